This is an optimization exercise on Yosys and OpenROAD, whose aim is small area, a short achievable clock period and few clock cycles per item, not a production implementation. RTL that was checked went through simulation tests only; none was proved equivalent to the original. The runs stand in the order in which they began. Some may have run side by side, so a run need not build on the results above it, and the first need not be the original design. Not every run is shown, and edits may drop behaviour that the tests do not exercise. The RTL of runs 2 and 3 was laid out without a check of its function.

File: design/flow/design.v
module MULDIV_ctrl (
    input clk,
    input start,
    input reset,
    input muldiv_sel,
    input [5:0] AB_status,
    input div_rdy,
    input [1:0] op_mul,
    input op_div1,
    input [31:0] A,
    input [31:0] B,
    input [31:0] A_2C,
	input [31:0] B_2C,
    output reg div_start,
    output reg reg_AB_en,
    output reg reg_muldiv_en,
    output reg mux_muldiv_sel,
    output reg mux_muldiv_out_sel,
    output reg mux_fastres_sel,
    output reg [31:0] fastres,
    output reg muldiv_done
	);
    wire Am1, Bm1, A0, B0, A1, B1;
    parameter IDLE = 3'd0, DIV = 3'd1, DIV_out = 3'd2,
    MUL1 = 3'd3, MUL2 = 3'd4, MUL_out = 3'd5;
    reg [2:0] current_state , next_state;
    reg mux_fastres_sel_temp;
    assign {Bm1, B0, B1, Am1, A0, A1} = AB_status;
always @ (posedge clk or negedge reset) begin
    if(!reset)
        current_state <= IDLE;
    else
        current_state <= next_state;
end
always @*
    mux_fastres_sel = mux_fastres_sel_temp;
always @*
begin
    casez(AB_status)
        6'b???001: begin
        	if(AB_status[5:3] == 3'b000 ||
        	   AB_status[5:3] == 3'b001 ||
        	   AB_status[5:3] == 3'b010 ||
        	   AB_status[5:3] == 3'b100) begin
            	fastres = 32'd0;
           		mux_fastres_sel_temp = 1'b1;
       		end
           	else begin
		       	fastres = 32'd0;
		        mux_fastres_sel_temp = 1'b1;
          	end
           	if(AB_status[3] && muldiv_sel && !op_div1)
           	    fastres = 32'hffffffff;
        end
        6'b000010: begin
            if(muldiv_sel == 1'b0) begin
                if(op_mul == 2'b00)
                    fastres = B;
                else if(op_mul == 2'b01)
                    fastres = {32{B[31]}};
                else
                    fastres = 32'd0;
            end
            else begin
                if (op_div1 == 1'b0)
                    fastres = 32'd0;
                else
                    fastres = 32'd1;
            end
            mux_fastres_sel_temp = 1'b1;
        end
        6'b000100: begin
            if(muldiv_sel == 1'b0) begin
				if(op_mul == 2'b00)
                    fastres = B_2C;
                else if(op_mul == 2'b01)
                    fastres = {32{~B[31]}};
                else
                    fastres = 32'hffffffff;
			end
			else begin
				if (op_div1 == 1'b0)
					fastres = 32'd0;
				else
					fastres = 32'hffffffff;
			end
			mux_fastres_sel_temp = 1'b1;
        end
        6'b010010: begin
            if(muldiv_sel == 1'b0) begin
                if(op_mul == 2'b00)
                    fastres = 32'd1;
                else
                    fastres = 32'd0;
            end
            else begin
                if (op_div1 == 1'b0)
                    fastres = 32'd1;
                else
                    fastres = 32'd0;
            end
            mux_fastres_sel_temp = 1'b1;
        end
        6'b100010: begin
			if(muldiv_sel == 1'b0) begin
				fastres = 32'hffffffff;
			end
			else begin
				if (op_div1 == 1'b0)
					fastres = 32'hffffffff;
				else
					fastres = 32'd0;
			end
            mux_fastres_sel_temp = 1'b1;
        end
       	6'b010100: begin
			if(muldiv_sel == 1'b0) begin
				fastres = 32'hffffffff;
			end
			else begin
				if (op_div1 == 1'b0)
					fastres = 32'hffffffff;
				else
					fastres = 32'd0;
			end
            mux_fastres_sel_temp = 1'b1;
        end
        6'b100100: begin
			if(muldiv_sel == 1'b0) begin
				if(op_mul == 2'b00)
                    fastres = 32'd1;
                else
                    fastres = 32'd0;
			end
			else begin
				if (op_div1 == 1'b0)
					fastres = 32'd1;
				else
					fastres = 32'd0;
			end
			mux_fastres_sel_temp = 1'b1;
        end
        6'b010000: begin
            if(muldiv_sel == 1'b0) begin
                if(op_mul == 2'b00)
                    fastres = A;
                else if(op_mul != 2'b11)
                    fastres = {32{A[31]}};
                else
                    fastres = 32'd0;
            end
            else begin
                if (op_div1 == 1'b0)
                    fastres = A;
                else
                    fastres = 32'd0;
            end
            mux_fastres_sel_temp = 1'b1;
        end
        6'b100000: begin
			if(muldiv_sel == 1'b0) begin
				if(op_mul == 2'b00)
                    fastres = A_2C;
                else
                    fastres = {32{~A[31]}};
			end
			else begin
				if (op_div1 == 1'b0)
					fastres = A_2C;
				else
					fastres = 32'd0;
			end
			mux_fastres_sel_temp = 1'b1;
        end
        6'b001??0: begin
        	if(AB_status[2:1] != 2'b11) begin
		        if(muldiv_sel == 1'b0)
		            fastres = 32'd0;
		        else begin
		            if (op_div1 == 1'b0)
		                fastres = 32'hffffffff;
		            else
		                fastres = A;
		        end
		        mux_fastres_sel_temp = 1'b1;
		  	end
		  	else begin
		  		fastres = 32'd0;
		  		mux_fastres_sel_temp = 1'b0;
		  	end
        end
        6'b000000: begin
            mux_fastres_sel_temp = 1'b0;
            fastres = 32'd0;
        end
		default: begin
            mux_fastres_sel_temp = 1'b1;
            fastres = 32'd0;
        end
    endcase
end
always @*
begin
case(current_state)
    IDLE: begin
        if(start == 1'b1) begin
            div_start = 1'b0;
            reg_muldiv_en = 1'b0;
            mux_muldiv_sel = 1'b0;
            mux_muldiv_out_sel = 1'b0;
            if(mux_fastres_sel_temp) begin
                reg_AB_en = 1'b0;
                muldiv_done = 1'b1;
                next_state = IDLE;
            end
            else begin
                reg_AB_en = 1'b1;
                muldiv_done = 1'b0;
                if(muldiv_sel)
                    next_state = DIV;
                else
                    next_state = MUL1;
            end
        end
        else begin
            div_start = 1'b0;
            reg_AB_en = 1'b0;
            reg_muldiv_en = 1'b0;
            mux_muldiv_sel = 1'b0;
            mux_muldiv_out_sel = 1'b0;
            muldiv_done = 1'b0;
            next_state = IDLE;
       end
    end
    DIV: begin
        reg_AB_en = 1'b0;
        mux_muldiv_sel = 1'b1;
        mux_muldiv_out_sel = 1'b0;
        muldiv_done = 1'b0;
        if (div_rdy == 1'b1) begin
            div_start = 1'b0;
            reg_muldiv_en = 1'b1;
            next_state = DIV_out;
        end
        else begin
            div_start = 1'b1;
            reg_muldiv_en = 1'b0;
            next_state = DIV;
        end
    end
    DIV_out: begin
        div_start = 1'b0;
        reg_AB_en = 1'b0;
        reg_muldiv_en = 1'b0;
        mux_muldiv_sel = 1'b0;
        mux_muldiv_out_sel = 1'b1;
        muldiv_done = 1'b1;
        next_state = IDLE;
    end
    MUL1: begin
        div_start = 1'b0;
        reg_AB_en = 1'b0;
        reg_muldiv_en = 1'b0;
        mux_muldiv_sel = 1'b0;
        mux_muldiv_out_sel = 1'b0;
        muldiv_done = 1'b0;
        next_state = MUL2;
    end
    MUL2: begin
        div_start = 1'b0;
        reg_AB_en = 1'b0;
        reg_muldiv_en = 1'b1;
        mux_muldiv_sel = 1'b0;
        mux_muldiv_out_sel = 1'b0;
        muldiv_done = 1'b0;
        next_state = MUL_out;
    end
    MUL_out: begin
        div_start = 1'b0;
        reg_AB_en = 1'b0;
        reg_muldiv_en = 1'b1;
        mux_muldiv_sel = 1'b0;
        mux_muldiv_out_sel = 1'b0;
        muldiv_done = 1'b1;
        next_state = IDLE;
    end
    default: begin
        div_start = 1'b0;
        reg_AB_en = 1'b0;
        reg_muldiv_en = 1'b0;
        mux_muldiv_sel = 1'b0;
        mux_muldiv_out_sel = 1'b0;
        muldiv_done = 1'b0;
        next_state = IDLE;
    end
    endcase
end
endmodule
module MULDIV_in(
    input [31:0] in_A,
    input [31:0] in_B,
    input op_div0,
    input [1:0] op_mul,
    input muldiv_sel,
    output [5:0] AB_status,
    output [31:0] out_A,
    output [31:0] out_B,
    output [31:0] out_A_2C,
	output [31:0] out_B_2C
	);
    wire [31:0] A_2C, B_2C, A_s, B_s;
    wire [31:0] Dividend, Divisor, M_inA, M_inB;
    reg A0, B0, A1, B1, Am1, Bm1;
    assign A_2C = ~in_A + 1;
    assign B_2C = ~in_B + 1;
    assign A_s = in_A[31] ? A_2C : in_A;
    assign B_s = in_B[31] ? B_2C : in_B;
    assign Dividend = op_div0 ? in_A : A_s;
    assign Divisor = op_div0 ? in_B : B_s;
    assign M_inA = op_mul[1] ? (op_mul[0] ? in_A : A_s) : A_s;
    assign M_inB = op_mul[1] ? in_B : B_s;
    assign out_A = muldiv_sel ? Dividend : M_inA;
    assign out_B = muldiv_sel ? Divisor : M_inB;
	assign out_A_2C = A_2C;
	assign out_B_2C = B_2C;
	always @* begin
		case(in_A)
			32'd0: begin
				A0 = 1'b1;
				A1 = 1'b0;
				Am1 = 1'b0;
	       end
			32'd1: begin
				A0 = 1'b0;
				A1 = 1'b1;
				Am1 = 1'b0;
			end
			32'hffffffff: begin
			    A0 = 1'b0;
				A1 = 1'b0;
				if(muldiv_sel) begin
					if(op_div0)
						Am1 = 1'b0;
					else
						Am1 = 1'b1;
				end
				else begin
					if(op_mul != 2'b11)
						Am1 = 1'b1;
					else
						Am1 = 1'b0;
				end
			end
			default: begin
				A0 = 1'b0;
				A1 = 1'b0;
				Am1 = 1'b0;
			end
		endcase
	end
	always @* begin
		case(in_B)
			32'd0: begin
				B0 = 1'b1;
				B1 = 1'b0;
				Bm1 = 1'b0;
	       end
			32'd1: begin
				B0 = 1'b0;
				B1 = 1'b1;
				Bm1 = 1'b0;
			end
			32'hffffffff: begin
			    B0 = 1'b0;
				B1 = 1'b0;
				if(muldiv_sel) begin
					if(op_div0)
						Bm1 = 1'b0;
					else
						Bm1 = 1'b1;
				end
				else begin
					if(op_mul == 2'b00 || op_mul == 2'b01)
						Bm1 = 1'b1;
					else
						Bm1 = 1'b0;
				end
			end
			default: begin
				B0 = 1'b0;
				B1 = 1'b0;
				Bm1 = 1'b0;
			end
		endcase
	end
    assign AB_status = {Bm1, B1, B0, Am1, A1, A0};
endmodule
module multiplier_32(
    input clk,
    input reset,
    input [31:0] M_inA,
    input [31:0] M_inB,
    output [63:0] P
    );
    wire [7:0] A[0:3], B[0:3];
    wire [15:0] PPHH[3:0], PPHL[3:0], PPLH[3:0], PPLL[3:0];
    wire [15:0] PPHHs2[3:0], PPHLs2[3:0], PPLHs2[3:0], PPLLs2[3:0];
    wire [31:0] MHHs2, MHLs2, MLHs2, MLLs2;
    reg [15:0] PPHH_mreg[3:0], PPHL_mreg[3:0], PPLH_mreg[3:0], PPLL_mreg[3:0];
    assign A[3][7:0] = M_inA[31:24];
    assign A[2][7:0] = M_inA[23:16];
    assign A[1][7:0] = M_inA[15:8];
    assign A[0][7:0] = M_inA[7:0];
    assign B[3][7:0] = M_inB[31:24];
    assign B[2][7:0] = M_inB[23:16];
    assign B[1][7:0] = M_inB[15:8];
    assign B[0][7:0] = M_inB[7:0];
    multiplier_8 PPHH3(A[3], B[3], PPHH[3]);
    multiplier_8 PPHH2(A[3], B[2], PPHH[2]);
    multiplier_8 PPHH1(A[2], B[3], PPHH[1]);
    multiplier_8 PPHH0(A[2], B[2], PPHH[0]);
    multiplier_8 PPHL3(A[3], B[1], PPHL[3]);
    multiplier_8 PPHL2(A[3], B[0], PPHL[2]);
    multiplier_8 PPHL1(A[2], B[1], PPHL[1]);
    multiplier_8 PPHL0(A[2], B[0], PPHL[0]);
    multiplier_8 PPLH3(A[1], B[3], PPLH[3]);
    multiplier_8 PPLH2(A[1], B[2], PPLH[2]);
    multiplier_8 PPLH1(A[0], B[3], PPLH[1]);
    multiplier_8 PPLH0(A[0], B[2], PPLH[0]);
    multiplier_8 PPLL3(A[1], B[1], PPLL[3]);
    multiplier_8 PPLL2(A[1], B[0], PPLL[2]);
    multiplier_8 PPLL1(A[0], B[1], PPLL[1]);
    multiplier_8 PPLL0(A[0], B[0], PPLL[0]);
    always @ (posedge clk or negedge reset)
    begin
        if(!reset) begin
            PPHH_mreg[0] <= 16'd0;
            PPHH_mreg[1] <= 16'd0;
            PPHH_mreg[2] <= 16'd0;
            PPHH_mreg[3] <= 16'd0;
            PPHL_mreg[0] <= 16'd0;
            PPHL_mreg[1] <= 16'd0;
            PPHL_mreg[2] <= 16'd0;
            PPHL_mreg[3] <= 16'd0;
            PPLH_mreg[0] <= 16'd0;
            PPLH_mreg[1] <= 16'd0;
            PPLH_mreg[2] <= 16'd0;
            PPLH_mreg[3] <= 16'd0;
            PPLL_mreg[0] <= 16'd0;
            PPLL_mreg[1] <= 16'd0;
            PPLL_mreg[2] <= 16'd0;
            PPLL_mreg[3] <= 16'd0;
        end
        else begin
            PPHH_mreg[0] <= PPHH[0];
            PPHH_mreg[1] <= PPHH[1];
            PPHH_mreg[2] <= PPHH[2];
            PPHH_mreg[3] <= PPHH[3];
            PPHL_mreg[0] <= PPHL[0];
            PPHL_mreg[1] <= PPHL[1];
            PPHL_mreg[2] <= PPHL[2];
            PPHL_mreg[3] <= PPHL[3];
            PPLH_mreg[0] <= PPLH[0];
            PPLH_mreg[1] <= PPLH[1];
            PPLH_mreg[2] <= PPLH[2];
            PPLH_mreg[3] <= PPLH[3];
            PPLL_mreg[0] <= PPLL[0];
            PPLL_mreg[1] <= PPLL[1];
            PPLL_mreg[2] <= PPLL[2];
            PPLL_mreg[3] <= PPLL[3];
        end
    end
    assign PPHHs2[0] = PPHH_mreg[0];
    assign PPHHs2[1] = PPHH_mreg[1];
    assign PPHHs2[2] = PPHH_mreg[2];
    assign PPHHs2[3] = PPHH_mreg[3];
    assign PPHLs2[0] = PPHL_mreg[0];
    assign PPHLs2[1] = PPHL_mreg[1];
    assign PPHLs2[2] = PPHL_mreg[2];
    assign PPHLs2[3] = PPHL_mreg[3];
    assign PPLHs2[0] = PPLH_mreg[0];
    assign PPLHs2[1] = PPLH_mreg[1];
    assign PPLHs2[2] = PPLH_mreg[2];
    assign PPLHs2[3] = PPLH_mreg[3];
    assign PPLLs2[0] = PPLL_mreg[0];
    assign PPLLs2[1] = PPLL_mreg[1];
    assign PPLLs2[2] = PPLL_mreg[2];
    assign PPLLs2[3] = PPLL_mreg[3];
    assign MHHs2 = (PPHHs2[3] << 16) + ((PPHHs2[2] + PPHHs2[1]) << 8) + PPHHs2[0];
    assign MHLs2 = (PPHLs2[3] << 16) + ((PPHLs2[2] + PPHLs2[1]) << 8) + PPHLs2[0];
    assign MLHs2 = (PPLHs2[3] << 16) + ((PPLHs2[2] + PPLHs2[1]) << 8) + PPLHs2[0];
    assign MLLs2 = (PPLLs2[3] << 16) + ((PPLLs2[2] + PPLLs2[1]) << 8) + PPLLs2[0];
    assign P = (MHHs2 << 32) + ((MHLs2 + MLHs2) << 16) + MLLs2;
endmodule
module multiplier_8(
    input [7:0] a,
    input [7:0] b,
    output [15:0] f
    );
    assign f = a * b;
endmodule
module divider_32(
	input clk,
	input start,
	input reset,
	input [31:0] dividend,
	input [31:0] divisor,
	output rdy,
	output [63:0] div_out);
	wire [31:0] Q32;
	wire A;
	wire [31:0] Rin, Rout, R;
	wire Q;
	wire [4:0] mux_A_sel;
	wire mux_Rin_sel;
	wire reg_Rin_en;
	wire reg_Q_en;
	reg [31:0] reg_R, reg_Q;
	div_control div_control(start, clk, reset, mux_A_sel, mux_Rin_sel, reg_Rin_en, reg_Q_en, rdy);
	div_block div_block(A, divisor, Rin, Rout, Q);
	assign A = dividend[31-mux_A_sel];
	assign Rin = mux_Rin_sel ? reg_R : 32'd0;
	assign Q32 = reg_Q;
	assign R = reg_R;
	assign div_out = {Q32, R};
	always @ (posedge clk or negedge reset) begin
	   if(!reset) begin
	       reg_R <= 32'd0;
           reg_Q <= 32'd0;
	   end
	   else begin
            if (start == 0) begin
                reg_R <= 32'd0;
                reg_Q <= 32'd0;
            end
            else begin
                if (reg_Rin_en == 1)
                    reg_R <= Rout;
                else
                	reg_R <= reg_R;
                if (reg_Q_en == 1) begin
                    reg_Q[31:1] <= reg_Q[30:0];
                    reg_Q[0] <= Q;
                end else
                    reg_Q <= reg_Q;
            end
        end
	end
endmodule
module div_array(
	input [31:0] a,
	input [31:0] b,
	output [31:0] r,
	output q);
	wire [32:0] r_temp;
	wire q_temp;
	assign r_temp = a - b;
	assign q_temp = ~r_temp[32];
	assign r = q_temp ? r_temp[31:0] : a;
	assign q = q_temp;
endmodule
module div_block(
	input A,
	input [31:0] B,
	input [31:0] Rin,
	output [31:0] Rout,
	output Q);
    div_array row_0({Rin[30:0], A}, B, Rout, Q);
endmodule
module div_control(
	input start,
	input clk,
	input reset,
	output reg [4:0] mux_A_sel,
	output reg mux_Rin_sel,
	output reg reg_Rin_en,
	output reg reg_Q_en,
	output reg rdy);
	parameter R1 = 1'b0, Rounds = 1'b1;
	reg current_state;
	reg next_state;
	reg [4:0] round_count;
	reg start_count, rdy_b4_delay;
	always @ (posedge clk or negedge reset) begin
		if(!reset) begin
			current_state <= 1'b0;
			rdy <= 1'b0;	
		end
		else begin
			current_state <= next_state;
			rdy <= rdy_b4_delay;			
		end
	end
	always @ (posedge clk or negedge reset) begin
		if(!reset)
			round_count <= 5'b0;
		else
		begin
			if(start_count)
				round_count <= round_count + 1;
			else
				round_count <= 5'b0;			
		end
	end
	always @* begin
    	case(current_state)
	    	R1: begin
	       		mux_A_sel = 5'b0;
	           	mux_Rin_sel = 1'b0;
	           	rdy_b4_delay = 1'b0;
	    		if(start) begin
	           	   	start_count = 1'b1;
	               	reg_Rin_en = 1'b1;
	               	reg_Q_en = 1'b1;
	               	next_state = Rounds;
	           	end
	           	else begin
	           		start_count = 1'b0;
	               	reg_Rin_en = 1'b0;
	               	reg_Q_en = 1'b0;
	               	next_state = R1;
	           	end
	       	end
	       	Rounds: begin
	       		if(round_count != 5'd31) begin
			   		mux_A_sel = round_count;
			   		start_count = 1'b1;
			   		mux_Rin_sel = 1'b1;
			       	reg_Rin_en = 1'b1;
			       	reg_Q_en = 1'b1;
			       	rdy_b4_delay = 1'b0;
			       	next_state = Rounds;
	           	end
	           	else begin
	           		mux_A_sel = round_count;
	           		start_count = 1'b0;
			   		mux_Rin_sel = 1'b1;
			       	reg_Rin_en = 1'b1;
			       	reg_Q_en = 1'b1;
			       	rdy_b4_delay = 1'b1;
			       	next_state = R1;
	           	end
	       	end
	       	default: begin
	           	start_count = 1'b0;
	           	next_state = R1;
	           	mux_A_sel = 5'b0;
	           	rdy_b4_delay = 0;
	           	mux_Rin_sel = 0;
	           	reg_Rin_en = 0;
	           	reg_Q_en = 0;
	       	end
        endcase
	end
endmodule
module DIVout(
    input [31:0] Q,
    input [31:0] R,
    input Dividend32,
    input [31:0] Divisor_2C,
    input Divisor32,
    input [1:0] op_div,
    output [31:0] out_div);
    wire [31:0] Q_2C, R_2C, out_Rs, out_Qs, out_Q, out_R;
    wire [1:0] signs;
    assign Q_2C = ~Q + 1;
    assign R_2C = ~R + 1;
    assign signs = {Divisor32, Dividend32};
    assign out_Qs = signs[1] ? (signs[0] ? Q : Q_2C) : (signs[0] ? Q_2C : Q);
    assign out_Q = op_div[0] ? Q : out_Qs;
    assign out_Rs = signs[0] ? R_2C : R;
    assign out_R = op_div[0] ? R : out_Rs;
    assign out_div = op_div[1] ? out_R : out_Q;
endmodule
module MULout(
    input [63:0] P,
    input M_inA32,
    input M_inB32,
    input [1:0] op_mul,
    output [31:0] out_mul
    );
    wire [63:0] P_2C, P_s, P_su;
    wire [1:0] signs;
    assign P_2C = ~P + 1;
    assign signs = {M_inA32, M_inB32};
    assign P_s = signs[1] ? (signs[0] ? P : P_2C) : (signs[0] ? P_2C : P);
    assign P_su = signs[1] ? P_2C : P;
    assign out_mul = op_mul[1] ? (op_mul[0] ? P[63:32] : P_su[63:32]) : (op_mul[0] ? P_s[63:32] : P_s[31:0]);
endmodule
module MULDIV_top (
    input clk,
    input start,
    input reset,
    input [31:0] in_A,
    input [31:0] in_B,
    input [1:0] op_div,
    input [1:0] op_mul,
    input muldiv_sel,
    output [31:0] R,
    output muldiv_done
	);
    wire [63:0] AB, P, QR, muldiv1, muldiv2;
    wire [31:0] out_A, out_B, out_A_2C, out_B_2C;
    wire [31:0] out_mul, out_div, muldiv_out;
    wire [5:0] AB_status;
    wire div_start, div_rdy;
    wire reg_AB_en, reg_muldiv_en, mux_muldiv_sel, mux_muldiv_out_sel, mux_fastres_sel;
    wire [31:0] fastres;
    reg [63:0] reg_AB, reg_muldiv;
    MULDIV_ctrl MULDIV_ctrl(clk, start, reset, muldiv_sel, AB_status, div_rdy, op_mul, op_div[1], in_A, in_B, out_A_2C, out_B_2C,
    div_start, reg_AB_en, reg_muldiv_en, mux_muldiv_sel, mux_muldiv_out_sel, mux_fastres_sel, fastres, muldiv_done);
    MULDIV_in MULDIV_in(in_A, in_B, op_div[0], op_mul, muldiv_sel,
    AB_status, out_A, out_B, out_A_2C, out_B_2C);
    assign AB = reg_AB;
    multiplier_32 MUL(clk, reset, AB[63:32], AB[31:0], P);
    divider_32 DIV(clk, div_start, reset, AB[63:32], AB[31:0], div_rdy, QR);
    assign muldiv1 = mux_muldiv_sel ? QR : P;
    assign muldiv2 = reg_muldiv;
    MULout MULout(muldiv2, in_A[31], in_B[31], op_mul, out_mul);
    DIVout DIVout(muldiv2[63:32], muldiv2[31:0], in_A[31], out_B, in_B[31], op_div, out_div);
    assign muldiv_out = mux_muldiv_out_sel ? out_div : out_mul;
    assign R = mux_fastres_sel ? fastres : muldiv_out;
    always @ (posedge clk or negedge reset) begin
        if(!reset) begin
            reg_AB <= 63'd0;
            reg_muldiv <= 63'd0;
        end
        else begin
            if(reg_AB_en) begin
                reg_AB[31:0] <= out_B;
                reg_AB[63:32] <= out_A;
            end
            if(reg_muldiv_en)
                reg_muldiv <= muldiv1;
        end
    end
endmodule
File: design/flow/run.sh
#!/bin/bash
# synth_recipe.tcl (not shown) runs the flow's synth.tcl, then flattens the netlist and writes it again
# the make line also repeats each setting of config.mk as NAME=value (left out here)
make -C /OpenROAD-flow-scripts/flow DESIGN_CONFIG=/design/flow/config.mk WORK_HOME=/design/flow/orfs CLKGATE_MAP_FILE= SYNTH_SCRIPT=/design/flow/synth_recipe.tcl finish
File: design/flow/config.mk
export PLATFORM = sky130hd
export DESIGN_NAME = MULDIV_top
export DESIGN_NICKNAME = MULDIV_top
export VERILOG_FILES = /design/flow/design.v
export SDC_FILE = /design/flow/constraint.sdc
export NUM_CORES = 4
export LEC_CHECK = 0
export CAP_MARGIN = 20
export CORE_MARGIN = 2
export CORE_UTILIZATION = 45
export PLACE_DENSITY = 0.6
export SLEW_MARGIN = 20
File: design/flow/constraint.sdc
create_clock -name core_clock -period 10.0 [get_ports {clk}]
set_input_delay 2.0000 -clock core_clock [delete_from_list [all_inputs] [get_ports {clk}]]
set_output_delay 2.0000 -clock core_clock [all_outputs]
set_load 0.01 [all_outputs]
==> summary.txt, run 1 <==
worst-path fanout max = 18
asr flop ratio synth = 1.000
area added between synthesis and finish = 7.765%
slew at the pin with the worst max-slew slack = 1.202 ns
I/O Buffers = 104
top cell type's share of synthesized area = 0.1773
Hold-fix buffers, CTS = 0
final WL = 222,000 um
type of origin of the critical path = primary input
hold crit path type = reg -> reg
starting density of the core = 0.4542
drc violations = 0
Worst-path clk slew = 0.07 ns
Final Max Slew Viols = 0
Clk Latency, worst-skew pair = 0.70 ns
Seq/Total Area, Yosys = 0.1729
clk_skew = 0.05279 ns
r2r endpoint = reg_muldiv[62]$_DFFE_PN0P_
Crit path largest cell delay = 0.80 ns
Final period util = 0.9414
fmax = 0.1062 GHz
core box area = 145,900 sq um
initial antenna violation count = 31
Register Area = 11,470 sq um
die area = 150,400 sq um
cell taking the most area after synthesis = fa_1
io pins = 105
post-synth cell types = 82
overall routing resource usage = 0.2953
cell breakdown of the critical path = clkdlybuf4s50_1, or4_1, nor4_1, nand4_1, a221oi_1, nand4_1, inv_1, nand2_1, and2_1, nor4b_1, o21ai_0, clkdlybuf4s50_1
hold path start = DIV.reg_Q[0]$_DFFE_PN0P_
Num CTS Buffers = 60
Hold Path Cell Cnt = 1
drt via density = 5.726
Multi-input gate area = 49,680 sq um
TritonCTS clock tree = built
Post-Synth Adder-Cell Area = 0.3315
Synth Area in Compound Gates = 0.1315
Final setup viols = 0
vias post-DR = 56.39k
Reg2Reg Depth = 35
Antenna Nets Post-Route = 0
Post-Synth XOR/XNOR Area = 0.07612
CP max stage cell = nand4_1
Post-Synth Simple-Gate Area = 0.2003
critical path class = in -> out
worst reg2reg startpoint = MUL.PPLH_mreg[2][0]$_DFF_PN0_
row cnt = 140
die width = 387.8 um
root buffer cell = clkbuf_16
WP data required = 8.00 ns
relative slew slack = 0.1988
vias in the first global route = 57.17k
Post-CTS Setup Inserts = 0
Starting DRT DRC Count = 4,613
HPWL Detailed = 167,900 um
Die Height = 387.8 um
clock period minus worst slack = 9.414 ns
DRT Pass-1 Iters = 8
WHS Endpoint = DIV.reg_Q[1]$_DFFE_PN0P_
mapped cell area = 66,280 sq um
status = timing/DRC/antenna clean
RSZ-0062 raised after global routing = no
first-pass GRT wire length = 343,300 um
Final nets = 9,344
Num Clock Sinks = 458
crit end category = output pin
post-synth net total = 9,484
mux contribution to synthesized area = 0.008760
EDFF count, synth = 0
total grt overflow = 0
gpl congestion = 1.071
Fillers = 14.12k
clock buffer depth = 3
Synth area leaders = fa_1 (18%), dfrtp_1 (17%), ha_1 (15%)
Final TNS setup = 0 ns
largest family of logic cells by synthesized area = adder cells
max_cap viols = 0
Avg Cell Area, Syn = 8.276 sq um
wire length per cell = 22.54 um
Syn. warnings = 14
CTS H-Tree Depth = 2
fraction of layout cells with a size suffix above 1 = 0.04016
Post-Syn Instances = 8,008
CP arrival = 7.41 ns
largest net degree at the start of global routing = 149
Final Hold Fails = 0
post-cts resize count = 0
flop-to-flop setup slack = 1.55 ns
register bit count reported by yosys = 458
Primary FF master, synth = dfrtp_1
flip-flops by register name (all words and copies together), names as in the netlist:
signal	cells
DIV.div_control.current_state	1
MUL.PPLH_mreg	64
MUL.PPLL_mreg	64
reg_AB	64
MULDIV_ctrl.current_state	3
DIV.div_control.round_count	5
MUL.PPHL_mreg	64
DIV.reg_R	32
MUL.PPHH_mreg	64
reg_muldiv	64
DIV.reg_Q	32
DIV.div_control.rdy	1
cell type report:
type | instances | area share
Sequential cell | 458 | 0.1606
Clock inverter | 41 | 0.008899
Antenna cell | 13 | 0.0004555
Timing Repair Buffer | 234 | 0.02841
Tap cell | 1917 | 0.03358
Inverter | 951 | 0.04998
Clock buffer | 71 | 0.02244
Multi-Input combinational cell | 6163 | 0.6956
placed cells by master (no fill, tap or decap), types with 104 or more instances in the layout:
| cell type | synthesis | routed |
|---|---|---|
| xnor2_1 | 401 | 400 |
| and2_1 | 670 | 670 |
| fa_1 | 587 | 587 |
| dfrtp_1 | 458 | 450 |
| buf_4 | 0 | 129 |
| nand2_1 | 862 | 861 |
| xor2_1 | 175 | 174 |
| a21oi_1 | 428 | 428 |
| nor2_1 | 546 | 543 |
| inv_1 | 950 | 950 |
| ha_1 | 817 | 817 |
| nand3_1 | 104 | 104 |
| o21ai_0 | 433 | 433 |
layer usage:
| metal | wire, um | up-vias | GRT usage | part of all wire |
|---|---|---|---|---|
| li1 | - | 25970 | - | - |
| met1 | 95890 | 27960 | 0.3930 | 0.43 |
| met2 | 97800 | 1968 | 0.4693 | 0.44 |
| met3 | 17470 | 465 | 0.05577 | 0.079 |
| met4 | 10620 | 28 | 0.1253 | 0.048 |
| met5 | 175 | - | 0 | 0.00079 |
worst max-delay path by stage:
stage / cells after the start / start / end / slack (ns)
floorplan: 38 / MUL.PPLH_mreg[2][0]$_DFF_PN0_ / reg_muldiv[62]$_DFFE_PN0P_ / 2.76
global placement: 12 / in_B[16] / R[18] / 0.45
detailed placement: 12 / in_B[16] / R[18] / 0.76
CTS: 12 / in_B[16] / R[18] / 0.74
global route: 12 / in_B[16] / R[9] / 0.42
finish: 12 / in_B[16] / R[9] / 0.59
critical path: cells and delay by family:
family                 cells  cell delay, ns
AOI/OAI and AO/OA          2            0.49
buffers and inverters      3            1.52
and+or+nand+nor            7            3.40
synth_stat cells, types with 102 or more instances:
cell      count
xor2_1      175
ha_1        817
a21o_1      102
o21ai_0     433
clkbuf_1    419
and2_1      670
nand2_1     862
a21oi_1     428
fa_1        587
xnor2_1     401
nand3_1     104
nor2_1      546
dfrtp_1     458
inv_1       950
metrics by stage:
step | cells | util | setup WS, ns | instance area (sq um) | hold WS, ns
after floorplan | 8008 | - | 2.758 | 66280 | 0.4443
after global placement | 9723 | 0.4738 | 0.4493 | 69130 | 0.4582
after detailed placement | 9723 | 0.4738 | 0.7565 | 69130 | 0.4585
after CTS | 9835 | 0.4891 | 0.7445 | 71370 | 0.4371
after global routing | 9839 | 0.4893 | 0.4163 | 71400 | 0.4723
final | 9848 | 0.4895 | 0.5857 | 71420 | 0.4532
cells by family after synthesis:
logic type / count (synthesis)
XOR/XNOR: 576
AND/OR/NAND/NOR: 2696
flip-flops: 458
buffers and inverters: 1387
multiplexers: 50
adder cells (fa/ha/maj): 1404
AO/OA/AOI/OAI: 1437
Testbench counts, summed over its fixed seeds: cycles 28,472, items 2,400.
Power of run 1 is not shown: default switching activity piles up to over one toggle a cycle in this logic, so the estimate is an artifact.
==> inputs of run 2 (changes only) <==
==> design/flow/design.v (replaced) <==
module MULDIV_top (
    input clk,
    input start,
    input reset,
    input [31:0] in_A,
    input [31:0] in_B,
    input [1:0] op_div,
    input [1:0] op_mul,
    input muldiv_sel,
    output [31:0] R,
    output muldiv_done
    );
    localparam S_IDLE = 3'd0, S_NORM = 3'd1, S_ITER = 3'd2, S_FIX = 3'd3, S_DONE = 3'd4;
    reg [2:0] state;
    reg       done_r;
    reg        is_div, na, nb, bz, out_hi;
    reg  [1:0] op;
    reg  [5:0] wa, wb;
    reg  [5:0] cnt;
    reg [33:0] areg, breg;
    reg [63:0] acc;
    function [5:0] bitlen;
        input [31:0] v;
        integer i;
        begin
            bitlen = 6'd0;
            for (i = 0; i < 32; i = i + 1)
                if (v[i]) bitlen = i + 1;
        end
    endfunction
    wire sa_in = muldiv_sel ? ~op_div[0] : (op_mul != 2'd3);
    wire sb_in = muldiv_sel ? ~op_div[0] : ~op_mul[1];
    wire na_in = sa_in & in_A[31];
    wire nb_in = sb_in & in_B[31];
    wire [4:0] ha = wa[5:1];
    wire [4:0] hb = wb[5:1];
    wire swap = ~is_div & (ha < hb);
    wire [4:0] hsel = swap ? ha : hb;
    wire [6:0] wa_est = {1'b0, wa} + {6'b0, na};
    wire [6:0] dsh = wa_est - {1'b0, wb};           
    wire div_none = dsh[6] | bz;                     
    wire [5:0] mul_sh = {(5'd16 - hsel), 1'b0};
    wire [5:0] sh = is_div ? dsh[5:0] : mul_sh;
    wire [33:0] sh_src = swap ? areg : breg;
    wire [33:0] sh_out = sh_src << sh;
    wire fix_q   = ~op[1];
    wire fix_neg = op[1] ? na : (na ^ nb) & ~bz;
    wire need_fix = fix_neg | (bz & ~op[1]);
    wire in_norm = (state == S_NORM);
    wire in_iter = (state == S_ITER);
    wire in_fix  = (state == S_FIX);
    wire [2:0] bd = in_norm ? (na ? 3'b110 : 3'b001) :
                    (in_iter & ~is_div) ? breg[33:31] : 3'b000;
    wire d_mag2 = (bd == 3'b011) | (bd == 3'b100);
    wire d_mag1 = bd[1] ^ bd[0];
    wire d_neg  = bd[2] & ~(bd[1] & bd[0]);
    wire [34:0] pp_mag = d_mag2 ? {areg, 1'b0} : d_mag1 ? {areg[33], areg} : 35'd0;
    wire div_step = in_iter & is_div;
    wire [34:0] Yop = div_step ? ({breg[33], breg} ^ {35{~nb}}) : (pp_mag ^ {35{d_neg}});
    wire        cin = div_step ? ~nb : in_fix ? fix_neg : d_neg;
    wire [34:0] Xop = div_step ? {3'b0, acc[31:0]} :
                      in_fix ? {3'b111, ~(fix_q ? acc[63:32] : acc[31:0])} :
                      {acc[32:0], 2'b00};
    wire [35:0] S = {1'b0, Xop} + {1'b0, Yop} + {35'd0, cin};
    wire hi_y = pp_mag[34] ^ d_neg;
    wire [28:0] hi_new = acc[61:33] + {29{hi_y}} + {28'd0, S[35]};
    wire q = ~S[34];
    wire last = (cnt == 6'd1);
    always @(posedge clk or negedge reset) begin
        if (!reset) begin
            state  <= S_IDLE;
            done_r <= 1'b0;
        end else begin
            done_r <= 1'b0;
            case (state)
                S_IDLE: if (start) state <= S_NORM;
                S_NORM: begin
                    if (is_div & div_none) begin
                        if (need_fix) state <= S_FIX;
                        else begin state <= S_DONE; done_r <= 1'b1; end
                    end else state <= S_ITER;
                end
                S_ITER: if (last) begin
                    if (is_div & need_fix) state <= S_FIX;
                    else begin state <= S_DONE; done_r <= 1'b1; end
                end
                S_FIX: begin state <= S_DONE; done_r <= 1'b1; end
                default: state <= S_IDLE;
            endcase
        end
    end
    always @(posedge clk) begin
        case (state)
            S_IDLE: begin
                areg   <= {na_in, na_in, in_A};
                breg   <= {nb_in, nb_in, in_B};
                acc    <= 64'd0;
                wa     <= bitlen(in_A ^ {32{na_in}});
                wb     <= bitlen(in_B ^ {32{nb_in}});
                na     <= na_in;
                nb     <= nb_in;
                bz     <= (in_B == 32'd0);
                is_div <= muldiv_sel;
                op     <= muldiv_sel ? op_div : op_mul;
            end
            S_NORM: begin
                breg <= sh_out;
                if (swap) areg <= breg;
                if (is_div) begin
                    acc <= {hi_new, S[34:0]};
                    cnt <= dsh[5:0] + 6'd1;
                    out_hi  <= ~op[1] & ~need_fix;
                end else begin
                    cnt <= {1'b0, hsel} + 6'd1;
                    out_hi  <= (op != 2'd0);
                end
            end
            S_ITER: begin
                cnt <= cnt - 6'd1;
                if (is_div) begin
                    breg <= {breg[33], breg[33:1]};
                    acc  <= {acc[62:32], q, q ? S[31:0] : acc[31:0]};
                end else begin
                    breg <= {breg[31:0], 2'b00};
                    acc  <= {hi_new, S[34:0]};
                end
            end
            S_FIX: begin
                acc[31:0] <= S[31:0];
            end
            default: ;
        endcase
    end
    assign R = out_hi ? acc[63:32] : acc[31:0];
    assign muldiv_done = done_r;
endmodule
==> run 2 against run 1 <==
Area after synthesis is 75% lower. Clock skew is 0.042 ns lower. Cell count is 74% lower. Die area is 74% lower. Sequential share of layout area is 9.5 points higher.
==> summary.txt, run 2 <==
status = timing/DRC/antenna clean
crit end category = flop
Bufs and invs on worst path = 0 (-3)
DRT Pass-1 Iters = 6 (-2)
Final period util = 0.9075 (-0.03396)
cell taking the most area after synthesis = edfxtp_1
Crit path top cell by count = a21oi_1
asr flop ratio synth = 0.02484 (-0.9752)
Crit path largest cell delay = 0.58 ns (-0.22 ns)
io pins = 105 (unchanged)
vias in the first global route = 15.01k (-74%)
commonest cells in the synthesized netlist = nand2_1 (272), a21oi_1 (233), nor2_1 (202)
Post-CTS Setup Inserts = 0 (unchanged)
Fillers = 3,522 (-75%)
r2r endpoint = acc[61]$_DFFE_PP_
final WL = 53,790 um (-76%)
critical path class = reg -> reg
Syn. warnings = 1 (-13)
drt via density = 6.050 (+5.6%)
row cnt = 70 (-50%)
CP arrival = 9.27 ns (+1.86 ns)
commonest cells after routing, fill and taps aside = nand2_1 (271), a21oi_1 (232), nor2_1 (200)
count leader, synth = nand2_1
Final nets = 2,276 (-76%)
drc violations = 0 (unchanged)
CP Launch Point = state[0]$_DFFE_PN0P_
Largest regs = acc (64), areg (34), breg (34)
total grt overflow = 0 (unchanged)
post-synth net total = 2,248 (-76%)
Final setup viols = 0 (unchanged)
Final TNS setup = 0 ns (unchanged)
slew at the pin with the worst max-slew slack = 1.027 ns (-0.1746 ns)
EDFF count, synth = 157 (+157)
die area = 38,960 sq um (-74%)
first-pass GRT wire length = 83,870 um (-76%)
root buffer cell = clkbuf_16
worst-path fanout max = 27 (+9)
largest family of logic cells by synthesized area = compound AO/OA/AOI/OAI gates
Hold Path Cell Cnt = 1 (unchanged)
fraction of layout cells with a size suffix above 1 = 0.07606 (+0.03589)
worst reg2reg startpoint = state[0]$_DFFE_PN0P_
CP max stage cell = dfrtp_1
Num CTS Buffers = 17 (-72%)
top cell type's share of synthesized area = 0.2801 (+0.1028)
Final Hold Fails = 0 (unchanged)
Worst-path clk slew = 0.06 ns (about the same)
type of origin of the critical path = flop
CTS H-Tree Depth = 4 (+2)
commonest non-fill, non-tap cell in the layout = nand2_1
Multi-input gate area = 11,350 sq um (-77%)
RSZ-0062 raised after global routing = no
Reg2Reg Depth = 36 (+2.9%)
hold crit path type = reg -> reg
clock period minus worst slack = 9.075 ns (-0.3396 ns)
mapped cell area = 16,830 sq um (-75%)
I/O Buffers = 104 (unchanged)
Seq/Total Area, Yosys = 0.2861 (+0.1131)
Synth area leaders = edfxtp_1 (28%), a21oi_1 (6.9%), nand2_1 (6.1%)
Clk Latency, worst-skew pair = 0.46 ns (-0.24 ns)
Post-Synth XOR/XNOR Area = 0.07545 (-0.0006651)
WP data required = 10.20 ns (+2.20 ns)
max_cap viols = 0 (unchanged)
clock buffer depth = 2 (-1)
Antenna Nets Post-Route = 0 (unchanged)
vias post-DR = 15.72k (-72%)
mux contribution to synthesized area = 0.09753 (+0.08877)
largest net degree at the start of global routing = 64 (-57%)
relative slew slack = 0.3090 (+0.1102)
overall routing resource usage = 0.2764 (-0.01888)
Crit path depth = 36 (+24)
HPWL Detailed = 40,880 um (-76%)
core box area = 36,700 sq um (-75%)
register bit count reported by yosys = 161 (-65%)
TritonCTS clock tree = built
Num Clock Sinks = 161 (-65%)
post-synth cell types = 75 (-8.5%)
post-cts resize count = 0 (unchanged)
Post-Synth Simple-Gate Area = 0.1909 (-0.009420)
wire length per cell = 20.70 um (-8.1%)
area added between synthesis and finish = 11.98%
Synth Area in Compound Gates = 0.2373 (+0.1058)
clk_skew = 0.01106 ns (-0.04173 ns)
Die Height = 197.4 um (-49%)
Worst Setup EP = acc[61]$_DFFE_PP_
die width = 197.4 um (-49%)
Crit path max-delay family = compound AO/OA/AOI/OAI gates
gpl congestion = 0.9444 (-12%)
max FFs per register = 64
starting density of the core = 0.4586 (+0.004433)
Primary FF master, synth = edfxtp_1
Post-Syn Instances = 2,089 (-74%)
Most flops, register = acc
Avg Cell Area, Syn = 8.057 sq um (-2.6%)
Starting DRT DRC Count = 1,356 (-71%)
Post-Synth Adder-Cell Area = 0.06780 (-0.2637)
Antenna diodes = 0 (-13)
flop-to-flop setup slack = 0.93 ns (-0.62 ns)
Hold-fix buffers, CTS = 0 (unchanged)
fmax = 0.1102 GHz (+3.7%)
Register Area = 4815 sq um (-58%)
Final Max Slew Viols = 0 (unchanged)
initial antenna violation count = 0 (-100%)
-- run 2: cell count changes in the layout (fill, tap and decap cells not counted), moves of 67 or more --
cell and change:
edfxtp_1 +157, and2_1 -664, fa_1 -580, dfrtp_1 -446, nand2_1 -590, ha_1 -737, buf_4 -94, xnor2_1 -326
o21ai_0 -280, inv_1 -887, xor2_1 -103, a21oi_1 -196, nor2_1 -343, nor3_1 -67
-- run 2: cells by family after synthesis --
kind of cell	Yosys count
mux	136
xor+xnor	145
buf+inv	195
flops	161
fa+ha+maj	87
compound gates	652
simple gates	713
-- run 2: stage by stage --
stage	worst slack [ns]	utilization	cells	instance area [sq um]	hold WS, ns
2_1_floorplan	1.776	-	2089	16830	0.5051
3_3_place_gp	1.170	0.4985	2566	18290	0.5262
3_5_place_dp	0.9752	0.4985	2566	18290	0.5171
4_1_cts	0.9386	0.5136	2598	18850	0.5393
5_1_grt	0.1314	0.5136	2598	18850	0.5549
6_report	0.9253	0.5136	2598	18850	0.5359
-- run 2: layout make-up --
class,instances,share of cell area
Tap cell,468,0.03107
Clock buffer,19,0.02297
Clock inverter,13,0.006373
Inverter,65,0.01295
Timing Repair Buffer,139,0.06918
Multi-Input combinational cell,1733,0.6020
Sequential cell,161,0.2555
-- run 2: worst min-delay path by stage --
stage	from	endpoint	slack, ns
2_1_floorplan	op[0]$_DFFE_PP_	out_hi$_DFFE_PP_	0.51
3_3_place_gp	op[0]$_DFFE_PP_	out_hi$_DFFE_PP_	0.53
3_5_place_dp	op[0]$_DFFE_PP_	out_hi$_DFFE_PP_	0.52
4_1_cts	op[0]$_DFFE_PP_	out_hi$_DFFE_PP_	0.54
5_1_grt	op[0]$_DFFE_PP_	out_hi$_DFFE_PP_	0.55
6_report	op[0]$_DFFE_PP_	out_hi$_DFFE_PP_	0.54
-- run 2: routing by layer --
layer,GRT usage,up-vias,wire length [um]
li1,-,7699,-
met1,0.3668,7382,23730
met2,0.4686,567,25590
met3,0.04285,69,3290
met4,0.07463,0,1171
met5,0,-,0
-- run 2: worst register-to-register path: cells and delay by family, from the launching register on --
kind / cells / cell delay, ns
AOI/OAI and AO/OA: 21 / 4.27
xor gates and xnor gates: 2 / 0.30
adders and majority gates: 4 / 1.51
DFF: 1 / 0.58
muxes: 1 / 0.51
and+or+nand+nor: 8 / 1.67
Power of run 2 is left out for the same reason.
==> inputs of run 3 (changes only) <==
--- a/design/flow/design.v
+++ b/design/flow/design.v
@@ -19,6 +19,11 @@
     reg  [5:0] cnt;
     reg [33:0] areg, breg;
     reg [63:0] acc;
+    reg x_div, x_fix;            
+    reg y_div;                   
+    reg b_s1, b_s2, b_neg;       
+    reg fix_hi;                  
+    reg c_fix;                   
     function [5:0] bitlen;
         input [31:0] v;
         integer i;
@@ -43,29 +48,33 @@
     wire [5:0] sh = is_div ? dsh[5:0] : mul_sh;
     wire [33:0] sh_src = swap ? areg : breg;
     wire [33:0] sh_out = sh_src << sh;
-    wire fix_q   = ~op[1];
     wire fix_neg = op[1] ? na : (na ^ nb) & ~bz;
     wire need_fix = fix_neg | (bz & ~op[1]);
-    wire in_norm = (state == S_NORM);
-    wire in_iter = (state == S_ITER);
-    wire in_fix  = (state == S_FIX);
-    wire [2:0] bd = in_norm ? (na ? 3'b110 : 3'b001) :
-                    (in_iter & ~is_div) ? breg[33:31] : 3'b000;
-    wire d_mag2 = (bd == 3'b011) | (bd == 3'b100);
-    wire d_mag1 = bd[1] ^ bd[0];
-    wire d_neg  = bd[2] & ~(bd[1] & bd[0]);
-    wire [34:0] pp_mag = d_mag2 ? {areg, 1'b0} : d_mag1 ? {areg[33], areg} : 35'd0;
-    wire div_step = in_iter & is_div;
-    wire [34:0] Yop = div_step ? ({breg[33], breg} ^ {35{~nb}}) : (pp_mag ^ {35{d_neg}});
-    wire        cin = div_step ? ~nb : in_fix ? fix_neg : d_neg;
-    wire [34:0] Xop = div_step ? {3'b0, acc[31:0]} :
-                      in_fix ? {3'b111, ~(fix_q ? acc[63:32] : acc[31:0])} :
+    wire [34:0] pp = ({35{b_s2}} & {areg, 1'b0}) | ({35{b_s1}} & {areg[33], areg});
+    wire [34:0] Yop = y_div ? ({breg[33], breg} ^ {35{~nb}}) : (pp ^ {35{b_neg}});
+    wire [34:0] Xop = x_div ? {3'b0, acc[31:0]} :
+                      x_fix ? {3'b111, ~(fix_hi ? acc[63:32] : acc[31:0])} :
                       {acc[32:0], 2'b00};
-    wire [35:0] S = {1'b0, Xop} + {1'b0, Yop} + {35'd0, cin};
-    wire hi_y = pp_mag[34] ^ d_neg;
-    wire [28:0] hi_new = acc[61:33] + {29{hi_y}} + {28'd0, S[35]};
+    wire        cin = y_div ? ~nb : (b_neg | c_fix);
+    wire [36:0] S2 = {1'b0, Xop, 1'b1} + {1'b0, Yop, cin};
+    wire [35:0] S = S2[36:1];
+    wire hi_y = ((b_s1 | b_s2) & areg[33]) ^ b_neg;
+    wire [28:0] hi = acc[61:33];
+    wire [28:0] hi_p = hi + 29'd1;
+    wire [28:0] hi_m = hi - 29'd1;
+    wire [28:0] hi_new = hi_y ? (S[35] ? hi : hi_m) : (S[35] ? hi_p : hi);
     wire q = ~S[34];
     wire last = (cnt == 6'd1);
+    function [2:0] bdec;    
+        input [2:0] x;
+        begin
+            bdec[2] = (x == 3'b011) | (x == 3'b100);
+            bdec[1] = x[1] ^ x[0];
+            bdec[0] = x[2] & ~(x[1] & x[0]);
+        end
+    endfunction
+    wire go_fix  = is_div & need_fix;
+    wire norm_end = is_div & div_none;
     always @(posedge clk or negedge reset) begin
         if (!reset) begin
             state  <= S_IDLE;
@@ -75,13 +84,13 @@
             case (state)
                 S_IDLE: if (start) state <= S_NORM;
                 S_NORM: begin
-                    if (is_div & div_none) begin
-                        if (need_fix) state <= S_FIX;
+                    if (norm_end) begin
+                        if (go_fix) state <= S_FIX;
                         else begin state <= S_DONE; done_r <= 1'b1; end
                     end else state <= S_ITER;
                 end
                 S_ITER: if (last) begin
-                    if (is_div & need_fix) state <= S_FIX;
+                    if (go_fix) state <= S_FIX;
                     else begin state <= S_DONE; done_r <= 1'b1; end
                 end
                 S_FIX: begin state <= S_DONE; done_r <= 1'b1; end
@@ -90,6 +99,9 @@
         end
     end
     always @(posedge clk) begin
+        x_div <= 1'b0; x_fix <= 1'b0; y_div <= 1'b0;
+        {b_s2, b_s1, b_neg} <= 3'b000;
+        c_fix <= 1'b0;
         case (state)
             S_IDLE: begin
                 areg   <= {na_in, na_in, in_A};
@@ -102,27 +114,40 @@
                 bz     <= (in_B == 32'd0);
                 is_div <= muldiv_sel;
                 op     <= muldiv_sel ? op_div : op_mul;
+                b_s1   <= muldiv_sel;
+                b_neg  <= muldiv_sel & na_in;
             end
             S_NORM: begin
                 breg <= sh_out;
                 if (swap) areg <= breg;
                 if (is_div) begin
-                    acc <= {hi_new, S[34:0]};
-                    cnt <= dsh[5:0] + 6'd1;
-                    out_hi  <= ~op[1] & ~need_fix;
+                    acc    <= {hi_new, S[34:0]};
+                    cnt    <= dsh[5:0] + 6'd1;
+                    out_hi <= ~op[1] & ~need_fix;
+                    x_div  <= ~div_none;
+                    y_div  <= ~div_none;
+                    x_fix  <= div_none;
+                    c_fix  <= div_none & fix_neg;
                 end else begin
-                    cnt <= {1'b0, hsel} + 6'd1;
-                    out_hi  <= (op != 2'd0);
+                    cnt    <= {1'b0, hsel} + 6'd1;
+                    out_hi <= (op != 2'd0);
+                    {b_s2, b_s1, b_neg} <= bdec(sh_out[33:31]);
                 end
+                fix_hi <= ~op[1];
             end
             S_ITER: begin
                 cnt <= cnt - 6'd1;
                 if (is_div) begin
                     breg <= {breg[33], breg[33:1]};
                     acc  <= {acc[62:32], q, q ? S[31:0] : acc[31:0]};
+                    x_div <= ~last;
+                    y_div <= ~last;
+                    x_fix <= last;
+                    c_fix <= last & fix_neg;
                 end else begin
                     breg <= {breg[31:0], 2'b00};
                     acc  <= {hi_new, S[34:0]};
+                    if (!last) {b_s2, b_s1, b_neg} <= bdec(breg[31:29]);
                 end
             end
             S_FIX: begin
==> run 3 against run 2 <==
Still clean on timing, DRC and antenna. Setup slack better by 3.5 ns. Worst hold slack gained 0.14 ns. First-iteration DRC count grew 16%. Wire length rose by 21%. Synthesized cell count grew 7.5%. Via count increased by 10%. Fmax up 63%.
==> summary.txt, run 3 <==
status = timing/DRC/antenna clean
clock buffer depth = 2 (unchanged)
Final nets = 2,366 (+4.0%)
row cnt = 72 (+2.9%)
total grt overflow = 0 (unchanged)
Post-Syn Instances = 2,245 (+7.5%)
EDFF count, synth = 158 (+0.64%)
HPWL Detailed = 49,020 um (+20%)
top cell type's share of synthesized area = 0.2676 (-0.01248)
register bit count reported by yosys = 168 (+4.3%)
Num CTS Buffers = 17 (unchanged)
Clk Latency, worst-skew pair = 0.48 ns (+0.02 ns)
Final setup viols = 0 (unchanged)
utilization after layout = 0.5072 (-0.006367)
Synth area leaders = edfxtp_1 (27%), nand2_1 (7.5%), mux2i_1 (6.5%)
TritonCTS clock tree = built
Syn. warnings = 1 (unchanged)
vias post-DR = 17.30k (+10%)
met3 WL = 3803 um (+16%)
worst hold slack = 0.6738 ns (+0.1379 ns)
drc violations = 0 (unchanged)
crit end category = flop
area added between synthesis and finish = 10.83%
commonest non-fill, non-tap cell in the layout = nand2_1
Num Clock Sinks = 168 (+4.3%)
Most flops, register = acc
io pins = 105 (unchanged)
Die Height = 202.5 um (+2.6%)
Final TNS setup = 0 ns (unchanged)
pre-CTS setup slack = 4.204 ns (+3.229 ns)
max FFs per register = 64 (unchanged)
met1 WL = 27,380 um (+15%)
slew at the pin with the worst max-slew slack = 1.153 ns (+0.1263 ns)
commonest cells after routing, fill and taps aside = nand2_1 (352), nor2_1 (178), edfxtp_1 (158)
highest metal layer with signal wires = met4
Worst-path clk slew = 0.08 ns (+0.02 ns)
Final Hold Fails = 0 (unchanged)
core box area = 38,740 sq um (+5.6%)
gpl congestion = 1.052 (+11%)
Avg Cell Area, Syn = 7.897 sq um (-2.0%)
I/O Buffers = 104 (unchanged)
relative slew slack = 0.2239 (-0.08512)
hold crit path type = reg -> reg
RSZ-0062 raised after global routing = no
Final period util = 0.5574 (-0.3501)
final WL = 64,860 um (+21%)
first-pass GRT wire length = 99,460 um (+19%)
vias in the first global route = 16.31k (+8.7%)
Worst Setup Slack, final = 4.426 ns (+3.501 ns)
Antenna diodes = 0 (unchanged)
cell taking the most area after synthesis = edfxtp_1
count leader, synth = nand2_1
clock period minus worst slack = 5.574 ns (-3.501 ns)
worst-path fanout max = 105 (+290%)
Seq/Total Area, Yosys = 0.2800 (-0.006006)
Primary FF master, synth = edfxtp_1
fmax = 0.1794 GHz (+63%)
post-synth net total = 2,379 (+5.8%)
Post-CTS Setup Inserts = 0 (unchanged)
WP data required = 10.23 ns (+0.03 ns)
CTS H-Tree Depth = 4 (unchanged)
Hold-fix buffers, CTS = 0 (unchanged)
Largest regs = acc (64), areg (34), breg (34)
critical path class = reg -> reg
asr flop ratio synth = 0.02381 (-0.001035)
type of origin of the critical path = flop
overall routing resource usage = 0.3168 (+0.04035)
post-synth cell types = 96 (+28%)
met2 wire len = 30,480 um (+19%)
wire length per cell = 23.47 um (+13%)
root buffer cell = clkbuf_16
flop-to-flop setup slack = 4.43 ns (+3.50 ns)
starting density of the core = 0.4577 (-0.0009880)
initial antenna violation count = 0 (unchanged)
drt via density = 6.262 (+3.5%)
max_cap viols = 0 (unchanged)
DRT Pass-1 Iters = 5 (-1)
CP arrival = 5.80 ns (-3.47 ns)
die width = 202.5 um (+2.6%)
Starting DRT DRC Count = 1,569 (+16%)
Antenna Nets Post-Route = 0 (unchanged)
mapped cell area = 17,730 sq um (+5.3%)
clk_skew = 0.01298 ns (+0.001921 ns)
die area = 41,000 sq um (+5.2%)
post-cts resize count = 0 (unchanged)
Final Max Slew Viols = 0 (unchanged)
fraction of layout cells with a size suffix above 1 = 0.06370 (-0.01236)
largest net degree at the start of global routing = 106 (+66%)
commonest cells in the synthesized netlist = nand2_1 (352), nor2_1 (181), edfxtp_1 (158)
[run 3: cell families (layout without fill, tap and decap cells)]
group           count (synthesis)  after routing  share of synthesized area
compound gates                620            620                     0.2358
xor+xnor                      113            113                    0.05583
fa+ha+maj                      62             62                    0.04545
buf+inv                       269            269                    0.05921
flops                         168            168                     0.2800
mux                           149            149                    0.09810
simple gates                  864            864                     0.2256
[run 3: per-stage QoR]
step,cells,instance area [sq um]
after global placement,2731,19060
after detailed placement,2731,19060
after floorplan,2245,17730
after global routing,2763,19650
after CTS,2763,19650
final,2763,19650
[run 3: worst paths after layout]
| path | start | endpoint | cells after the start |
|---|---|---|---|
| max | x_div$_SDFF_PP0_ | acc[53]$_DFFE_PP_ | 15 |
| min | cnt[0]$_DFFE_PN_ | cnt[0]$_DFFE_PN_ | 1 |
| max reg2reg | x_div$_SDFF_PP0_ | acc[53]$_DFFE_PP_ | 15 |
| min reg2reg | cnt[0]$_DFFE_PN_ | cnt[0]$_DFFE_PN_ | 1 |
| max in group asynchronous | reset | state[0]$_DFFE_PN0P_ | 1 |
| min in group asynchronous | reset | done_r$_DFF_PN0_ | 1 |
[run 3: final cells by class]
cell class / instances / area [sq um]
clock buffers: 19 / 464.2
clock inverters: 13 / 123.9
fillers: 3734 / 19090
inverters: 101 / 379.1
multi-input cells: 1808 / 11780
flip-flops and latches: 168 / 4971
well taps: 518 / 648.1
repair buffers: 136 / 1281
[run 3: critical path, cell delays in order, from the launching register on]
cell and delay (ns):
dfxtp_4 0.56, buf_4 0.78, nor2_1 0.11, a21oi_1 0.21, inv_1 0.08, fa_1 0.41
nor2b_1 0.20, o21ai_1 0.11, a21boi_1 0.28, o311ai_1 0.19, a21bo_2 0.29, a21o_1 0.26
a211o_1 0.53, a221oi_2 0.71, nor4_1 0.11, or3_1 0.39
[run 3: per-layer routing]
metal	up-vias	global-route usage
met5	-	0
met4	0	0.1522
met3	114	0.03531
met2	673	0.5210
met1	8282	0.4163
li1	8233	-
Power of run 3 is left out for the same reason.
==> inputs of run 4 (changes only) <==
==> design/flow/design.v (replaced) <==
module MULDIV_top (
    input clk,
    input start,
    input reset,
    input [31:0] in_A,
    input [31:0] in_B,
    input [1:0] op_div,
    input [1:0] op_mul,
    input muldiv_sel,
    output [31:0] R,
    output muldiv_done
    );
    localparam S_IDLE = 3'd0, S_NORM = 3'd1, S_ITER = 3'd2, S_FIX = 3'd3, S_DONE = 3'd4;
    reg [2:0] state;
    reg       done_r;
    reg        is_div, na, nb, bz, out_hi;
    reg  [1:0] op;
    reg  [5:0] lza, lzb;         
    reg  [5:0] cnt;
    reg [33:0] areg, breg;
    reg [63:0] acc;
    reg b_s1, b_s2;              
    reg y_div;                   
    reg y_inv, x_inv, c_in;      
    function [5:0] lzc;
        input [31:0] v;
        integer i;
        begin
            lzc = 6'd32;
            for (i = 0; i < 32; i = i + 1)
                if (v[i]) lzc = 31 - i;
        end
    endfunction
    wire sa_in = muldiv_sel ? ~op_div[0] : (op_mul != 2'd3);
    wire sb_in = muldiv_sel ? ~op_div[0] : ~op_mul[1];
    wire na_in = sa_in & in_A[31];
    wire nb_in = sb_in & in_B[31];
    wire [5:0] lza_in = lzc({in_A[31] & ~sa_in, in_A[30:0] ^ {31{in_A[31]}}});
    wire [5:0] lzb_in = lzc({in_B[31] & ~sb_in, in_B[30:0] ^ {31{in_B[31]}}});
    wire swap = ~is_div & (lza > lzb);               
    wire [4:0] dza = lza[5:1] + {4'd0, lza[0]};      
    wire [4:0] dzb = lzb[5:1] + {4'd0, lzb[0]};
    wire [4:0] dz  = swap ? dza : dzb;
    wire [6:0] dsh = {1'b0, lzb} - {1'b0, lza} + {6'd0, na};    
    wire div_none = dsh[6] | bz;                     
    wire [5:0] sh = is_div ? dsh[5:0] : {dz, 1'b0};
    wire [33:0] sh_src = swap ? areg : breg;
    wire [33:0] sh_out = sh_src << sh;
    wire q_neg = (na ^ nb) & ~bz;
    wire is_rem = op[1];
    wire [34:0] Ymag = ({35{b_s1}} & {areg[33], areg}) | ({35{b_s2}} & {areg, 1'b0}) |
                       ({35{y_div}} & {breg[32:0], 2'b00});
    wire [34:0] Yop = Ymag ^ {35{y_inv}};
    wire [34:0] Xop = {acc[32:0], 2'b00} ^ {35{x_inv}};
    wire [36:0] S2 = {1'b0, Xop, 1'b1} + {1'b0, Yop, c_in};
    wire [35:0] S = S2[36:1];
    wire hi_y = ((b_s1 | b_s2) & areg[33]) ^ y_inv;
    wire [28:0] hi = acc[61:33];
    wire [28:0] hi_p = hi + 29'd1;
    wire [28:0] hi_m = hi - 29'd1;
    wire [28:0] hi_new = hi_y ? (S[35] ? hi : hi_m) : (S[35] ? hi_p : hi);
    wire q = ~S[34];
    wire last = (cnt == 6'd1);
    function [2:0] bdec;
        input [2:0] x;
        begin
            bdec[2] = (x == 3'b011) | (x == 3'b100);
            bdec[1] = x[1] ^ x[0];
            bdec[0] = x[2] & ~(x[1] & x[0]);
        end
    endfunction
    wire go_fix = ~is_rem | na;
    always @(posedge clk or negedge reset) begin
        if (!reset) begin
            state  <= S_IDLE;
            done_r <= 1'b0;
        end else begin
            done_r <= 1'b0;
            case (state)
                S_IDLE: if (start) state <= S_NORM;
                S_NORM: begin
                    if (is_div & div_none) begin
                        if (go_fix) state <= S_FIX;
                        else begin state <= S_DONE; done_r <= 1'b1; end
                    end else state <= S_ITER;
                end
                S_ITER: if (last) begin
                    if (is_div & go_fix) state <= S_FIX;
                    else begin state <= S_DONE; done_r <= 1'b1; end
                end
                S_FIX: begin state <= S_DONE; done_r <= 1'b1; end
                default: state <= S_IDLE;
            endcase
        end
    end
    reg [2:0] bd_next;
    always @* begin
        bd_next = bdec(state == S_NORM ? sh_out[33:31] : breg[31:29]);
    end
    always @(posedge clk) begin
        b_s1 <= 1'b0; b_s2 <= 1'b0; y_div <= 1'b0;
        y_inv <= 1'b0; x_inv <= 1'b0; c_in <= 1'b0;
        case (state)
            S_IDLE: begin
                areg   <= {na_in, na_in, in_A};
                breg   <= {nb_in, nb_in, in_B};
                acc    <= 64'd0;
                lza    <= lza_in;
                lzb    <= lzb_in;
                na     <= na_in;
                nb     <= nb_in;
                bz     <= (in_B == 32'd0);
                is_div <= muldiv_sel;
                op     <= muldiv_sel ? op_div : op_mul;
                out_hi <= ~muldiv_sel & (op_mul != 2'd0);
                b_s1   <= muldiv_sel;
                y_inv  <= muldiv_sel & na_in;
                c_in   <= muldiv_sel & na_in;
            end
            S_NORM: begin
                breg <= sh_out;
                if (is_div) begin
                    if (~div_none | is_rem) acc <= {hi_new, S[34:0]};
                    areg <= 34'd0;                   
                    cnt  <= dsh[5:0] + 6'd1;
                    if (div_none) begin
                        b_s1  <= ~is_rem;
                        y_inv <= ~is_rem & (q_neg | bz);
                        c_in  <= is_rem | q_neg;
                        x_inv <= is_rem;
                    end else begin
                        y_div <= 1'b1;
                        y_inv <= ~nb;
                        c_in  <= ~nb;
                    end
                end else begin
                    if (swap) areg <= breg;
                    cnt  <= 6'd17 - {1'b0, dz};
                    {b_s2, b_s1, y_inv} <= bd_next;
                    c_in <= bd_next[0];
                end
            end
            S_ITER: begin
                cnt <= cnt - 6'd1;
                if (is_div) begin
                    breg <= {breg[33], breg[33:1]};
                    areg <= {areg[32:0], q};
                    if (last & ~is_rem) acc <= 64'd0;
                    else if (q) acc[32:0] <= S[34:2];
                    if (last) begin
                        b_s1  <= ~is_rem;
                        y_inv <= ~is_rem & (q_neg | bz);
                        c_in  <= is_rem | q_neg;
                        x_inv <= is_rem;
                    end else begin
                        y_div <= 1'b1;
                        y_inv <= ~nb;
                        c_in  <= ~nb;
                    end
                end else begin
                    breg <= {breg[31:0], 2'b00};
                    acc  <= {hi_new, S[34:0]};
                    if (!last) begin
                        {b_s2, b_s1, y_inv} <= bd_next;
                        c_in <= bd_next[0];
                    end
                end
            end
            S_FIX: begin
                if (is_rem) acc[32:0] <= S[34:2];
                else acc <= {hi_new, S[34:0]};
            end
            default: ;
        endcase
    end
    assign R = out_hi ? acc[63:32] : acc[31:0];
    assign muldiv_done = done_r;
endmodule
--- a/design/flow/config.mk
+++ b/design/flow/config.mk
@@ -9,4 +9,5 @@
 export CORE_MARGIN = 2
 export CORE_UTILIZATION = 45
 export PLACE_DENSITY = 0.6
+export SETUP_SLACK_MARGIN = 5
 export SLEW_MARGIN = 20
==> run 4 against run 3 <==
Synthesized cell count down 15%. Design area is 5.2% lower. Still clean. Area after synthesis fell by 6.9%. Sequential share of layout area increased by 1.0 points. Highest routed layer unchanged. Setup slack better by 0.89 ns. First-iteration DRC count fell by 13%. Register-to-register slack better by 0.89 ns. Utilization grew 0.54 points. Flip-flop and latch count is 2 lower. Clock-buffer cell count rose by 8.
==> summary.txt, run 4 <==
CP arrival = 5.04 ns (-0.76 ns)
Antenna Nets Post-Route = 0 (unchanged)
DRT Pass-1 Iters = 6 (+1)
initial antenna violation count = 0 (unchanged)
worst-path fanout max = 51 (-51%)
top cell type's share of synthesized area = 0.2837 (+0.01607)
Seq/Total Area, Yosys = 0.2970 (+0.01699)
WHS Endpoint = areg[22]$_DFFE_PP_
first-pass GRT wire length = 82,050 um (-17%)
CTS H-Tree Depth = 4 (unchanged)
post-synth net total = 2,039 (-14%)
overall routing resource usage = 0.2735 (-0.04323)
vias post-DR = 15.23k (-12%)
critical path class = reg -> reg
type of origin of the critical path = flop
Avg Cell Area, Syn = 8.695 sq um (+10%)
max_cap viols = 0 (unchanged)
Hold-fix buffers, CTS = 0 (unchanged)
relative slew slack = 0.3483 (+0.1244)
register bit count reported by yosys = 166 (-1.2%)
Fillers = 3,483 (-6.7%)
starting density of the core = 0.4543 (-0.003369)
fraction of layout cells with a size suffix above 1 = 0.09634 (+0.03264)
total grt overflow = 0 (unchanged)
Die Height = 195.6 um (-3.4%)
drt via density = 6.323 (+0.97%)
Largest regs = acc (64), areg (34), breg (34)
r2r endpoint = b_s1$_DFF_P_
Reg2Reg Depth = 14 (-1)
EDFF count, synth = 156 (-1.3%)
commonest non-fill, non-tap cell in the layout = nand2_1
crit end category = flop
commonest cells after routing, fill and taps aside = nand2_1 (198), edfxtp_1 (156), nor2_1 (142)
row cnt = 70 (-2.8%)
Multi-input gate area = 11,010 sq um (-6.5%)
cell taking the most area after synthesis = edfxtp_1
die area = 38,240 sq um (-6.7%)
count leader, synth = nand2_1
Syn. warnings = 1 (unchanged)
hold crit path type = reg -> reg
placed cell areas = 17,960 sq um (-5.8%)
final WL = 53,120 um (-18%)
clock buffer depth = 2 (unchanged)
area added between synthesis and finish = 12.83%
status = timing/DRC/antenna clean
flop-to-flop setup slack = 5.32 ns (+0.89 ns)
root buffer cell = clkbuf_16
Synth area leaders = edfxtp_1 (28%), mux2i_1 (7.2%), mux2_2 (6.3%)
clk_skew = 0.01493 ns (+0.001947 ns)
Final nets = 2,068 (-13%)
Final TNS setup = 0 ns (unchanged)
HPWL Detailed = 40,390 um (-18%)
Worst-path clk slew = 0.07 ns (about the same)
I/O Buffers = 104 (unchanged)
RSZ-0062 raised after global routing = no
slew at the pin with the worst max-slew slack = 0.9772 ns (-0.1762 ns)
mapped cell area = 16,510 sq um (-6.9%)
hold path start = areg[21]$_DFFE_PP_
Num Clock Sinks = 166 (-1.2%)
commonest cells in the synthesized netlist = nand2_1 (198), edfxtp_1 (156), nor2_1 (145)
Num CTS Buffers = 17 (unchanged)
gpl congestion = 0.9640 (-8.3%)
Hold Path Cell Cnt = 2 (+1)
Most flops, register = acc
Final period util = 0.4685 (-0.08888)
max FFs per register = 64 (unchanged)
Final Max Slew Viols = 0 (unchanged)
Register Area = 4907 sq um (-1.3%)
largest net degree at the start of global routing = 58 (-45%)
TritonCTS clock tree = built
Final Hold Fails = 0 (unchanged)
post-synth cell types = 81 (-16%)
drc violations = 0 (unchanged)
wire length per cell = 22.05 um (-6.1%)
die width = 195.6 um (-3.4%)
Final setup viols = 0 (unchanged)
WP data required = 10.35 ns (+0.12 ns)
vias in the first global route = 14.67k (-10%)
clock period minus worst slack = 4.685 ns (-0.8888 ns)
Post-Syn Instances = 1,899 (-15%)
io pins = 105 (unchanged)
Primary FF master, synth = edfxtp_1
asr flop ratio synth = 0.02410 (+0.0002869)
Antenna diodes = 0 (unchanged)
worst reg2reg startpoint = is_div$_DFFE_PP_
post-route cell area = 18,630 sq um (-5.2%)
core box area = 36,350 sq um (-6.2%)
Post-CTS Setup Inserts = 0 (unchanged)
fmax = 0.2135 GHz (+19%)
Clk Latency, worst-skew pair = 0.47 ns (about the same)
Starting DRT DRC Count = 1,363 (-13%)
[run 4: changes by cell type after synthesis, sizes merged, moves of 24 or more]
cell    before  now
a211oi      42   18
o21ai      162   85
mux2        15   93
nand2      352  200
clkbuf     134   91
inv        101   61
a222oi       1   32
xnor2       63   93
nor2       181  145
[run 4: routing by layer]
metal / vias up / GRT usage / share of wire / routed length (um)
met4: 0 / 0.1131 / 0.037 / 1970
met2: 563 / 0.4702 / 0.48 / 25630
met3: 110 / 0.02884 / 0.052 / 2759
met1: 7301 / 0.3510 / 0.43 / 22760
met5: - / 0 / 0 / 0
li1: 7258 / - / - / -
[run 4: logic make-up after synthesis]
group / synth area share
DFF: 0.2970
AOI/OAI and AO/OA: 0.2136
and+or+nand+nor: 0.1805
muxes: 0.1350
adders and majority gates: 0.05244
xor gates and xnor gates: 0.07797
buffers and inverters: 0.04349
[run 4: worst max-delay path by stage]
stage	to	slack [ns]	depth (start not counted)	start
finish	b_s1$_DFF_P_	5.32	14	is_div$_DFFE_PP_
CTS	acc[29]$_DFFE_PP_	5.01	14	b_s1$_DFF_P_
floorplan	acc[0]$_DFFE_PP_	5.23	15	x_inv$_SDFF_PP0_
global placement	acc[2]$_DFFE_PP_	5.05	14	y_inv$_DFF_P_
detailed placement	acc[5]$_DFFE_PP_	4.91	14	b_s1$_DFF_P_
global route	b_s1$_DFF_P_	5.01	15	is_div$_DFFE_PP_
[run 4: per-stage QoR]
| stage | instances | setup slack (ns) | hold slack [ns] | util |
|---|---|---|---|---|
| after floorplan | 1899 | 5.225 | 0.5526 | - |
| after global placement | 2375 | 5.053 | 0.6035 | 0.4934 |
| after detailed placement | 2376 | 4.909 | 0.5972 | 0.4941 |
| after CTS | 2409 | 5.006 | 0.6131 | 0.5120 |
| after global routing | 2409 | 5.012 | 0.6588 | 0.5126 |
| final | 2409 | 5.315 | 0.6355 | 0.5126 |
[run 4: what timing repair did]
item                       CTS  global route
pin swaps                    1             0
gates resized for setup      0             4
gates cloned                 1             0
hold endpoints to repair     0             0
setup endpoints to repair   33            37
[run 4: layout make-up]
type	instances	area share
inverters	61	0.01229
well taps	468	0.03143
multi-input cells	1552	0.5909
repair buffers	130	0.06763
clock buffers	27	0.03217
flip-flops and latches	166	0.2634
clock inverters	5	0.002149
[run 4: worst max-delay path: stages, from the launching register on]
cell	delay (ns)
edfxtp_1	0.73
buf_6	0.49
inv_1	0.37
o2111a_1	0.25
nor3_2	0.18
buf_4	0.47
mux2_2	0.42
mux2i_1	0.17
mux2i_1	0.13
and3_1	0.21
o21ai_0	0.43
and2_1	0.21
ha_1	0.23
o22ai_1	0.15
nand2_1	0.09
Testbench counts for the RTL of run 4, summed over its fixed seeds: cycles 23,482, items 2,400.
Power of run 4 is left out for the same reason.
==> inputs of run 5 (changes only) <==
==> design/flow/design.v (replaced) <==
module MULDIV_top (
    input clk,
    input start,
    input reset,
    input [31:0] in_A,
    input [31:0] in_B,
    input [1:0] op_div,
    input [1:0] op_mul,
    input muldiv_sel,
    output [31:0] R,
    output muldiv_done
    );
    localparam S_IDLE = 3'd0, S_NORM = 3'd1, S_ITER = 3'd2, S_FIX = 3'd3, S_DONE = 3'd4, S_CORR = 3'd5;
    reg [2:0] state;
    reg       done_r;
    reg        is_div, is_mul_n, na, nb, bz, out_hi;
    reg  [1:0] op;
    reg  [5:0] lza, lzb;         
    wire [5:0] cnt = lza;        
    reg [32:0] areg;             
    reg [35:0] breg;
    reg [63:0] acc;
    reg b1_s1, b1_s2, n1;        
    reg b0_s1, b0_s2;            
    reg y0_inv, x0;              
    reg y_div;                   
    reg x_inv, x_se, c_in;       
    function [5:0] lzc;
        input [31:0] x;
        reg [15:0] v1, p1;
        reg [7:0]  v2;
        reg [15:0] p2;
        reg [3:0]  v3;
        reg [11:0] p3;
        reg [1:0]  v4;
        reg [7:0]  p4;
        reg [4:0]  p5;
        integer k;
        begin
            for (k = 0; k < 16; k = k + 1) begin
                v1[k] = x[2*k+1] | x[2*k];
                p1[k] = ~x[2*k+1];
            end
            for (k = 0; k < 8; k = k + 1) begin
                v2[k] = v1[2*k+1] | v1[2*k];
                p2[2*k+1 -: 2] = v1[2*k+1] ? {1'b0, p1[2*k+1]} : {1'b1, p1[2*k]};
            end
            for (k = 0; k < 4; k = k + 1) begin
                v3[k] = v2[2*k+1] | v2[2*k];
                p3[3*k+2 -: 3] = v2[2*k+1] ? {1'b0, p2[4*k+3 -: 2]} : {1'b1, p2[4*k+1 -: 2]};
            end
            for (k = 0; k < 2; k = k + 1) begin
                v4[k] = v3[2*k+1] | v3[2*k];
                p4[4*k+3 -: 4] = v3[2*k+1] ? {1'b0, p3[6*k+5 -: 3]} : {1'b1, p3[6*k+2 -: 3]};
            end
            p5 = v4[1] ? {1'b0, p4[7:4]} : {1'b1, p4[3:0]};
            lzc = (v4[1] | v4[0]) ? {1'b0, p5} : 6'd32;
        end
    endfunction
    wire sa_in = muldiv_sel ? ~op_div[0] : (op_mul != 2'd3);
    wire sb_in = muldiv_sel ? ~op_div[0] : ~op_mul[1];
    wire na_in = sa_in & in_A[31];
    wire nb_in = sb_in & in_B[31];
    wire [5:0] lza_in = lzc({in_A[31] & ~sa_in, in_A[30:0] ^ in_A[31:1]});
    wire [5:0] lzb_in = lzc({in_B[31] & ~sb_in, in_B[30:0] ^ in_B[31:1]});
    wire swap = is_mul_n & (lza > lzb);               
    wire [3:0] cza = lza[5:2] + {3'd0, lza[1:0] != 2'd0};    
    wire [3:0] czb = lzb[5:2] + {3'd0, lzb[1:0] != 2'd0};
    wire [3:0] cz  = swap ? cza : czb;
    wire [6:0] dsh = {1'b0, lzb} - {1'b0, lza} + {6'd0, na};    
    wire div_none = dsh[6] | bz;                     
    wire [5:0] sh = is_mul_n ? {cz, 2'b00} : dsh[5:0];
    wire [35:0] sh_src = swap ? {{3{areg[32]}}, areg} : breg;
    wire [35:0] sh_out = sh_src << sh;
    wire q_neg = (na ^ nb) & ~bz;
    wire is_rem = op[1];
    wire [34:0] a35 = {{2{areg[32]}}, areg};
    wire [34:0] Y1 = (({35{b1_s1}} & a35) | ({35{b1_s2}} & {a35[33:0], 1'b0})) ^ {35{n1}};
    wire [34:0] Y0 = (({35{b0_s1}} & a35) | ({35{b0_s2}} & {a35[33:0], 1'b0})) ^ {35{y0_inv}};
    wire [39:0] A1 = {{3{Y1[34]}}, Y1, 2'b00};
    wire [39:0] A0 = y_div ? ({breg, 4'b0000} ^ {40{y0_inv}}) : {{5{Y0[34]}}, Y0};
    wire [39:0] X  = x_inv ? ~{{2{x_se & acc[33]}}, acc[33:0], 4'b0000}
                           : {{2{x_se & acc[33]}}, acc[33:0], 1'b0, n1, 1'b0, x0};
    wire [39:0] cs_s = X ^ A1 ^ A0;
    wire [39:0] cs_c = (X & A1) | (X & A0) | (A1 & A0);
    wire [40:0] T2 = {cs_s, 1'b1} + {cs_c[38:0], 1'b0, c_in};
    wire [39:0] T = T2[40:1];
    wire [25:0] hi = acc[59:34];
    wire [25:0] hi_p = hi + 26'd1;
    wire [25:0] hi_m = hi - 26'd1;
    wire [25:0] hi_new = T[39] ? hi_m : (T[38] ? hi_p : hi);
    wire q = ~T[39];
    wire last = (cnt == 6'd1);
    function [2:0] bdec;
        input [2:0] x;
        begin
            bdec[2] = (x == 3'b011) | (x == 3'b100);
            bdec[1] = x[1] ^ x[0];
            bdec[0] = x[2] & ~(x[1] & x[0]);
        end
    endfunction
    wire go_fix = ~is_rem | na;
    always @(posedge clk or negedge reset) begin
        if (!reset) begin
            state  <= S_IDLE;
            done_r <= 1'b0;
        end else begin
            done_r <= 1'b0;
            case (state)
                S_IDLE: if (start) state <= S_NORM;
                S_NORM: begin
                    if (is_div & div_none) begin
                        if (go_fix) state <= S_FIX;
                        else begin state <= S_DONE; done_r <= 1'b1; end
                    end else state <= S_ITER;
                end
                S_ITER: if (last) begin
                    if (is_div & is_rem & ~q) state <= S_CORR;
                    else if (is_div & go_fix) state <= S_FIX;
                    else begin state <= S_DONE; done_r <= 1'b1; end
                end
                S_CORR: begin
                    if (na) state <= S_FIX;
                    else begin state <= S_DONE; done_r <= 1'b1; end
                end
                S_FIX: begin state <= S_DONE; done_r <= 1'b1; end
                default: state <= S_IDLE;
            endcase
        end
    end
    wire [5:0] bd_next = (state == S_NORM) ? {bdec(sh_out[35:33]), bdec(sh_out[33:31])}
                                           : {bdec(breg[31:29]), bdec(breg[29:27])};
    always @(posedge clk) begin
        {b1_s2, b1_s1, n1, b0_s2, b0_s1, y0_inv, x0} <= 7'd0;
        y_div <= 1'b0; x_inv <= 1'b0; x_se <= 1'b0; c_in <= 1'b0;
        case (state)
            S_IDLE: begin
                areg   <= {na_in, in_A};
                breg   <= {{4{nb_in}}, in_B};
                acc    <= 64'd0;
                lza    <= lza_in;
                lzb    <= lzb_in;
                na     <= na_in;
                nb     <= nb_in;
                bz     <= (in_B == 32'd0);
                is_div <= muldiv_sel;
                is_mul_n <= ~muldiv_sel;
                op     <= muldiv_sel ? op_div : op_mul;
                out_hi <= ~muldiv_sel & (op_mul != 2'd0);
                b0_s1  <= muldiv_sel;
                y0_inv <= muldiv_sel & na_in;
                x0     <= muldiv_sel & na_in;
            end
            S_NORM: begin
                breg <= sh_out;
                if (is_div) begin
                    if (~div_none | is_rem) acc <= {hi_new, T[37:0]};
                    areg <= 33'd0;                   
                    lza  <= dsh[5:0] + 6'd1;
                    if (div_none) begin
                        b0_s1  <= ~is_rem;
                        y0_inv <= ~is_rem & (q_neg | bz);
                        x0     <= ~is_rem & q_neg;
                        x_inv  <= is_rem;
                        x_se   <= is_rem;
                        c_in   <= is_rem;
                    end else begin
                        y_div  <= 1'b1;
                        x_se   <= 1'b1;
                        y0_inv <= ~nb;
                        x0     <= ~nb;
                    end
                end else begin
                    if (swap) areg <= breg[32:0];
                    lza  <= 6'd9 - {2'd0, cz};
                    {b1_s2, b1_s1, n1, b0_s2, b0_s1, y0_inv} <= bd_next;
                    x0 <= bd_next[0];
                end
            end
            S_ITER: begin
                lza <= cnt - 6'd1;
                if (is_div) begin
                    if (~last) breg <= {breg[35], breg[35:1]};
                    areg <= {areg[31:0], q};
                    if (last & ~is_rem) acc <= 64'd0;
                    else acc[33:0] <= T[37:4];
                    if (last) begin
                        if (is_rem & ~q) begin
                            y_div  <= 1'b1;
                            x_se   <= 1'b1;
                            y0_inv <= nb;
                            x0     <= nb;
                        end else begin
                            b0_s1  <= ~is_rem;
                            y0_inv <= ~is_rem & (q_neg | bz);
                            x0     <= ~is_rem & q_neg;
                            x_inv  <= is_rem;
                            x_se   <= is_rem;
                            c_in   <= is_rem;
                        end
                    end else begin
                        y_div  <= 1'b1;
                        x_se   <= 1'b1;
                        y0_inv <= q ^ nb;
                        x0     <= q ^ nb;
                    end
                end else begin
                    breg <= {breg[31:0], 4'b0000};
                    acc  <= {hi_new, T[37:0]};
                    if (!last) begin
                        {b1_s2, b1_s1, n1, b0_s2, b0_s1, y0_inv} <= bd_next;
                        x0 <= bd_next[0];
                    end
                end
            end
            S_CORR: begin
                acc[33:0] <= T[37:4];
                x_inv <= 1'b1;       
                x_se  <= 1'b1;
                c_in  <= 1'b1;
            end
            S_FIX: begin
                if (is_rem) acc[33:0] <= T[37:4];
                else acc <= {hi_new, T[37:0]};
            end
            default: ;
        endcase
    end
    assign R = out_hi ? acc[63:32] : acc[31:0];
    assign muldiv_done = done_r;
endmodule
--- a/design/flow/config.mk
+++ b/design/flow/config.mk
@@ -7,7 +7,7 @@
 export LEC_CHECK = 0
 export CAP_MARGIN = 20
 export CORE_MARGIN = 2
-export CORE_UTILIZATION = 45
-export PLACE_DENSITY = 0.6
+export CORE_UTILIZATION = 70
+export PLACE_DENSITY = 0.75
 export SETUP_SLACK_MARGIN = 5
 export SLEW_MARGIN = 20
==> run 5 against run 4 <==
Cell count is 9.4% higher. Area after synthesis is 13% higher. Utilization is 30 points higher. Wire length is 22% higher. Clock-buffer cell count is 10 lower. Via count is 24% higher. Flip-flop and latch count stayed put. Die area is 27% lower. Register-to-register slack worse by 0.41 ns. Design area is 13% higher. Non-clock buffer count is 30 higher.
==> summary.txt, run 5 <==
final WL = 64,650 um (+22%)
fraction of layout cells with a size suffix above 1 = 0.1017 (+0.005353)
EDFF count, synth = 152 (-2.6%)
starting density of the core = 0.7148 (+0.2605)
Crit path max-delay family = adder cells
commonest cells after routing, fill and taps aside = nand2_1 (255), nor2_1 (170), inv_1 (165)
post-synth cell types = 82 (+1.2%)
worst reg2reg startpoint = lza[0]$_DFFE_PP_
Seq/Total Area, Yosys = 0.2604 (-0.03662)
root buffer cell = clkbuf_16
status = timing/DRC/antenna clean
Largest regs = acc (64), breg (36), areg (33)
Crit path depth = 16 (+2)
first-pass GRT wire length = 96,940 um (+18%)
type of origin of the critical path = flop
initial antenna violation count = 0 (unchanged)
RSZ-0062 raised after global routing = yes
gpl congestion = 1.044 (+8.3%)
area added between synthesis and finish = 13.00%
hold crit path type = reg -> reg
register bit count reported by yosys = 166 (unchanged)
cell taking the most area after synthesis = edfxtp_1
Num CTS Buffers = 17 (unchanged)
clock buffer depth = 2 (unchanged)
slew at the pin with the worst max-slew slack = 1.155 ns (+0.1777 ns)
cell breakdown of the critical path = ha_1, inv_1, ha_1, fa_1, nor2b_2, buf_4, mux4_2, mux2i_2, mux2i_1, a21oi_2, a21oi_1, and2_1, ha_1, o31ai_1, a21oi_1, o21ai_0
I/O Buffers = 104 (unchanged)
crit end category = flop
Final setup viols = 0 (unchanged)
CP max stage cell = fa_1
Final Max Slew Viols = 0 (unchanged)
Crit path largest cell delay = 0.65 ns (-0.08 ns)
drc violations = 0 (unchanged)
commonest non-fill, non-tap cell in the layout = nand2_1
Post-Syn Instances = 2,249 (+18%)
die width = 167.4 um (-14%)
vias post-DR = 18.87k (+24%)
Final Hold Fails = 0 (unchanged)
overall routing resource usage = 0.4389 (+0.1653)
Reg2Reg Depth = 16 (+2)
vias in the first global route = 17.56k (+20%)
r2r endpoint = y0_inv$_DFF_P_
clock period minus worst slack = 5.097 ns (+0.4118 ns)
die area = 28,010 sq um (-27%)
CP arrival = 5.45 ns (+0.41 ns)
Bufs and invs on worst path = 2 (-1)
Most flops, register = acc
Antenna Nets Post-Route = 0 (unchanged)
largest net degree at the start of global routing = 71 (+22%)
Final period util = 0.5097 (+0.04118)
Clk Latency, worst-skew pair = 0.46 ns (about the same)
hold path start = areg[26]$_DFFE_PP_
max_cap viols = 0 (unchanged)
mapped cell area = 18,680 sq um (+13%)
Hold-fix buffers, CTS = 0 (unchanged)
core box area = 26,130 sq um (-28%)
io pins = 105 (unchanged)
Antenna diodes = 0 (unchanged)
wire length per cell = 24.53 um (+11%)
critical path class = reg -> reg
Starting DRT DRC Count = 3,415 (+150%)
Worst Setup EP = y0_inv$_DFF_P_
HPWL Detailed = 46,430 um (+15%)
commonest cells in the synthesized netlist = nand2_1 (255), nor2_1 (176), inv_1 (165)
Final TNS setup = 0 ns (unchanged)
Syn. warnings = 1 (unchanged)
CP Launch Point = lza[0]$_DFFE_PP_
TritonCTS clock tree = built
Worst-path clk slew = 0.08 ns (about the same)
Final nets = 2,492 (+21%)
row cnt = 59 (-16%)
worst-path fanout max = 30 (-41%)
DRT Pass-1 Iters = 26 (+20)
total grt overflow = 0 (unchanged)
top cell type's share of synthesized area = 0.2443 (-0.03936)
Synth area leaders = edfxtp_1 (24%), ha_1 (6.3%), xnor2_1 (5.2%)
fmax = 0.1962 GHz (-8.1%)
WP data required = 10.35 ns (about the same)
Num Clock Sinks = 166 (unchanged)
Crit path top cell by count = ha_1
Die Height = 167.4 um (-14%)
count leader, synth = nand2_1
Primary FF master, synth = edfxtp_1
post-synth net total = 2,453 (+20%)
drt via density = 7.157 (+13%)
relative slew slack = 0.2219 (-0.1264)
clk_skew = 0.02270 ns (+0.007775 ns)
asr flop ratio synth = 0.02410 (unchanged)
max FFs per register = 64 (unchanged)
flop-to-flop setup slack = 4.90 ns (-0.41 ns)
Avg Cell Area, Syn = 8.306 sq um (-4.5%)
CTS H-Tree Depth = 4 (unchanged)
==> run 5: cell types whose count changed in the layout (fill, tap and decap cells not counted), sizes merged, moves of 32 or more <==
cell / delta
xor2: +32
inv: +106
a22oi: +65
nand2: +55
fa: +36
a21oi: +44
o21ai: +54
==> run 5: repair_timing <==
item	in CTS	in global routing
pin swaps	2	7
resized for setup	26	36
setup buffers	5	19
endpoints found under the setup margin	34	43
cloned	0	3
==> run 5: metal layers <==
layer | vias to the layer above | global-route usage | wire length, um
li1 | 8209 | - | -
met1 | 8644 | 0.5558 | 22690
met2 | 1657 | 0.7021 | 29260
met3 | 357 | 0.08060 | 8119
met4 | 0 | 0.2677 | 4579
met5 | - | 0 | 0
==> run 5: worst register-to-register path, delay by kind of cell (launching register included) <==
family	cells	cell delay (ns)
AO/OA/AOI/OAI	5	1.26
adder cells (fa/ha/maj)	4	1.47
buffers and inverters	2	0.41
flip-flops	1	0.51
multiplexers	3	0.96
AND/OR/NAND/NOR	2	0.39
==> run 5: how the worst min path moves through the flow <==
stage / to / slack [ns] / cells after the start
floorplan: x_se$_DFF_P_ / 0.50 / 2
global route: areg[27]$_DFFE_PP_ / 0.70 / 2
global placement: acc[63]$_DFFE_PP_ / 0.63 / 2
finish: areg[27]$_DFFE_PP_ / 0.67 / 2
CTS: areg[27]$_DFFE_PP_ / 0.66 / 2
detailed placement: acc[63]$_DFFE_PP_ / 0.64 / 2
==> run 5: kinds of logic after synthesis <==
kind of cell	after synthesis	synth area share
buffers and inverters	306	0.06182
multiplexers	165	0.1002
flip-flops	166	0.2604
XOR/XNOR	196	0.09190
AND/OR/NAND/NOR	657	0.1594
AO/OA/AOI/OAI	627	0.2226
adder cells (fa/ha/maj)	132	0.1037
==> run 5: per-stage QoR <==
stage                     cell area [sq um]    util  worst slack (ns)  hold slack (ns)  instances
after CTS                             20710  0.7926             5.017           0.6607       2613
after global placement                19930  0.7626             4.497           0.6267       2575
after floorplan                       18690       -             4.991           0.5042       2249
final                                 21110  0.8078             4.903           0.6739       2636
after global routing                  21110  0.8078             4.757           0.6996       2636
after detailed placement              19960  0.7637             4.345           0.6397       2576
==> run 5: cell type report <==
type / count / area (sq um)
sequential: 166 / 4872
clock buffer: 17 / 425.4
tap: 335 / 419.2
clock inverter: 15 / 171.4
timing repair buffer: 160 / 1622
fill: 1719 / 5024
multi-input combinational: 1777 / 12980
inverter: 166 / 623.1
Testbench counts for the RTL of run 5, summed over its fixed seeds: cycles 18,203, items 2,400.
Power of run 5 is left out for the same reason.
==> inputs of run 6 (changes only) <==
--- a/design/flow/design.v
+++ b/design/flow/design.v
@@ -61,8 +61,8 @@
     wire sb_in = muldiv_sel ? ~op_div[0] : ~op_mul[1];
     wire na_in = sa_in & in_A[31];
     wire nb_in = sb_in & in_B[31];
-    wire [5:0] lza_in = lzc({in_A[31] & ~sa_in, in_A[30:0] ^ in_A[31:1]});
-    wire [5:0] lzb_in = lzc({in_B[31] & ~sb_in, in_B[30:0] ^ in_B[31:1]});
+    wire [5:0] lza_in = (in_A[31] & ~sa_in) ? 6'd0 : lzc({1'b0, in_A[30:0] ^ in_A[31:1]});
+    wire [5:0] lzb_in = (in_B[31] & ~sb_in) ? 6'd0 : lzc({1'b0, in_B[30:0] ^ in_B[31:1]});
     wire swap = is_mul_n & (lza > lzb);               
     wire [3:0] cza = lza[5:2] + {3'd0, lza[1:0] != 2'd0};    
     wire [3:0] czb = lzb[5:2] + {3'd0, lzb[1:0] != 2'd0};
@@ -76,11 +76,12 @@
     wire is_rem = op[1];
     wire [34:0] a35 = {{2{areg[32]}}, areg};
     wire [34:0] Y1 = (({35{b1_s1}} & a35) | ({35{b1_s2}} & {a35[33:0], 1'b0})) ^ {35{n1}};
-    wire [34:0] Y0 = (({35{b0_s1}} & a35) | ({35{b0_s2}} & {a35[33:0], 1'b0})) ^ {35{y0_inv}};
+    wire [34:0] Y0 = (({35{b0_s1}} & a35) | ({35{b0_s2}} & {a35[33:0], 1'b0}) |
+                      ({35{y_div}} & {breg[30:0], 4'b0000})) ^ {35{y0_inv}};
+    wire        y0_se = ((b0_s1 | b0_s2) & areg[32]) ^ y0_inv;
     wire [39:0] A1 = {{3{Y1[34]}}, Y1, 2'b00};
-    wire [39:0] A0 = y_div ? ({breg, 4'b0000} ^ {40{y0_inv}}) : {{5{Y0[34]}}, Y0};
-    wire [39:0] X  = x_inv ? ~{{2{x_se & acc[33]}}, acc[33:0], 4'b0000}
-                           : {{2{x_se & acc[33]}}, acc[33:0], 1'b0, n1, 1'b0, x0};
+    wire [39:0] A0 = {y_div ? (breg[35:31] ^ {5{y0_inv}}) : {5{y0_se}}, Y0};
+    wire [39:0] X  = {{2{x_se & acc[33]}}, acc[33:0], 1'b0, n1, 1'b0, x0} ^ {40{x_inv}};
     wire [39:0] cs_s = X ^ A1 ^ A0;
     wire [39:0] cs_c = (X & A1) | (X & A0) | (A1 & A0);
     wire [40:0] T2 = {cs_s, 1'b1} + {cs_c[38:0], 1'b0, c_in};
@@ -184,25 +185,17 @@
                     areg <= {areg[31:0], q};
                     if (last & ~is_rem) acc <= 64'd0;
                     else acc[33:0] <= T[37:4];
-                    if (last) begin
-                        if (is_rem & ~q) begin
-                            y_div  <= 1'b1;
-                            x_se   <= 1'b1;
-                            y0_inv <= nb;
-                            x0     <= nb;
-                        end else begin
-                            b0_s1  <= ~is_rem;
-                            y0_inv <= ~is_rem & (q_neg | bz);
-                            x0     <= ~is_rem & q_neg;
-                            x_inv  <= is_rem;
-                            x_se   <= is_rem;
-                            c_in   <= is_rem;
-                        end
+                    if (last & ~is_rem) begin
+                        b0_s1  <= 1'b1;
+                        y0_inv <= q_neg | bz;
+                        x0     <= q_neg;
                     end else begin
-                        y_div  <= 1'b1;
+                        y_div  <= ~(last & q);
                         x_se   <= 1'b1;
-                        y0_inv <= q ^ nb;
-                        x0     <= q ^ nb;
+                        y0_inv <= last ? (~q & nb) : (q ^ nb);
+                        x0     <= last ? (~q & nb) : (q ^ nb);
+                        x_inv  <= last & q;
+                        c_in   <= last & q;
                     end
                 end else begin
                     breg <= {breg[31:0], 4'b0000};
==> run 6 against run 5 <==
Die area grew 1.4%. First-iteration DRC count shrank 15%. Setup slack better by 0.20 ns. Non-clock buffer count down 8. Fmax up 4.0%. Global-route usage up 0.085 points. Area after synthesis increased by 1.4%. Register-to-register slack better by 0.20 ns. Worst hold slack gained 0.0049 ns. Via count down 0.74%. Sequential share of layout area is 0.31 points higher.
==> summary.txt, run 6 <==
CTS H-Tree Depth = 4 (unchanged)
root buffer cell = clkbuf_16
cell taking the most area after synthesis = edfxtp_1
crit end category = flop
Synth area leaders = edfxtp_1 (24%), ha_1 (6.3%), mux2i_1 (5.8%)
Final Max Slew Viols = 0 (unchanged)
flop-to-flop setup slack = 5.10 ns (+0.20 ns)
post-synth cell types = 98 (+20%)
overall routing resource usage = 0.4397 (+0.0008473)
first-pass GRT wire length = 97,630 um (+0.71%)
max_cap viols = 0 (unchanged)
pre-CTS setup slack = 4.672 ns (+0.3263 ns)
Num Clock Sinks = 166 (unchanged)
gpl congestion = 1.044 (about the same)
worst reg2reg startpoint = areg[9]$_DFFE_PP_
vias in the first global route = 17.56k (-0.034%)
total grt overflow = 0 (unchanged)
CP Launch Point = areg[9]$_DFFE_PP_
Most flops, register = acc
relative slew slack = 0.2748 (+0.05291)
WP data required = 10.19 ns (-0.16 ns)
max FFs per register = 64 (unchanged)
Reg2Reg Depth = 15 (-1)
clk_skew = 0.01810 ns (-0.004602 ns)
wire length per cell = 24.71 um (+0.77%)
Avg Cell Area, Syn = 8.575 sq um (+3.2%)
critical path class = reg -> reg
die area = 28,390 sq um (+1.4%)
WHS Endpoint = areg[21]$_DFFE_PP_
post-synth net total = 2,414 (-1.6%)
DRT Pass-1 Iters = 8 (-69%)
Syn. warnings = 1 (unchanged)
count leader, synth = nand2_1
Largest regs = acc (64), breg (36), areg (33)
CP arrival = 5.09 ns (-0.36 ns)
post-route cell area = 20,920 sq um (-0.92%)
area added between synthesis and finish = 10.42%
Post-Syn Instances = 2,209 (-1.8%)
vias post-DR = 18.73k (-0.74%)
Final Hold Fails = 0 (unchanged)
starting density of the core = 0.7088 (-0.006078)
Worst-path clk slew = 0.08 ns (about the same)
fmax = 0.2041 GHz (+4.0%)
Final setup viols = 0 (unchanged)
core box area = 26,730 sq um (+2.3%)
Starting DRT DRC Count = 2,900 (-15%)
final WL = 63,890 um (-1.2%)
Antenna Nets Post-Route = 0 (unchanged)
largest net degree at the start of global routing = 67 (-5.6%)
Final nets = 2,436 (-2.2%)
die width = 168.5 um (+0.68%)
fraction of layout cells with a size suffix above 1 = 0.08645 (-0.01524)
Fillers = 1,779 (+3.5%)
Hold-fix buffers, CTS = 0 (unchanged)
initial antenna violation count = 1 (+1)
hold path start = areg[20]$_DFFE_PP_
placed cell areas = 20,080 sq um (+0.64%)
Final TNS setup = 0 ns (unchanged)
TritonCTS clock tree = built
mapped cell area = 18,940 sq um (+1.4%)
Worst Setup Slack, final = 5.101 ns (+0.1980 ns)
Antenna diodes = 0 (unchanged)
EDFF count, synth = 152 (unchanged)
Seq/Total Area, Yosys = 0.2568 (-0.003595)
HPWL Detailed = 48,050 um (+3.5%)
clock period minus worst slack = 4.899 ns (-0.1980 ns)
status = timing/DRC/antenna clean
io pins = 105 (unchanged)
hold crit path type = reg -> reg
top cell type's share of synthesized area = 0.2410 (-0.003373)
register bit count reported by yosys = 166 (unchanged)
slew at the pin with the worst max-slew slack = 1.084 ns (-0.07116 ns)
utilization after layout = 0.7826 (-0.02518)
Num CTS Buffers = 17 (unchanged)
row cnt = 60 (+1.7%)
commonest cells in the synthesized netlist = nand2_1 (219), inv_1 (162), edfxtp_1 (152)
Hold Path Cell Cnt = 2 (unchanged)
worst-path fanout max = 6 (-80%)
asr flop ratio synth = 0.02410 (unchanged)
drt via density = 7.245 (+1.2%)
Primary FF master, synth = edfxtp_1
clock buffer depth = 2 (unchanged)
Die Height = 168.5 um (+0.68%)
RSZ-0062 raised after global routing = no
I/O Buffers = 104 (unchanged)
type of origin of the critical path = flop
Final period util = 0.4899 (-0.01980)
drc violations = 0 (unchanged)
Clk Latency, worst-skew pair = 0.45 ns (about the same)
commonest non-fill, non-tap cell in the layout = nand2_1
commonest cells after routing, fill and taps aside = nand2_1 (219), inv_1 (162), edfxtp_1 (152)
r2r endpoint = acc[32]$_DFFE_PP_
run 6: cell count changes after synthesis, sizes merged, moves of 28 or more:
cell | before | now
nor2 | 176 | 132
nand2 | 255 | 220
a22oi | 108 | 73
a222oi | 2 | 30
xnor2 | 110 | 78
o21ai | 139 | 83
run 6: worst max-delay path by stage:
stage,depth (start not counted),end,slack (ns)
finish,15,acc[32]$_DFFE_PP_,5.10
global route,16,acc[60]$_DFFE_PP_,4.92
CTS,16,acc[60]$_DFFE_PP_,5.06
detailed placement,16,acc[60]$_DFFE_PP_,4.67
global placement,17,acc[63]$_DFFE_PP_,4.76
floorplan,22,x0$_DFF_P_,5.12
run 6: kinds of logic after synthesis:
| group | after synthesis | synth area share |
|---|---|---|
| simple gates | 627 | 0.1581 |
| compound gates | 622 | 0.2313 |
| buf+inv | 313 | 0.06665 |
| xor+xnor | 184 | 0.08508 |
| flops | 166 | 0.2568 |
| mux | 164 | 0.09915 |
| fa+ha+maj | 133 | 0.1029 |
run 6: worst max-delay path: stages (launching register included):
cell and delay [ns]:
edfxtp_1 0.53, a222oi_1 0.51, xor2_1 0.18, fa_1 0.57
inv_1 0.05, ha_2 0.39, and4_1 0.22, nand2_1 0.07
or4_1 0.56, a31oi_1 0.27, o22ai_1 0.16, o21ai_0 0.37
a21oi_1 0.20, o21a_1 0.23, xor2_1 0.21, o2bb2ai_1 0.12
run 6: final cells by class:
| cell class | count | area, sq um | share of cell area |
|---|---|---|---|
| sequential | 166 | 4892 | 0.2339 |
| multi-input combinational | 1730 | 12970 | 0.6201 |
| timing repair buffer | 152 | 1440 | 0.06886 |
| inverter | 164 | 620.6 | 0.02967 |
| tap | 341 | 426.7 | 0.02040 |
| clock inverter | 14 | 137.6 | 0.006581 |
| clock buffer | 18 | 429.2 | 0.02052 |
run 6: layer usage:
metal | vias up | wire, um | global-route usage
li1 | 8211 | - | -
met1 | 8716 | 23230 | 0.5599
met4 | 2 | 4128 | 0.2552
met2 | 1508 | 28960 | 0.7042
met5 | - | 14 | 0
met3 | 291 | 7562 | 0.08324
run 6: what timing repair did:
item | CTS | global route
pin swaps | 0 | 10
setup endpoints to repair | 34 | 33
gates cloned | 0 | 0
gates resized for setup | 7 | 26
setup buffers | 0 | 19
run 6: per-stage QoR:
step                      instances  hold WS, ns
final                          2585       0.6788
after global routing           2585       0.7100
after CTS                      2566       0.6685
after detailed placement       2534       0.6558
after global placement         2533       0.6372
after floorplan                2209       0.5911
Testbench counts for the RTL of run 6, summed over its fixed seeds: cycles 18,203, items 2,400.
Power of run 6 is left out for the same reason.
==> inputs of run 7 (changes only) <==
--- a/design/flow/config.mk
+++ b/design/flow/config.mk
@@ -5,9 +5,10 @@
 export SDC_FILE = /design/flow/constraint.sdc
 export NUM_CORES = 4
 export LEC_CHECK = 0
-export CAP_MARGIN = 20
+export CAP_MARGIN = 10
 export CORE_MARGIN = 2
 export CORE_UTILIZATION = 70
 export PLACE_DENSITY = 0.75
 export SETUP_SLACK_MARGIN = 5
-export SLEW_MARGIN = 20
+export SLEW_MARGIN = 10
+export TNS_END_PERCENT = 5
==> run 7 against run 6 <==
Still clean. First-iteration DRC count decreased by 0.93%. Sequential share of layout area increased by 0.16 points. Cell count is 0.43% lower. Critical path type unchanged. Register-to-register slack barely moved. Design area decreased by 0.69%.
==> summary.txt, run 7 <==
status = timing/DRC/antenna clean
total grt overflow = 0 (unchanged)
WP data required = 10.32 ns (+0.13 ns)
Num Clock Sinks = 166 (unchanged)
utilization after layout = 0.7772 (-0.005384)
mapped cell area = 18,940 sq um (unchanged)
Layout Cells excl Fill = 2,574 (-0.43%)
WHS Endpoint = areg[21]$_DFFE_PP_
worst-path fanout max = 11 (+5)
EDFF count, synth = 152 (unchanged)
Fillers = 1,807 (+1.6%)
Final nets = 2,426 (-0.41%)
commonest non-fill, non-tap cell in the layout = nand2_1
cell taking the most area after synthesis = edfxtp_1
CP arrival = 5.23 ns (+0.14 ns)
wire length per cell = 24.66 um (-0.21%)
worst reg2reg startpoint = areg[7]$_DFFE_PP_
core box area = 26,730 sq um (unchanged)
Most flops, register = acc
die area = 28,390 sq um (unchanged)
Starting DRT DRC Count = 2,873 (-0.93%)
register bit count reported by yosys = 166 (unchanged)
fraction of layout cells with a size suffix above 1 = 0.07971 (-0.006739)
final WL = 63,480 um (-0.64%)
I/O Buffers = 104 (unchanged)
CTS H-Tree Depth = 4 (unchanged)
Clk Latency, worst-skew pair = 0.45 ns (about the same)
starting density of the core = 0.7088 (unchanged)
Final Max Slew Viols = 0 (unchanged)
crit end category = flop
initial antenna violation count = 1 (unchanged)
Antenna Nets Post-Route = 0 (unchanged)
vias in the first global route = 17.63k (+0.40%)
critical path class = reg -> reg
TritonCTS clock tree = built
max FFs per register = 64 (unchanged)
DRT Pass-1 Iters = 9 (+1)
flop-to-flop setup slack = 5.09 ns (about the same)
commonest cells in the synthesized netlist = nand2_1 (219), inv_1 (162), edfxtp_1 (152)
dpl cells = 2,533 (-0.039%)
gpl congestion = 1.044 (unchanged)
Num CTS Buffers = 17 (unchanged)
clock period minus worst slack = 4.910 ns (+0.01165 ns)
post-synth cell types = 98 (unchanged)
io pins = 105 (unchanged)
r2r endpoint = acc[55]$_DFFE_PP_
row cnt = 60 (unchanged)
drc violations = 0 (unchanged)
post-synth net total = 2,414 (unchanged)
drt via density = 7.237 (-0.11%)
Syn. warnings = 1 (unchanged)
Final TNS setup = 0 ns (unchanged)
HPWL Detailed = 47,840 um (-0.44%)
count leader, synth = nand2_1
clk_skew = 0.01740 ns (-0.0006979 ns)
Antenna diodes = 0 (unchanged)
hold path start = areg[20]$_DFFE_PP_
Reg2Reg Depth = 16 (+1)
hold crit path type = reg -> reg
RSZ-0062 raised after global routing = yes
Worst Setup Slack, final = 5.090 ns (-0.01165 ns)
clock buffer depth = 2 (unchanged)
Final period util = 0.4910 (+0.001165)
Primary FF master, synth = edfxtp_1
commonest cells after routing, fill and taps aside = nand2_1 (219), inv_1 (162), edfxtp_1 (152)
relative slew slack = 0.1352 (-0.1396)
die width = 168.5 um (unchanged)
Die Height = 168.5 um (unchanged)
Final Hold Fails = 0 (unchanged)
top cell type's share of synthesized area = 0.2410 (unchanged)
Post-Syn Instances = 2,209 (unchanged)
pre-CTS setup slack = 4.688 ns (+0.01617 ns)
overall routing resource usage = 0.4408 (+0.001105)
first-pass GRT wire length = 97,880 um (+0.26%)
asr flop ratio synth = 0.02410 (unchanged)
type of origin of the critical path = flop
slew at the pin with the worst max-slew slack = 1.284 ns (+0.1999 ns)
Synth area leaders = edfxtp_1 (24%), ha_1 (6.3%), mux2i_1 (5.8%)
Worst-path clk slew = 0.09 ns (about the same)
Hold Path Cell Cnt = 2 (unchanged)
area added between synthesis and finish = 9.657%
Avg Cell Area, Syn = 8.575 sq um (unchanged)
vias post-DR = 18.63k (-0.54%)
fmax = 0.2037 GHz (-0.24%)
Final setup viols = 0 (unchanged)
largest net degree at the start of global routing = 67 (unchanged)
Seq/Total Area, Yosys = 0.2568 (unchanged)
root buffer cell = clkbuf_16
Largest regs = acc (64), breg (36), areg (33)
max_cap viols = 0 (unchanged)
run 7: worst max path at each step:
stage	start	end
2_1_floorplan	y0_inv$_DFF_P_	x0$_DFF_P_
3_3_place_gp	y_div$_SDFF_PP0_	acc[63]$_DFFE_PP_
3_5_place_dp	y_div$_SDFF_PP0_	acc[63]$_DFFE_PP_
4_1_cts	areg[9]$_DFFE_PP_	acc[55]$_DFFE_PP_
5_1_grt	areg[9]$_DFFE_PP_	acc[55]$_DFFE_PP_
6_report	areg[7]$_DFFE_PP_	acc[55]$_DFFE_PP_
run 7: logic make-up (layout without fill, tap and decap cells):
kind of cell	Yosys count	after routing	synth area share
flops	166	166	0.2568
mux	164	164	0.09915
compound gates	622	622	0.2313
simple gates	627	627	0.1581
xor+xnor	184	184	0.08508
fa+ha+maj	133	133	0.1029
buf+inv	313	337	0.06665
run 7: cell type report:
cell class | count | area, sq um | share of cell area
multi-input cells | 1730 | 12930 | 0.6225
flip-flops and latches | 166 | 4892 | 0.2355
repair buffers | 142 | 1338 | 0.06439
inverters | 164 | 623.1 | 0.03000
well taps | 341 | 426.7 | 0.02054
clock buffers | 17 | 425.4 | 0.02048
clock inverters | 14 | 136.4 | 0.006566
run 7: routing by layer:
layer  part of all wire  track usage
met5            0.00025            0
met4              0.071       0.2759
met3               0.12      0.08464
met2               0.45       0.6969
met1               0.37       0.5603
run 7: worst max-delay path, cell delays in order (launching register included):
cell and delay (ns):
edfxtp_1 0.54, a222oi_1 0.46, xor2_1 0.20, fa_1 0.59, inv_1 0.05, ha_1 0.37
and4_1 0.23, nand2_1 0.07, or4_1 0.56, nand2_1 0.15, nand2_1 0.11, a21oi_2 0.29
nor3_1 0.08, buf_4 0.20, or4_1 0.50, a211o_1 0.31, nand2_1 0.06
run 7: stage by stage:
step	hold slack (ns)	cell area, sq um
floorplan	0.5911	18950
global placement	0.6372	20060
detailed placement	0.6546	20060
CTS	0.6704	20630
global route	0.7061	20770
finish	0.6709	20770
run 7: repair_timing:
| action | in CTS | in global routing |
|---|---|---|
| hold buffers | 0 | 0 |
| resized for setup | 7 | 19 |
| setup buffers | 0 | 10 |
| endpoints found under the hold margin | 0 | 0 |
| setup endpoints to repair | 34 | 36 |
| pin swaps | 0 | 6 |
Power of run 7 is left out for the same reason.
==> inputs of run 8 (changes only) <==
--- a/design/flow/config.mk
+++ b/design/flow/config.mk
@@ -7,8 +7,8 @@
 export LEC_CHECK = 0
 export CAP_MARGIN = 10
 export CORE_MARGIN = 2
-export CORE_UTILIZATION = 70
-export PLACE_DENSITY = 0.75
+export CORE_UTILIZATION = 75
+export PLACE_DENSITY = 0.8
 export SETUP_SLACK_MARGIN = 5
 export SLEW_MARGIN = 10
 export TNS_END_PERCENT = 5
==> run 8 against run 7 <==
Wire length up 0.93%. Critical path depth down 1. Flip-flop and latch count unchanged. Global-route usage up 3.2 points. Cell count down 0.27%. Die area down 6.5%. Largest cell class unchanged.
==> summary.txt, run 8 <==
cell taking the most area after synthesis = edfxtp_1
relative slew slack = 0.2107 (+0.07552)
clock buffer depth = 2 (unchanged)
Seq/Total Area, Yosys = 0.2568 (unchanged)
total grt overflow = 0 (unchanged)
die area = 26,540 sq um (-6.5%)
Clk Latency, worst-skew pair = 0.45 ns (about the same)
Crit path max-delay family = compound AO/OA/AOI/OAI gates
largest net degree at the start of global routing = 67 (unchanged)
root buffer cell = clkbuf_16
vias post-DR = 19.08k (+2.4%)
commonest cells after routing, fill and taps aside = nand2_1 (218), inv_1 (162), edfxtp_1 (152)
Final Max Slew Viols = 0 (unchanged)
drc violations = 0 (unchanged)
overall routing resource usage = 0.4728 (+0.03199)
Syn. warnings = 1 (unchanged)
area added between synthesis and finish = 9.934%
gpl congestion = 1.097 (+5.1%)
clk_skew = 0.01791 ns (+0.0005082 ns)
cell breakdown of the critical path = a222oi_1, xor2_1, fa_1, inv_1, ha_1, a2111o_1, o21a_1, o2111ai_2, a211o_1, o211a_1, buf_6, inv_8, or4_1, o32ai_1, mux2i_1
Post-Synth Adder-Cell Area = 0.1029 (unchanged)
Antenna Nets Post-Route = 0 (unchanged)
slew at the pin with the worst max-slew slack = 1.172 ns (-0.1121 ns)
fmax = 0.2006 GHz (-1.5%)
Final Hold Fails = 0 (unchanged)
worst-path fanout max = 26 (+15)
critical path class = reg -> reg
final WL = 64,070 um (+0.93%)
Synth area leaders = edfxtp_1 (24%), ha_1 (6.3%), mux2i_1 (5.8%)
vias in the first global route = 17.65k (+0.12%)
Bufs and invs on worst path = 3 (+1)
Final TNS setup = 0 ns (unchanged)
mux contribution to synthesized area = 0.09915 (unchanged)
Primary FF master, synth = edfxtp_1
Most flops, register = acc
commonest cells in the synthesized netlist = nand2_1 (219), inv_1 (162), edfxtp_1 (152)
RSZ-0062 raised after global routing = yes
row cnt = 58 (-3.3%)
EDFF count, synth = 152 (unchanged)
HPWL Detailed = 47,120 um (-1.5%)
hold crit path type = reg -> reg
max FFs per register = 64 (unchanged)
io pins = 105 (unchanged)
Hold-fix buffers, CTS = 0 (unchanged)
core box area = 24,960 sq um (-6.6%)
wire length per cell = 24.96 um (+1.2%)
crit end category = flop
Fillers = 1,538 (-15%)
initial antenna violation count = 4 (+3)
type of origin of the critical path = flop
largest family of logic cells by synthesized area = compound AO/OA/AOI/OAI gates
mapped cell area = 18,940 sq um (unchanged)
Post-Synth XOR/XNOR Area = 0.08508 (unchanged)
TritonCTS clock tree = built
register bit count reported by yosys = 166 (unchanged)
Final period util = 0.4985 (+0.007466)
die width = 162.9 um (-3.3%)
status = timing/DRC/antenna clean
Synth Area in Compound Gates = 0.2313 (unchanged)
WP data required = 10.20 ns (-0.12 ns)
Avg Cell Area, Syn = 8.575 sq um (unchanged)
Crit path largest cell delay = 0.58 ns (about the same)
Num Clock Sinks = 166 (unchanged)
CP arrival = 5.18 ns (-0.05 ns)
starting density of the core = 0.7588 (+0.05002)
Worst-path clk slew = 0.08 ns (about the same)
Starting DRT DRC Count = 3,865 (+35%)
commonest non-fill, non-tap cell in the layout = nand2_1
Num CTS Buffers = 17 (unchanged)
first-pass GRT wire length = 97,010 um (-0.89%)
top cell type's share of synthesized area = 0.2410 (unchanged)
fraction of layout cells with a size suffix above 1 = 0.08318 (+0.003471)
max_cap viols = 0 (unchanged)
post-synth net total = 2,414 (unchanged)
Post-Syn Instances = 2,209 (unchanged)
DRT Pass-1 Iters = 10 (+1)
clock period minus worst slack = 4.985 ns (+0.07466 ns)
drt via density = 7.432 (+2.7%)
count leader, synth = nand2_1
CTS H-Tree Depth = 4 (unchanged)
Final nets = 2,429 (+0.12%)
I/O Buffers = 104 (unchanged)
asr flop ratio synth = 0.02410 (unchanged)
Die Height = 162.9 um (-3.3%)
CP max stage cell = fa_1
Final setup viols = 0 (unchanged)
post-synth cell types = 98 (unchanged)
Post-Synth Simple-Gate Area = 0.1581 (unchanged)
Largest regs = acc (64), breg (36), areg (33)
[run 8: cell count changes in the layout (fill, tap and decap cells not counted), sizes merged]
cell / before / now
clkinvlp: 1 / 3
clkinv: 4 / 3
diode: 0 / 1
clkbuf: 17 / 18
inv: 173 / 169
buf: 38 / 41
bufinv: 0 / 2
[run 8: logic make-up (layout without fill, tap and decap cells)]
family	count (synthesis)	in the layout
AO/OA/AOI/OAI	622	622
XOR/XNOR	184	184
adder cells (fa/ha/maj)	133	133
buffers and inverters	313	340
flip-flops	166	166
multiplexers	164	164
other	0	1
AND/OR/NAND/NOR	627	627
[run 8: worst paths after layout]
path / slack [ns] / cells past startpoint / from / endpoint
worst max-delay path: 5.02 / 15 / areg[6]$_DFFE_PP_ / acc[62]$_DFFE_PP_
worst min-delay path: 0.68 / 2 / areg[22]$_DFFE_PP_ / areg[23]$_DFFE_PP_
worst max register to register: 5.02 / 15 / areg[6]$_DFFE_PP_ / acc[62]$_DFFE_PP_
worst min register to register: 0.68 / 2 / areg[22]$_DFFE_PP_ / areg[23]$_DFFE_PP_
max in group asynchronous: 8.10 / 1 / reset / done_r$_DFF_PN0_
min in group asynchronous: 1.74 / 1 / reset / state[1]$_DFFE_PN0P_
[run 8: what timing repair did]
item	CTS	global route
endpoints found under the setup margin	38	39
gates resized for setup	7	24
pin swaps	0	7
buffers inserted	0	14
[run 8: layout make-up]
cell class / count / area (sq um) / area share
Antenna cell: 1 / 2.502 / 0.0001202
Clock buffer: 18 / 429.2 / 0.02061
Inverter: 164 / 623.1 / 0.02992
Tap cell: 330 / 412.9 / 0.01983
Sequential cell: 166 / 4892 / 0.2349
Multi-Input combinational cell: 1730 / 12960 / 0.6222
Clock inverter: 13 / 147.6 / 0.007090
Timing Repair Buffer: 145 / 1360 / 0.06531
[run 8: through the flow]
step / std cells / hold slack (ns) / worst slack, ns / util / area (sq um)
global route: 2566 / 0.6925 / 4.811 / 0.8341 / 20820
detailed placement: 2521 / 0.6395 / 4.638 / 0.8026 / 20040
finish: 2567 / 0.6825 / 5.015 / 0.8342 / 20820
floorplan: 2209 / 0.5911 / 5.119 / - / 18950
global placement: 2521 / 0.6397 / 4.805 / 0.8026 / 20040
CTS: 2552 / 0.6550 / 4.968 / 0.8261 / 20620
[run 8: worst reg2reg max path, stage by stage, from the launching register on]
cell and delay [ns]:
edfxtp_1 0.54, a222oi_1 0.53, xor2_1 0.19, fa_1 0.58
inv_1 0.05, ha_1 0.33, a2111o_1 0.40, o21a_1 0.22
o2111ai_2 0.36, a211o_1 0.20, o211a_1 0.15, buf_6 0.22
inv_8 0.13, or4_1 0.55, o32ai_1 0.18, mux2i_1 0.12
[run 8: metal layers]
layer / GRT usage / share of wire
met5: 0 / 0.00039
met4: 0.2993 / 0.076
met3: 0.1174 / 0.14
met2: 0.7398 / 0.45
met1: 0.5872 / 0.33
Power of run 8 is left out for the same reason.

-- static timing again, ports no longer ideal --
How much do the figures lean on ideal ports? The routed layouts below were timed once more, with nothing changed but the port constraints.
Step 1 sets driving cells, clkbuf_16 on the clock port and buf_2 on the other inputs (assumed; they add their load-dependent delay and slew).
Step 2 moves the port delays by t, midway between the first and last clock arrival at a register: inputs arrive t later, outputs are due t later. That takes back most of the time a late clock gives input paths.
Slacks: ideal / step 1 / step 2; pairs: ideal / step 1.
run	shift t [ns]	setup WS [ns]	worst setup path after step 2	clock arrival spread, ns
run 1	0.756	0.586 / 0.520 / 0.520	input to output	0.055 / 0.054
run 2	0.508	0.925 / 0.925 / 0.925	register to register	0.012 / 0.012
run 3	0.530	4.426 / 4.426 / 4.222	input to register	0.013 / 0.013
run 4	0.516	5.315 / 5.315 / 5.010	input to register	0.015 / 0.015
run 5	0.502	4.903 / 4.903 / 4.880	input to register	0.023 / 0.023
run 6	0.497	5.101 / 5.101 / 4.818	input to register	0.018 / 0.018
run 7	0.494	5.090 / 5.090 / 4.856	input to register	0.017 / 0.018
run 8	0.494	5.015 / 5.015 / 4.764	input to register	0.018 / 0.018
After both steps setup and hold are still met in every run listed. The setup slack of run 4, which loses most, moves by 0.000 ns with the drivers and by -0.305 ns with both steps.
